This design comes from an exercise in tuning for a short achievable clock period and few clock cycles on the open sky130 flow, not from production work.
In this exercise RTL edits were held to simulation tests only and were not proved equivalent to the original.
Order is by start time. A run may have started before the one above it ended, and the first run may already hold edits.
The series may have gaps, and a smaller design here may also do less where the tests do not look.
Power is estimated from default activity; no workload was simulated.

--- flow/run.sh ---
#!/bin/bash
# synth_recipe.tcl (not shown) runs the flow's synth.tcl, then flattens the netlist and writes it again
# the make line also repeats each setting of config.mk as NAME=value (left out here)
make -C /OpenROAD-flow-scripts/flow DESIGN_CONFIG=/design/flow/config.mk WORK_HOME=/design/flow/orfs CLKGATE_MAP_FILE= SYNTH_SCRIPT=/design/flow/synth_recipe.tcl finish
--- flow/config.mk ---
export PLATFORM = sky130hd
export DESIGN_NAME = CPU
export DESIGN_NICKNAME = CPU
export VERILOG_FILES = /design/flow/design.v
export SDC_FILE = /design/flow/constraint.sdc
export NUM_CORES = 4
export LEC_CHECK = 0
export CAP_MARGIN = 20
export CORE_MARGIN = 2
export CORE_UTILIZATION = 25
export SLEW_MARGIN = 20
--- flow/constraint.sdc ---
create_clock -name core_clock -period 13.5 [get_ports {Clk}]
set_input_delay 2.7000 -clock core_clock [delete_from_list [all_inputs] [get_ports {Clk}]]
set_output_delay 2.7000 -clock core_clock [all_outputs]
set_load 0.01 [all_outputs]
--- flow/design.v ---
module MUX2X5(A0, A1, S, Y);
	input [4:0] A0;
	input [4:0] A1;
	input S;
	output [4:0] Y;
	assign Y = S? A1 : A0;
endmodule
module MUX2X32(A0, A1, S, Y);
	input [31:0] A0;
	input [31:0] A1;
	input S;
	output [31:0] Y;
	assign Y = S? A1 : A0; 
endmodule
module MUX4X32(A0 , A1, A2, A3, S, Y);
    input [31:0] A0, A1, A2, A3;
    input [1:0] S;
    output [31:0] Y;
    assign Y = (S == 2'b00)? A0 : (S == 2'b01)? A1 :
	             (S == 2'b10)? A2 : A3; 
endmodule
module dff32(D, Clock, Reset, Q);	 
	input Clock, Reset;
	input [31:0] D;
	output reg [31:0] Q;
	always @(posedge Clock or negedge Reset) begin
		if(Reset == 0) Q <= 0;
		else     Q <= D;
	end
endmodule
module addsub32(A, B, sub, Result);
	input [31:0] A, B;
	input sub;
	output[31:0] Result;
	cla32 as32(A , B^{32{sub}} , sub , Result); 
endmodule
module cla32(a, b, c, s);
	input [31:0] a, b;
	input c;
	output[31:0] s;
	assign s = a + b + c; 
endmodule
module SHIFTER_32(X,Sa, Right, Arith, Sh);
    input[31:0]X;
    input[4:0]Sa;
    input Arith,Right;
    output [31:0]Sh;
    wire [31:0]T4,S4,T3,S3,T2,S2,T1,S1,T0;
    wire a = X[31] & Arith;
    wire [15:0]e={16{a}};
    parameter z=16'b0;
    wire [31:0]L1u,L1d,L2u,L2d,L3u,L3d,L4u,L4d,L5u,L5d;
    assign L1u={X[15:0],z};
    assign L1d={e,X[31:16]};
    MUX2X32 M1l(L1u,L1d,Right,T4);
    MUX2X32 M1r(X,T4,Sa[4],S4);
    assign L2u={S4[23:0],z[7:0]};
    assign L2d={e[7:0],S4[31:8]};
    MUX2X32 M2l(L2u,L2d,Right,T3);
    MUX2X32 M2r(S4,T3,Sa[3],S3);
    assign L3u={S3[27:0],z[3:0]};
    assign L3d={e[3:0],S3[31:4]};
    MUX2X32 M3l(L3u,L3d,Right,T2);
    MUX2X32 M3r(S3,T2,Sa[2],S2);
    assign L4u={S2[29:0],z[1:0]};
    assign L4d={e[1:0],S2[31:2]};
    MUX2X32 M4l(L4u,L4d,Right,T1);
    MUX2X32 M4r(S2,T1,Sa[1],S1);
    assign L5u={S1[30:0],z[0]};
    assign L5d={e[0],S1[31:1]};
    MUX2X32 M5l(L5u,L5d,Right,T0);
    MUX2X32 M5r(S1,T0,Sa[0],Sh);
endmodule
module ALU(X, Y, Aluc, R, Z);
	input [31:0] X, Y;
	input [3:0] Aluc;
	output wire [31:0] R;
	output wire Z;
	wire [31:0] d_and = X & Y;
	wire [31:0] d_or  = X | Y;
	wire [31:0] d_xor = X ^ Y;
	wire [31:0] d_lui = {Y[15:0],16'h0};
	wire [31:0] d_and_or = Aluc[2]? d_or:d_and;
	wire [31:0] d_xor_lui = Aluc[2]? d_lui:d_xor;
	wire [31:0] d_as, d_sh;
	addsub32 as32 (X, Y, Aluc[2], d_as);
	SHIFTER_32 shift_1 (Y, X[4:0], Aluc[2], Aluc[3], d_sh);
	MUX4X32 sel(d_as, d_and_or, d_xor_lui, d_sh, Aluc[1:0], R);
	assign Z = ~|R;
endmodule
module RegFile(Ra, Rb, D, Wr, We, Clk, Clrn, Qa, Qb);
	input [4:0] Ra, Rb, Wr;
	input [31:0] D;
	input Clk, Clrn, We;
	output [31:0] Qa, Qb;
    reg [31:0] Register[1:31];
	 assign Qa = (Ra == 0)? 0 : Register[Ra];
	 assign Qb = (Rb == 0)? 0 : Register[Rb];
	 integer i;
	 always @ (posedge Clk or negedge Clrn) begin
		if (Clrn == 0) begin				
			for (i=1 ; i <=31 ; i = i+1) Register[i] <= 0;
		end else  if (( We ) && ( Wr != 0)) 	
			Register[Wr] <= D;
	end
endmodule
module ControlUnit(Op, Func, Z, Wmem, Wreg, Regrt, Reg2reg, Aluc, Shift, Aluqb, Pcsrc, jal, Se);
	input [5:0] Op, Func;
	input Z;
	output [3:0] Aluc;
	output [1:0] Pcsrc;
	output Wmem, Wreg, Regrt, Se, Shift, Aluqb, Reg2reg, jal;
	wire i_add = (Op == 6'b000000 & Func == 6'b100000)?1:0;
	wire i_sub = (Op == 6'b000000 & Func == 6'b100010)?1:0;
	wire i_and = (Op == 6'b000000 & Func == 6'b100100)?1:0;
	wire i_or  = (Op == 6'b000000 & Func == 6'b100101)?1:0;
	wire i_xor = (Op == 6'b000000 & Func == 6'b100110)?1:0;
	wire i_sll = (Op == 6'b000000 & Func == 6'b000000)?1:0;
	wire i_srl = (Op == 6'b000000 & Func == 6'b000010)?1:0;
	wire i_sra = (Op == 6'b000000 & Func == 6'b000011)?1:0;
	wire i_jr  = (Op == 6'b000000 & Func == 6'b001000)?1:0;
	wire i_addi = (Op == 6'b001000)?1:0;
	wire i_andi = (Op == 6'b001100)?1:0; 
	wire i_ori  = (Op == 6'b001101)?1:0;
	wire i_xori = (Op == 6'b001110)?1:0;
	wire i_lw   = (Op == 6'b100011)?1:0;
	wire i_sw   = (Op == 6'b101011)?1:0;
	wire i_beq  = (Op == 6'b000100)?1:0;
	wire i_bne  = (Op == 6'b000101)?1:0;
	wire i_lui  = (Op == 6'b001111)?1:0;
	wire i_j    = (Op == 6'b000010)?1:0;
	wire i_jal  = (Op == 6'b000011)?1:0; 
	assign Wreg  = i_add  | i_sub  | i_and | i_or | i_xor  | 
	i_sll | i_srl |i_sra |	i_addi | i_andi | 
	i_ori | i_or | i_xori | i_lw  | i_lui |i_jal;
	assign Regrt  = i_addi | i_andi | i_ori | i_xori |i_lw |i_lui;
	assign jal = i_jal;
	assign Reg2reg  = i_lw;
	assign Shift  = i_sll | i_srl |i_sra;
	assign Aluqb = i_addi | i_andi | i_ori | i_xori | i_lw | i_lui |i_sw;
	assign Se = i_addi | i_lw | i_sw | i_beq | i_bne;
	assign Aluc[3] = i_sra;
	assign Aluc[2] = i_sub |i_or | i_srl | i_sra | i_ori |i_lui;
	assign Aluc[1] = i_xor | i_sll | i_srl | i_sra | i_xori |
	 i_beq | i_bne | i_lui;
	assign Aluc[0] = i_and | i_or | i_sll | i_srl |i_sra |
	 i_andi  | i_ori;
	assign Wmem  = i_sw;
	assign Pcsrc[1] = i_jr | i_j | i_jal;
	assign Pcsrc[0] = i_beq & Z | i_bne&~Z | i_j | i_jal;
endmodule
module CPU(Clk, Clrn, Inst, Dread, Iaddr, Wmem, Dwirte, Daddr);
	input Clk, Clrn;
	input [31:0] Inst, Dread;
	output [31:0] Iaddr, Daddr, Dwirte;
	output Wmem;
    wire [31:0] p4, adr, npc, res, ra, alu_mem, alua, alub;
    wire [4:0] reg_dest, wn;
    wire [3:0] aluc;
    wire [1:0] Pcsrc;
    wire zero, wreg, regrt, reg2reg, shift, aluqb, jal, se;
	ControlUnit CU (Inst[31:26], Inst[5:0], zero,         
					Wmem, wreg, regrt, reg2reg, aluc,
                    shift, aluqb, Pcsrc, jal, se);
	wire [31:0] sa = {27'b0 , Inst[10:6]};  
	wire e = se & Inst[15];
	wire [15:0] sign = {16{e}};
	wire [31:0] offset = {sign[13:0], Inst[15:0], 2'b00}; 
    wire [31:0] immdiate = {sign , Inst[15:0]}; 
	dff32 ip (npc , Clk , Clrn , Iaddr); 
	cla32 pcplus4(Iaddr , 32'h4 , 1'b0 , p4);
	cla32 br_adr(p4, offset, 1'b0, adr);
	wire [31:0] jpc = {p4[31:28] , Inst[25:0],2'b00}; 
	assign wn = reg_dest | {5{jal}}; 
	RegFile rf (Inst[25:21], Inst[20:16], res, wn,
	                wreg, Clk, Clrn, ra, Daddr);               
	MUX2X32 alu_a (ra , sa , shift , alua);
	MUX2X32 alu_b (Daddr, immdiate, aluqb, alub);
	ALU alu(alua, alub, aluc, Dwirte, zero);
	MUX2X5 reg_wn (Inst[15:11], Inst[20:16], regrt, reg_dest);
	MUX2X32 res_mem(Dwirte, Dread, reg2reg , alu_mem);
	MUX2X32 link(alu_mem,  p4 , jal , res);
	MUX4X32 nextpc( p4 , adr , ra , jpc , Pcsrc , npc);		
endmodule
==> results of run 1 <==
==> stage by stage <==
step | cell area, um^2 | cells | hold WS [ns] | setup WS, ns
floorplan | 63600 | 7720 | 0.450 | 1.66
global placement | 71900 | 11100 | 0.462 | 0.226
detailed placement | 72000 | 11100 | 0.471 | 0.392
CTS | 76100 | 11300 | 0.485 | 0.367
global route | 76300 | 11300 | 0.525 | 0.0717
finish | 76300 | 11300 | 0.497 | 0.179
==> final timing paths <==
path | start | endpoint | slack [ns] | depth (start not counted)
min reg2reg | rf.Register[26][2] | rf.Register[26][2] | 0.50 | 2
max in group asynchronous | Clrn | rf.Register[29][4] | 8.91 | 3
min | rf.Register[26][2] | rf.Register[26][2] | 0.50 | 2
max reg2reg | rf.Register[7][7] | ip.Q[20] | 4.60 | 32
min in group asynchronous | Clrn | rf.Register[25][22] | 2.01 | 1
max | Inst[20] | Dwirte[30] | 0.18 | 26
==> layout make-up <==
class                           instances  area (um^2)  area share
Timing Repair Buffer                  738         6460      0.0846
Tap cell                             3366         4210      0.0552
Clock buffer                          147         3140      0.0412
Clock inverter                         55          911      0.0119
Sequential cell                      1024        25600       0.336
Multi-Input combinational cell       5843        35400       0.464
Inverter                              137          517     0.00677
Antenna cell                           24         60.1    0.000787
==> power breakdown <==
part	switching, mW	leakage [nW]	internal, mW
Sequential	0.395	14.1	3.30
Clock	1.42	1.98	2.04
Combinational	1.77	17.5	0.840
Total	3.58	33.6	6.18
==> sequential cells by signal, summed over array words and instances, names as in the netlist <==
| signal | count |
|---|---|
| ip.Q | 32 |
| rf.Register | 992 |
==> cells in the mapped netlist (26+ instances only) <==
| master | n | share of area |
|---|---|---|
| sky130_fd_sc_hd__a211oi_1 | 54 | 0.0064 |
| sky130_fd_sc_hd__and3_1 | 440 | 0.043 |
| sky130_fd_sc_hd__o2111ai_1 | 27 | 0.0037 |
| sky130_fd_sc_hd__o21ai_1 | 27 | 0.0021 |
| sky130_fd_sc_hd__o22ai_1 | 50 | 0.0049 |
| sky130_fd_sc_hd__nor4_1 | 41 | 0.0040 |
| sky130_fd_sc_hd__a21oi_1 | 260 | 0.020 |
| sky130_fd_sc_hd__clkbuf_1 | 538 | 0.032 |
| sky130_fd_sc_hd__xnor2_1 | 65 | 0.0090 |
| sky130_fd_sc_hd__buf_1 | 33 | 0.0019 |
| sky130_fd_sc_hd__mux2i_1 | 42 | 0.0066 |
| sky130_fd_sc_hd__a31oi_1 | 34 | 0.0033 |
| sky130_fd_sc_hd__nand4_1 | 143 | 0.014 |
| sky130_fd_sc_hd__dfrtp_1 | 1024 | 0.40 |
| sky130_fd_sc_hd__o21ai_0 | 1172 | 0.092 |
| sky130_fd_sc_hd__inv_1 | 128 | 0.0076 |
| sky130_fd_sc_hd__nand3b_1 | 44 | 0.0052 |
| sky130_fd_sc_hd__buf_2 | 106 | 0.0083 |
| sky130_fd_sc_hd__nor3_1 | 74 | 0.0058 |
| sky130_fd_sc_hd__nand3_1 | 242 | 0.019 |
| sky130_fd_sc_hd__a22oi_1 | 350 | 0.041 |
| sky130_fd_sc_hd__a22o_1 | 78 | 0.011 |
| sky130_fd_sc_hd__a2111oi_0 | 125 | 0.017 |
| sky130_fd_sc_hd__ha_1 | 140 | 0.028 |
| sky130_fd_sc_hd__nand2_1 | 1338 | 0.079 |
| sky130_fd_sc_hd__nand2b_1 | 26 | 0.0026 |
| sky130_fd_sc_hd__a21o_1 | 27 | 0.0032 |
| sky130_fd_sc_hd__a221oi_1 | 114 | 0.016 |
| sky130_fd_sc_hd__o211ai_1 | 76 | 0.0090 |
| sky130_fd_sc_hd__nor2_1 | 325 | 0.019 |
==> routing by layer <==
layer	vias up	track usage	share of wire
met5	-	0	0.00073
met4	34	0.229	0.091
met3	1962	0.120	0.14
met2	6386	0.454	0.39
met1	35300	0.411	0.38
li1	28700	-	-
==> layout by cell type (no fill, tap or decap), drive strengths merged, types with 65 or more instances in the layout <==
cell	netlist	routed
nand3	245	245
clkbuf	539	147
clkdlybuf4s50	0	151
a22o	78	78
buf	177	587
nor2	336	336
xnor2	65	65
and3	440	440
a2111oi	133	133
inv	137	141
nand2	1340	1340
nor3	76	76
nand4	143	143
a22oi	360	360
a221oi	115	115
a21oi	264	264
o211ai	80	80
ha	140	140
dfrtp	1024	1024
o21ai	1205	1205
==> cell families (layout without fill, tap and decap cells) <==
logic type,Yosys count,in the layout
AO/OA/AOI/OAI,2691,2691
XOR/XNOR,89,89
adder cells (fa/ha/maj),142,142
buffers and inverters,853,1077
flip-flops,1024,1024
multiplexers,53,53
other,0,24
AND/OR/NAND/NOR,2868,2868
==> critical path, cell delays in order <==
cell and delay (ns):
sky130_fd_sc_hd__buf_4 0.26, sky130_fd_sc_hd__buf_12 0.25, sky130_fd_sc_hd__nand2b_1 0.34, sky130_fd_sc_hd__buf_4 0.29, sky130_fd_sc_hd__nor2_4 0.62, sky130_fd_sc_hd__a2111oi_0 0.27
sky130_fd_sc_hd__and4_1 0.35, sky130_fd_sc_hd__a211oi_2 0.49, sky130_fd_sc_hd__o221ai_2 0.23, sky130_fd_sc_hd__a21boi_0 0.21, sky130_fd_sc_hd__fa_1 0.49, sky130_fd_sc_hd__a21o_1 0.21
sky130_fd_sc_hd__a21oi_1 0.20, sky130_fd_sc_hd__o21bai_1 0.12, sky130_fd_sc_hd__a221o_1 0.44, sky130_fd_sc_hd__a211oi_2 0.57, sky130_fd_sc_hd__buf_4 0.23, sky130_fd_sc_hd__nor2_1 0.04
sky130_fd_sc_hd__o31a_1 0.31, sky130_fd_sc_hd__o41ai_1 0.39, sky130_fd_sc_hd__buf_4 0.20, sky130_fd_sc_hd__o21ai_0 0.12, sky130_fd_sc_hd__xnor2_1 0.22, sky130_fd_sc_hd__nand2_1 0.09
sky130_fd_sc_hd__o311ai_0 0.22, sky130_fd_sc_hd__clkdlybuf4s50_1 0.67
==> qor_table.md, run 1 <==
| Result | Value | Unit |
| --- | --- | --- |
| Arrival time at the worst endpoint | 10.62 | ns |
| Part of the cycle the worst path needs | 0.987 | - |
| Syn avg cell area | 8.24 | um^2 |
| Floorplan die width | 508 | um |
| Gate count after technology mapping | 7720 | - |
| Maximum clock frequency | 0.0751 | GHz |
| Final HPWL from detailed placement | 308000 | um |
| Pre-Repair DR Iteration Count | 13 | - |
| Setup-violating endpoint count in the final report | 0 | - |
| Number of standard-cell rows in the floorplan | 185 | - |
| Vert. Die Dim | 508 | um |
| Time the worst path needs with I/O delays and setup | 13.32 | ns |
| Worst-path maximum fanout | 38 | - |
| Total wire length after detailed routing | 436000 | um |
| Number of global-route vias before repair | 66200 | - |
| Initial antenna violation count | 40 | - |
| Max H-tree Level | 3 | - |
| Basic-gate share of the synthesized area counting and, or, nand and nor cells | 0.217 | - |
| HP Class | reg -> reg | - |
| Global route overflow | 0 | - |
| Antenna Violating Nets Remaining | 0 | - |
| Reg clk slew, reported paths | 0.06 | ns |
| TritonCTS clock tree | built | - |
| Share of the synthesized netlist area taken by xor and xnor gates | 0.0123 | - |
| Least-Margin Pin Slew | 1.38 | ns |
| Overall die area | 0.258 | mm^2 |
| Routed length per placed instance | 38.5 | um |
| CTS Buf Count | 109 | - |
| Violation count after the first detailed-route iteration | 13900 | - |
| Pin count of the biggest net entering global routing | 147 | - |
| Weighted congestion reported at the end of routability-driven placement | 1.06 | - |
| Count of endpoints failing hold in the final timing report | 0 | - |
| Via total after detailed routing | 72400 | - |
| Setup Total Neg Slack | 0 | ns |
| Initial standard-cell utilization of the core | 0.251 | - |
| Critical path endpoint category | output port | - |
| Clock buffer depth | 3 | - |
| # hold bufs at CTS | 0 | - |
| Fraction of layout instances using a drive strength above 1 | 0.133 | - |
| Final core area utilization | 0.301 | - |
| Synthesized area | 0.0636 | mm^2 |
| Number of max-cap violations | 0 | - |
| Overall routing resource usage | 0.325 | - |
| Number of distinct library cells after synthesis | 118 | - |
| Share of synthesized area occupied by flip-flops and latches | 0.403 | - |
| Post-synthesis share of cell area spent on full adders, half adders and majority gates | 0.0282 | - |
| Post CTS Setup Buffer Count | 0 | - |
| Worst vdd rail ir drop | 108 | uV |
| Worst clock skew | 0.0476 | ns |
| Global-route wire length before repair | 584000 | um |
| CTS Sinks | 1024 | - |
| Fraction of registers with async set or reset after synthesis | 1.00 | - |
| Pwr Total | 9.76 | mW |
| Post-synthesis mux area share | 0.00874 | - |
| Unrepaired setup endpoints after global routing | no | - |
| IO buf count | 162 | - |
| CORE AREA | 0.253 | mm^2 |
| Number of placed I/O pins | 163 | - |
| PostCTS Resize Cnt | 0 | - |
| Largest family of logic cells by synthesized area | compound AO/OA/AOI/OAI gates | - |
| Result of the run | complete, no violations | - |
| Total number of yosys warnings | 3 | - |
| DRC violation count after routing | 0 | - |
| Type of element launching the critical path | input port | - |
| Clock network latency to the later pin of the worst-skew pair | 0.78 | ns |
| Static leakage power | 33.6 | nW |
| Final slew viol count | 0 | - |
| Start-to-end type of the worst setup path | in -> out | - |
| CTS root buffer | sky130_fd_sc_hd__clkbuf_16 | - |
| Vias per Instance | 6.39 | - |
| EDFF count, synth | 0 | - |
| Power density over the cells | 128 | mW/mm^2 |
| Number of inserted filler cells in the final layout | 26800 | - |
| Register bit count reported by yosys | 1024 | - |
| Nets in the synthesized netlist | 7928 | - |
| Fraction of the mapped netlist area in compound gates | 0.275 | - |
| Predominant post-synthesis flop cell | sky130_fd_sc_hd__dfrtp_1 | - |
| Total number of nets in the final design | 8061 | - |
| Worst EP required | 10.80 | ns |
| Worst max-slew margin expressed relative to the limit | 0.0685 | - |
| Synthesis-to-finish area growth | 20.0 | % |
Testbench counts, summed over its fixed seeds: cycles 27,706.
==> run 2, diff against run 1 <==
--- a/flow/design.v
+++ b/flow/design.v
@@ -88,19 +88,19 @@
 	MUX4X32 sel(d_as, d_and_or, d_xor_lui, d_sh, Aluc[1:0], R);
 	assign Z = ~|R;
 endmodule
-module RegFile(Ra, Rb, D, Wr, We, Clk, Clrn, Qa, Qb);
+module RegFile(Ra, Rb, D, Wr, Clk, Clrn, Qa, Qb);
 	input [4:0] Ra, Rb, Wr;
 	input [31:0] D;
-	input Clk, Clrn, We;
+	input Clk, Clrn;
 	output [31:0] Qa, Qb;
-    reg [31:0] Register[1:31];
-	 assign Qa = (Ra == 0)? 0 : Register[Ra];
-	 assign Qb = (Rb == 0)? 0 : Register[Rb];
-	 integer i;
-	 always @ (posedge Clk or negedge Clrn) begin
-		if (Clrn == 0) begin				
-			for (i=1 ; i <=31 ; i = i+1) Register[i] <= 0;
-		end else  if (( We ) && ( Wr != 0)) 	
+	reg [31:0] Register[1:31];
+	assign Qa = (Ra == 0) ? 32'h0 : Register[Ra];
+	assign Qb = (Rb == 0) ? 32'h0 : Register[Rb];
+	integer i;
+	always @(posedge Clk or negedge Clrn) begin
+		if (Clrn == 0) begin
+			for (i = 1; i <= 31; i = i + 1) Register[i] <= 0;
+		end else if (Wr != 0)
 			Register[Wr] <= D;
 	end
 endmodule
@@ -154,31 +154,116 @@
 	input [31:0] Inst, Dread;
 	output [31:0] Iaddr, Daddr, Dwirte;
 	output Wmem;
-    wire [31:0] p4, adr, npc, res, ra, alu_mem, alua, alub;
-    wire [4:0] reg_dest, wn;
-    wire [3:0] aluc;
-    wire [1:0] Pcsrc;
-    wire zero, wreg, regrt, reg2reg, shift, aluqb, jal, se;
-	ControlUnit CU (Inst[31:26], Inst[5:0], zero,         
-					Wmem, wreg, regrt, reg2reg, aluc,
-                    shift, aluqb, Pcsrc, jal, se);
-	wire [31:0] sa = {27'b0 , Inst[10:6]};  
-	wire e = se & Inst[15];
-	wire [15:0] sign = {16{e}};
-	wire [31:0] offset = {sign[13:0], Inst[15:0], 2'b00}; 
-    wire [31:0] immdiate = {sign , Inst[15:0]}; 
-	dff32 ip (npc , Clk , Clrn , Iaddr); 
-	cla32 pcplus4(Iaddr , 32'h4 , 1'b0 , p4);
-	cla32 br_adr(p4, offset, 1'b0, adr);
-	wire [31:0] jpc = {p4[31:28] , Inst[25:0],2'b00}; 
-	assign wn = reg_dest | {5{jal}}; 
-	RegFile rf (Inst[25:21], Inst[20:16], res, wn,
-	                wreg, Clk, Clrn, ra, Daddr);               
-	MUX2X32 alu_a (ra , sa , shift , alua);
-	MUX2X32 alu_b (Daddr, immdiate, aluqb, alub);
-	ALU alu(alua, alub, aluc, Dwirte, zero);
-	MUX2X5 reg_wn (Inst[15:11], Inst[20:16], regrt, reg_dest);
-	MUX2X32 res_mem(Dwirte, Dread, reg2reg , alu_mem);
-	MUX2X32 link(alu_mem,  p4 , jal , res);
-	MUX4X32 nextpc( p4 , adr , ra , jpc , Pcsrc , npc);		
-endmodule
+	reg [31:0] pc;               
+	reg [31:0] ir;               
+	reg [31:0] pc4x;             
+	reg [31:0] res_m;            
+	reg [4:0]  rd_m;             
+	reg        ld_m;             
+	reg [31:0] dadr_m, dst_m;    
+	reg        wmem_m;
+	assign Iaddr  = pc;
+	assign Dwirte = dadr_m;
+	assign Daddr  = dst_m;
+	assign Wmem   = wmem_m;
+	wire [31:0] pc4  = pc + 32'd4;
+	wire        f_j  = (Inst[31:27] == 5'b00001);           
+	wire [31:0] f_jt = {pc4[31:28], Inst[25:0], 2'b00};
+	wire [5:0] op = ir[31:26];
+	wire [5:0] fn = ir[5:0];
+	wire [4:0] rs = ir[25:21];
+	wire [4:0] rt = ir[20:16];
+	wire [4:0] rd = ir[15:11];
+	wire rtype  = (op == 6'h00);
+	wire i_add  = rtype & (fn == 6'h20);
+	wire i_sub  = rtype & (fn == 6'h22);
+	wire i_and  = rtype & (fn == 6'h24);
+	wire i_or   = rtype & (fn == 6'h25);
+	wire i_xor  = rtype & (fn == 6'h26);
+	wire i_sll  = rtype & (fn == 6'h00);
+	wire i_srl  = rtype & (fn == 6'h02);
+	wire i_sra  = rtype & (fn == 6'h03);
+	wire i_jr   = rtype & (fn == 6'h08);
+	wire i_addi = (op == 6'h08);
+	wire i_andi = (op == 6'h0c);
+	wire i_ori  = (op == 6'h0d);
+	wire i_xori = (op == 6'h0e);
+	wire i_lui  = (op == 6'h0f);
+	wire i_lw   = (op == 6'h23);
+	wire i_sw   = (op == 6'h2b);
+	wire i_beq  = (op == 6'h04);
+	wire i_bne  = (op == 6'h05);
+	wire i_jal  = (op == 6'h03);
+	wire wr_rd = i_add | i_sub | i_and | i_or | i_xor | i_sll | i_srl | i_sra;
+	wire wr_rt = i_addi | i_andi | i_ori | i_xori | i_lui | i_lw;
+	wire [4:0] dest = wr_rd ? rd : wr_rt ? rt : i_jal ? 5'd31 : 5'd0;
+	wire use_rs = i_add | i_sub | i_and | i_or | i_xor | i_jr | i_addi | i_andi |
+	              i_ori | i_xori | i_lw | i_sw | i_beq | i_bne;
+	wire use_rt = i_add | i_sub | i_and | i_or | i_xor | i_sll | i_srl | i_sra |
+	              i_sw | i_beq | i_bne;
+	wire stall = ld_m & (rd_m != 5'd0) &
+	             ((use_rs & (rd_m == rs)) | (use_rt & (rd_m == rt)));
+	wire [31:0] qa, qb;
+	wire [31:0] wdata = ld_m ? Dread : res_m;
+	RegFile rf (rs, rt, wdata, rd_m, Clk, Clrn, qa, qb);
+	wire fwd_a = (rd_m != 5'd0) & (rd_m == rs);
+	wire fwd_b = (rd_m != 5'd0) & (rd_m == rt);
+	wire [31:0] a = fwd_a ? res_m : qa;
+	wire [31:0] b = fwd_b ? res_m : qb;
+	wire        sext  = i_addi | i_lw | i_sw;
+	wire        useimm = sext | i_andi | i_ori | i_xori;
+	wire [31:0] imm   = {{16{sext & ir[15]}}, ir[15:0]};
+	wire [31:0] bo    = useimm ? imm : b;
+	wire [31:0] sum   = a + (i_sub ? ~bo : bo) + {31'b0, i_sub};
+	wire [63:0] shr64 = {{32{i_sra & b[31]}}, b} >> ir[10:6];
+	wire [31:0] shr   = shr64[31:0];
+	wire [31:0] shl   = b << ir[10:6];
+	wire s_add = i_add | i_sub | i_addi | i_lw | i_sw;
+	wire s_and = i_and | i_andi;
+	wire s_or  = i_or | i_ori;
+	wire s_xor = i_xor | i_xori;
+	wire [31:0] res = ({32{s_add}} & sum) |
+	                  ({32{s_and}} & (a & bo)) |
+	                  ({32{s_or}}  & (a | bo)) |
+	                  ({32{s_xor}} & (a ^ bo)) |
+	                  ({32{i_sll}} & shl) |
+	                  ({32{i_srl | i_sra}} & shr) |
+	                  ({32{i_lui}} & {ir[15:0], 16'h0}) |
+	                  ({32{i_jal}} & pc4x);
+	wire        eq     = (a == b);
+	wire        taken  = ~stall & ((i_beq & eq) | (i_bne & ~eq));
+	wire        jr_go  = ~stall & i_jr;
+	wire [31:0] btgt   = pc4x + {{14{ir[15]}}, ir[15:0], 2'b00};
+	wire        xred   = taken | jr_go;
+	wire [31:0] xtgt   = i_jr ? a : btgt;
+	always @(posedge Clk or negedge Clrn) begin
+		if (Clrn == 0) begin
+			pc     <= 32'h0;
+			ir     <= 32'h0;
+			pc4x   <= 32'h0;
+			res_m  <= 32'h0;
+			rd_m   <= 5'd0;
+			ld_m   <= 1'b0;
+			dadr_m <= 32'h0;
+			dst_m  <= 32'h0;
+			wmem_m <= 1'b0;
+		end else begin
+			res_m  <= res;
+			rd_m   <= stall ? 5'd0 : dest;
+			ld_m   <= ~stall & i_lw;
+			dadr_m <= sum;
+			dst_m  <= b;
+			wmem_m <= ~stall & i_sw;
+			if (!stall) begin
+				if (xred) begin
+					pc <= xtgt;
+					ir <= 32'h0;
+				end else begin
+					pc   <= f_j ? f_jt : pc4;
+					ir   <= Inst;
+					pc4x <= pc4;
+				end
+			end
+		end
+	end
+endmodule
==> run 2 against run 1 <==
Compared with the run above:
- design area increased by 4.7%
- still clean
- largest power group unchanged
- worst setup slack improved by 4.2 ns
- synthesized area grew 7.6%
- highest routed layer unchanged
- utilization shrank 0.82 points
- clock-buffer cell count increased by 43
- first-iteration DRC count fell by 1.3%
- fmax up 46%
- non-clock buffer count down 271
- clock power grew 24%
- power rose by 25%
==> qor_table.md, run 2 <==
| Result | Value | Unit | Delta |
| --- | --- | --- | --- |
| Result of the run | complete, no violations | - |  |
| Setup Total Neg Slack | 0 | ns | unchanged |
| Number of placed I/O pins | 163 | - | unchanged |
| Largest register FFs | 992 | - | unchanged |
| Worst EP required | 14.22 | ns | +3.42 ns |
| Nets in the synthesized netlist | 8248 | - | +4.0% |
| Total number of nets in the final design | 8105 | - | +0.55% |
| Part of the cycle the worst path needs | 0.678 | - | -0.309 |
| IO buf count | 162 | - | unchanged |
| Number of cells on the critical path | 26 | - | unchanged |
| Reg clk slew, reported paths | 0.06 | ns | about the same |
| CP Buf/Inv Count | 3 | - | -3 |
| Time the worst path needs with I/O delays and setup | 9.15 | ns | -4.17 ns |
| Initial antenna violation count | 36 | - | -10% |
| Most frequent cell on the critical path | sky130_fd_sc_hd__o21ai_0 | - |  |
| Initial standard-cell utilization of the core | 0.251 | - | about the same |
| Area share of the leading cell type in the synthesized netlist | 0.435 | - | +0.0324 |
| Share of synthesized area occupied by flip-flops and latches | 0.435 | - | +0.0324 |
| Max H-tree Level | 4 | - | +1 |
| Finished layout cell area | 0.0800 | mm^2 | +4.7% |
| CTS Sinks | 1191 | - | +16% |
| Maximum clock frequency | 0.109 | GHz | +46% |
| Total number of yosys warnings | 3 | - | unchanged |
| Number of global-route vias before repair | 67000 | - | +1.1% |
| Power density over the cells | 153 | mW/mm^2 | +20% |
| Number of distinct library cells after synthesis | 94 | - | -20% |
| EDFF count, synth | 0 | - | unchanged |
| Gate count after technology mapping | 8056 | - | +4.4% |
| # hold bufs at CTS | 0 | - | unchanged |
| Number of max-cap violations | 0 | - | unchanged |
| Fraction of layout instances using a drive strength above 1 | 0.0999 | - | -0.0329 |
| Worst clock skew | 0.0611 | ns | +0.0134 ns |
| Floorplan die width | 527 | um | +3.7% |
| Critical Path End | res_m[16] | - |  |
| Global-route wire length before repair | 545000 | um | -6.6% |
| Static leakage power | 32.0 | nW | -4.8% |
| Routed length per placed instance | 34.0 | um | -12% |
| DRC violation count after routing | 0 | - | unchanged |
| Area post-placement | 0.0746 | mm^2 | +3.6% |
| CORE AREA | 0.273 | mm^2 | +7.7% |
| Post CTS Setup Buffer Count | 0 | - | unchanged |
| Highest-count cells in the layout ignoring fill and taps | 1181 x sky130_fd_sc_hd__dfrtp_1, 856 x sky130_fd_sc_hd__nor2_1, 851 x sky130_fd_sc_hd__a21oi_1, 815 x sky130_fd_sc_hd__nand3_1, 590 x sky130_fd_sc_hd__nand2_1 | - |  |
| Most instantiated library cell after synthesis | sky130_fd_sc_hd__dfrtp_1 | - |  |
| Most area-hungry cell type in the Yosys netlist | sky130_fd_sc_hd__dfrtp_1 | - |  |
| HP Class | reg -> reg | - |  |
| Critical path endpoint category | flip-flop | - |  |
| Number of inserted filler cells in the final layout | 28800 | - | +7.3% |
| Final slew viol count | 0 | - | unchanged |
| R2R Path End | res_m[16] | - |  |
| Flop2flop setup slack | 4.35 | ns | -0.25 ns |
| Least-Margin Pin Slew | 1.25 | ns | -0.132 ns |
| Beginning of the critical path | ir[17] | - |  |
| Unrepaired setup endpoints after global routing | no | - |  |
| Violation count after the first detailed-route iteration | 13800 | - | -1.3% |
| Arrival time at the worst endpoint | 9.87 | ns | -0.75 ns |
| Overall routing resource usage | 0.274 | - | -0.0511 |
| Count of endpoints failing hold in the final timing report | 0 | - | unchanged |
| CP max stage delay | 0.85 | ns | +0.18 ns |
| Type of element launching the critical path | flip-flop | - |  |
| Predominant post-synthesis flop cell | sky130_fd_sc_hd__dfrtp_1 | - |  |
| Syn avg cell area | 8.50 | um^2 | +3.2% |
| Weighted congestion reported at the end of routability-driven placement | 1.04 | - | -1.4% |
| Fraction of registers with async set or reset after synthesis | 1.00 | - | unchanged |
| Pwr Total | 12.2 | mW | +25% |
| Antenna Violating Nets Remaining | 0 | - | unchanged |
| Overall die area | 0.278 | mm^2 | +7.6% |
| Worst max-slew margin expressed relative to the limit | 0.165 | - | +0.0962 |
| Commonest non-fill, non-tap cell in the layout | sky130_fd_sc_hd__dfrtp_1 | - |  |
| Clock network latency to the later pin of the worst-skew pair | 0.87 | ns | +0.09 ns |
| Worst vdd rail ir drop | 117 | uV | +8.3% |
| CTS Buf Count | 142 | - | +30% |
| Commonest cells in the netlist | 1191 x sky130_fd_sc_hd__dfrtp_1, 905 x sky130_fd_sc_hd__nor2_1, 856 x sky130_fd_sc_hd__a21oi_1, 816 x sky130_fd_sc_hd__nand3_1, 603 x sky130_fd_sc_hd__nand2_1 | - |  |
| Number of standard-cell rows in the floorplan | 192 | - | +3.8% |
| TritonCTS clock tree | built | - |  |
| Total wire length after detailed routing | 395000 | um | -9.3% |
| Vert. Die Dim | 527 | um | +3.7% |
| Synthesized area | 0.0685 | mm^2 | +7.6% |
| Slowest stage cell, crit path | sky130_fd_sc_hd__nor3b_4 | - |  |
| Worst-path maximum fanout | 46 | - | +21% |
| Post-route insts no fill | 11600 | - | +2.8% |
| Register bit count reported by yosys | 1191 | - | +16% |
| Number of cells on the worst reg-to-reg path | 26 | - | -19% |
| PostCTS Resize Cnt | 0 | - | unchanged |
| Family with the most delay on the worst path | compound AO/OA/AOI/OAI gates | - |  |
| Pre-Repair DR Iteration Count | 12 | - | -1 |
| Synthesis-to-finish area growth | 16.8 | % |  |
| CTS root buffer | sky130_fd_sc_hd__clkbuf_16 | - |  |
| Most area-consuming cells after synthesis | sky130_fd_sc_hd__dfrtp_1 44%, sky130_fd_sc_hd__a21oi_1 6.3%, sky130_fd_sc_hd__nand3_1 6.0% | - |  |
| Global route overflow | 0 | - | unchanged |
| Total placed cells including tap cells | 11400 | - | +2.3% |
| Pin count of the biggest net entering global routing | 159 | - | +8.2% |
| Clock buffer depth | 3 | - | unchanged |
| Via total after detailed routing | 72900 | - | +0.67% |
| Reg-to-reg critical path startpoint | ir[17] | - |  |
| Largest reg by FF count | rf.Register | - |  |
| Vias per Instance | 6.26 | - | -2.0% |
| Start-to-end type of the worst setup path | reg -> reg | - |  |
| Setup-violating endpoint count in the final report | 0 | - | unchanged |
| Final HPWL from detailed placement | 256000 | um | -17% |
[run 2: cell count changes after synthesis, moves of 84 or more]
cell and delta:
sky130_fd_sc_hd__nand2_1 -735, sky130_fd_sc_hd__dfrtp_1 +167, sky130_fd_sc_hd__a21oi_1 +596, sky130_fd_sc_hd__nand3_1 +574
sky130_fd_sc_hd__o21ai_0 -647, sky130_fd_sc_hd__nor2_1 +580, sky130_fd_sc_hd__a221oi_1 -84, sky130_fd_sc_hd__and3_1 -224
sky130_fd_sc_hd__nand4_1 +113, sky130_fd_sc_hd__mux2i_1 +180
[run 2: worst min path at each step]
stage,start,depth (start not counted),slack [ns],endpoint
after floorplan,rf.Register[17][22],2,0.46,rf.Register[17][22]
after CTS,rf.Register[1][20],2,0.50,rf.Register[1][20]
after detailed placement,rf.Register[6][0],2,0.49,rf.Register[6][0]
after global routing,rf.Register[17][22],2,0.53,rf.Register[17][22]
final,rf.Register[1][20],2,0.50,rf.Register[1][20]
after global placement,rf.Register[1][20],2,0.47,rf.Register[1][20]
[run 2: power by group]
part	leakage [nW]	total, mW	switching (mW)	internal (mW)
Combinational	17.4	3.26	2.11	1.15
Clock	2.50	4.30	1.77	2.54
Sequential	12.0	4.67	0.603	4.07
[run 2: worst reg2reg max path, stage by stage (launching register included)]
cell and delay (ns):
sky130_fd_sc_hd__dfrtp_2 0.74, sky130_fd_sc_hd__buf_4 0.51, sky130_fd_sc_hd__nor3b_4 0.85, sky130_fd_sc_hd__buf_4 0.40
sky130_fd_sc_hd__buf_4 0.74, sky130_fd_sc_hd__and3_1 0.28, sky130_fd_sc_hd__a2111oi_0 0.05, sky130_fd_sc_hd__nor4bb_1 0.15
sky130_fd_sc_hd__a211oi_1 0.60, sky130_fd_sc_hd__a21oi_1 0.35, sky130_fd_sc_hd__nand2_1 0.14, sky130_fd_sc_hd__o21ai_0 0.18
sky130_fd_sc_hd__xnor2_1 0.19, sky130_fd_sc_hd__ha_1 0.37, sky130_fd_sc_hd__nor2b_1 0.15, sky130_fd_sc_hd__o21ai_0 0.37
sky130_fd_sc_hd__a21boi_0 0.23, sky130_fd_sc_hd__o21ai_0 0.43, sky130_fd_sc_hd__a21boi_0 0.27, sky130_fd_sc_hd__o31a_1 0.35
sky130_fd_sc_hd__o21ai_0 0.29, sky130_fd_sc_hd__a21oi_1 0.16, sky130_fd_sc_hd__a31oi_1 0.29, sky130_fd_sc_hd__nor2b_1 0.11
sky130_fd_sc_hd__o21a_1 0.18, sky130_fd_sc_hd__or3_1 0.33, sky130_fd_sc_hd__a311o_1 0.31
[run 2: layer usage]
metal  global-route usage  vias to the layer above  routed length, um
met5              0.00173                        -                368
met4                0.182                       40              32500
met3                0.111                     1863              56600
met2                0.385                     6410             159000
met1                0.342                    35500             147000
li1                     -                    29100                  -
[run 2: logic make-up (layout without fill, tap and decap cells)]
group           Yosys count  in the layout  share of synthesized area
flops                  1191           1191                      0.435
fa+ha+maj               126            126                     0.0232
compound gates         2266           2266                      0.205
buf+inv                 909            880                     0.0545
xor+xnor                140            140                     0.0179
other cells               0             31                          0
simple gates           3158           3158                      0.222
mux                     266            266                     0.0418
[run 2: through the flow]
| step | utilization | worst slack (ns) | hold WS, ns |
|---|---|---|---|
| detailed placement | 0.273 | 4.97 | 0.491 |
| global placement | 0.273 | 4.90 | 0.474 |
| floorplan | - | 8.13 | 0.455 |
| CTS | 0.292 | 4.95 | 0.504 |
| finish | 0.293 | 4.35 | 0.504 |
| global route | 0.293 | 4.47 | 0.529 |
[run 2: area by class of cell]
| cell class | instances | area (um^2) | share of cell area |
|---|---|---|---|
| clock buffers | 190 | 4010 | 0.0501 |
| inverters | 155 | 587 | 0.00734 |
| diodes | 31 | 77.6 | 0.000970 |
| flip-flops and latches | 1191 | 29800 | 0.373 |
| well taps | 3589 | 4490 | 0.0562 |
| clock inverters | 68 | 1130 | 0.0142 |
| multi-input cells | 5956 | 35800 | 0.447 |
| repair buffers | 467 | 4060 | 0.0508 |
Testbench counts for the RTL of run 2, summed over its fixed seeds: cycles 30,609.
==> run 3, diff against run 2 <==
--- a/flow/design.v
+++ b/flow/design.v
@@ -88,20 +88,29 @@
 	MUX4X32 sel(d_as, d_and_or, d_xor_lui, d_sh, Aluc[1:0], R);
 	assign Z = ~|R;
 endmodule
-module RegFile(Ra, Rb, D, Wr, Clk, Clrn, Qa, Qb);
-	input [4:0] Ra, Rb, Wr;
+module RegFile(Sa, Sb, D, We, Clk, Clrn, Qa, Qb);
+	input [31:1] Sa, Sb, We;
 	input [31:0] D;
 	input Clk, Clrn;
-	output [31:0] Qa, Qb;
+	output reg [31:0] Qa, Qb;
 	reg [31:0] Register[1:31];
-	assign Qa = (Ra == 0) ? 32'h0 : Register[Ra];
-	assign Qb = (Rb == 0) ? 32'h0 : Register[Rb];
+	integer k;
+	always @(*) begin
+		Qa = 32'h0;
+		Qb = 32'h0;
+		for (k = 1; k <= 31; k = k + 1) begin
+			Qa = Qa | ({32{Sa[k]}} & Register[k]);
+			Qb = Qb | ({32{Sb[k]}} & Register[k]);
+		end
+	end
 	integer i;
 	always @(posedge Clk or negedge Clrn) begin
 		if (Clrn == 0) begin
 			for (i = 1; i <= 31; i = i + 1) Register[i] <= 0;
-		end else if (Wr != 0)
-			Register[Wr] <= D;
+		end else begin
+			for (i = 1; i <= 31; i = i + 1)
+				if (We[i]) Register[i] <= D;
+		end
 	end
 endmodule
 module ControlUnit(Op, Func, Z, Wmem, Wreg, Regrt, Reg2reg, Aluc, Shift, Aluqb, Pcsrc, jal, Se);
@@ -154,26 +163,33 @@
 	input [31:0] Inst, Dread;
 	output [31:0] Iaddr, Daddr, Dwirte;
 	output Wmem;
-	reg [31:0] pc;               
-	reg [31:0] ir;               
-	reg [31:0] pc4x;             
-	reg [31:0] res_m;            
-	reg [4:0]  rd_m;             
-	reg        ld_m;             
-	reg [31:0] dadr_m, dst_m;    
+	reg [31:0] pc;                  
+	reg [31:0] ras;                 
+	reg [31:0] pc4x;                
+	reg [31:1] sa_x, sb_x;          
+	reg        fa_x, fb_x;          
+	reg        stall_x;             
+	reg [31:0] immv_x;              
+	reg [31:0] constv_x;            
+	reg [4:0]  sh_x;                
+	reg [4:0]  dest_x;              
+	reg        useimm_x, sub_x, sra_x;
+	reg        s_add_x, s_and_x, s_or_x, s_xor_x, s_sll_x, s_sr_x;
+	reg        lw_x, sw_x, beq_x, bne_x, jr_x;
+	reg [31:0] res_m;               
+	reg [31:1] we_m;                
+	reg        ld_m;                
+	reg [31:0] dadr_m, dst_m;       
 	reg        wmem_m;
 	assign Iaddr  = pc;
 	assign Dwirte = dadr_m;
 	assign Daddr  = dst_m;
 	assign Wmem   = wmem_m;
-	wire [31:0] pc4  = pc + 32'd4;
-	wire        f_j  = (Inst[31:27] == 5'b00001);           
-	wire [31:0] f_jt = {pc4[31:28], Inst[25:0], 2'b00};
-	wire [5:0] op = ir[31:26];
-	wire [5:0] fn = ir[5:0];
-	wire [4:0] rs = ir[25:21];
-	wire [4:0] rt = ir[20:16];
-	wire [4:0] rd = ir[15:11];
+	wire [5:0] op = Inst[31:26];
+	wire [5:0] fn = Inst[5:0];
+	wire [4:0] rs = Inst[25:21];
+	wire [4:0] rt = Inst[20:16];
+	wire [4:0] rd = Inst[15:11];
 	wire rtype  = (op == 6'h00);
 	wire i_add  = rtype & (fn == 6'h20);
 	wire i_sub  = rtype & (fn == 6'h22);
@@ -193,6 +209,7 @@
 	wire i_sw   = (op == 6'h2b);
 	wire i_beq  = (op == 6'h04);
 	wire i_bne  = (op == 6'h05);
+	wire i_j    = (op == 6'h02);
 	wire i_jal  = (op == 6'h03);
 	wire wr_rd = i_add | i_sub | i_and | i_or | i_xor | i_sll | i_srl | i_sra;
 	wire wr_rt = i_addi | i_andi | i_ori | i_xori | i_lui | i_lw;
@@ -201,68 +218,145 @@
 	              i_ori | i_xori | i_lw | i_sw | i_beq | i_bne;
 	wire use_rt = i_add | i_sub | i_and | i_or | i_xor | i_sll | i_srl | i_sra |
 	              i_sw | i_beq | i_bne;
-	wire stall = ld_m & (rd_m != 5'd0) &
-	             ((use_rs & (rd_m == rs)) | (use_rt & (rd_m == rt)));
+	wire sext = i_addi | i_lw | i_sw | i_beq | i_bne;
+	wire [31:0] immv = {{16{sext & Inst[15]}}, Inst[15:0]};
+	wire fa = (dest_x != 5'd0) & (dest_x == rs) & ~lw_x;
+	wire fb = (dest_x != 5'd0) & (dest_x == rt) & ~lw_x;
+	wire ldu = lw_x & (dest_x != 5'd0) &
+	           ((use_rs & (dest_x == rs)) | (use_rt & (dest_x == rt)));
+	reg [31:1] rs_oh, rt_oh;
+	integer n;
+	always @(*) begin
+		for (n = 1; n <= 31; n = n + 1) begin
+			rs_oh[n] = (rs == n) & ~fa;
+			rt_oh[n] = (rt == n) & ~fb;
+		end
+	end
+	wire [31:0] pc4    = pc + 32'd4;
+	wire        f_same = (rs == rt);
+	wire        f_pt   = (i_beq & f_same) | (i_bne & ~f_same);
+	wire [11:0] f_blo  = pc4[13:2] + Inst[11:0];
+	wire [31:0] f_btgt = {pc4[31:14], f_blo, 2'b00};
+	wire [31:0] f_jt   = {pc4[31:28], Inst[25:0], 2'b00};
+	wire [31:0] f_npc  = f_pt ? f_btgt : (i_j | i_jal) ? f_jt : i_jr ? ras : pc4;
 	wire [31:0] qa, qb;
 	wire [31:0] wdata = ld_m ? Dread : res_m;
-	RegFile rf (rs, rt, wdata, rd_m, Clk, Clrn, qa, qb);
-	wire fwd_a = (rd_m != 5'd0) & (rd_m == rs);
-	wire fwd_b = (rd_m != 5'd0) & (rd_m == rt);
-	wire [31:0] a = fwd_a ? res_m : qa;
-	wire [31:0] b = fwd_b ? res_m : qb;
-	wire        sext  = i_addi | i_lw | i_sw;
-	wire        useimm = sext | i_andi | i_ori | i_xori;
-	wire [31:0] imm   = {{16{sext & ir[15]}}, ir[15:0]};
-	wire [31:0] bo    = useimm ? imm : b;
-	wire [31:0] sum   = a + (i_sub ? ~bo : bo) + {31'b0, i_sub};
-	wire [63:0] shr64 = {{32{i_sra & b[31]}}, b} >> ir[10:6];
-	wire [31:0] shr   = shr64[31:0];
-	wire [31:0] shl   = b << ir[10:6];
-	wire s_add = i_add | i_sub | i_addi | i_lw | i_sw;
-	wire s_and = i_and | i_andi;
-	wire s_or  = i_or | i_ori;
-	wire s_xor = i_xor | i_xori;
-	wire [31:0] res = ({32{s_add}} & sum) |
-	                  ({32{s_and}} & (a & bo)) |
-	                  ({32{s_or}}  & (a | bo)) |
-	                  ({32{s_xor}} & (a ^ bo)) |
-	                  ({32{i_sll}} & shl) |
-	                  ({32{i_srl | i_sra}} & shr) |
-	                  ({32{i_lui}} & {ir[15:0], 16'h0}) |
-	                  ({32{i_jal}} & pc4x);
-	wire        eq     = (a == b);
-	wire        taken  = ~stall & ((i_beq & eq) | (i_bne & ~eq));
-	wire        jr_go  = ~stall & i_jr;
-	wire [31:0] btgt   = pc4x + {{14{ir[15]}}, ir[15:0], 2'b00};
-	wire        xred   = taken | jr_go;
-	wire [31:0] xtgt   = i_jr ? a : btgt;
+	RegFile rf (sa_x, sb_x, wdata, we_m, Clk, Clrn, qa, qb);
+	wire [31:0] a  = qa | ({32{fa_x}} & res_m);
+	wire [31:0] b  = qb | ({32{fb_x}} & res_m);
+	wire [31:0] bo = useimm_x ? immv_x : b;
+	wire [31:0] sum = a + (sub_x ? ~bo : bo) + {31'b0, sub_x};
+	wire [31:0] shl = b << sh_x;
+	wire [63:0] shr64 = {{32{sra_x & b[31]}}, b} >> sh_x;
+	wire [31:0] res = ({32{s_add_x}} & sum) |
+	                  ({32{s_and_x}} & (a & bo)) |
+	                  ({32{s_or_x}}  & (a | bo)) |
+	                  ({32{s_xor_x}} & (a ^ bo)) |
+	                  ({32{s_sll_x}} & shl) |
+	                  ({32{s_sr_x}}  & shr64[31:0]) |
+	                  constv_x;
+	wire [31:0] btgtx = pc4x + {immv_x[29:0], 2'b00};
+	wire        eq    = (a == b);
+	wire        taken = (beq_x & eq) | (bne_x & ~eq);
+	wire        m_t   = (pc == btgtx);
+	wire        m_n   = (pc == pc4x);
+	wire        m_j   = (pc == a);
+	wire        xred  = ~stall_x & ((((beq_x | bne_x) & (taken ? ~m_t : ~m_n))) | (jr_x & ~m_j));
+	wire [31:0] xtgt  = jr_x ? a : taken ? btgtx : pc4x;
+	wire        go    = ~stall_x & ~xred;    
+	reg [31:1] dest_oh;
+	integer m;
+	always @(*)
+		for (m = 1; m <= 31; m = m + 1) dest_oh[m] = (dest_x == m);
 	always @(posedge Clk or negedge Clrn) begin
 		if (Clrn == 0) begin
-			pc     <= 32'h0;
-			ir     <= 32'h0;
-			pc4x   <= 32'h0;
-			res_m  <= 32'h0;
-			rd_m   <= 5'd0;
-			ld_m   <= 1'b0;
-			dadr_m <= 32'h0;
-			dst_m  <= 32'h0;
-			wmem_m <= 1'b0;
+			pc       <= 32'h0;
+			ras      <= 32'h0;
+			pc4x     <= 32'h0;
+			sa_x     <= 31'h0;
+			sb_x     <= 31'h0;
+			fa_x     <= 1'b0;
+			fb_x     <= 1'b0;
+			stall_x  <= 1'b0;
+			immv_x   <= 32'h0;
+			constv_x <= 32'h0;
+			sh_x     <= 5'd0;
+			dest_x   <= 5'd0;
+			useimm_x <= 1'b0;
+			sub_x    <= 1'b0;
+			sra_x    <= 1'b0;
+			s_add_x  <= 1'b0;
+			s_and_x  <= 1'b0;
+			s_or_x   <= 1'b0;
+			s_xor_x  <= 1'b0;
+			s_sll_x  <= 1'b0;
+			s_sr_x   <= 1'b0;
+			lw_x     <= 1'b0;
+			sw_x     <= 1'b0;
+			beq_x    <= 1'b0;
+			bne_x    <= 1'b0;
+			jr_x     <= 1'b0;
+			res_m    <= 32'h0;
+			we_m     <= 31'h0;
+			ld_m     <= 1'b0;
+			dadr_m   <= 32'h0;
+			dst_m    <= 32'h0;
+			wmem_m   <= 1'b0;
 		end else begin
 			res_m  <= res;
-			rd_m   <= stall ? 5'd0 : dest;
-			ld_m   <= ~stall & i_lw;
+			we_m   <= stall_x ? 31'h0 : dest_oh;
+			ld_m   <= ~stall_x & lw_x;
 			dadr_m <= sum;
 			dst_m  <= b;
-			wmem_m <= ~stall & i_sw;
-			if (!stall) begin
-				if (xred) begin
-					pc <= xtgt;
-					ir <= 32'h0;
-				end else begin
-					pc   <= f_j ? f_jt : pc4;
-					ir   <= Inst;
-					pc4x <= pc4;
-				end
+			wmem_m <= ~stall_x & sw_x;
+			if (stall_x) begin
+				stall_x <= 1'b0;
+			end else if (xred) begin
+				pc       <= xtgt;
+				sa_x     <= 31'h0;
+				sb_x     <= 31'h0;
+				fa_x     <= 1'b0;
+				fb_x     <= 1'b0;
+				constv_x <= 32'h0;
+				dest_x   <= 5'd0;
+				s_add_x  <= 1'b0;
+				s_and_x  <= 1'b0;
+				s_or_x   <= 1'b0;
+				s_xor_x  <= 1'b0;
+				s_sll_x  <= 1'b0;
+				s_sr_x   <= 1'b0;
+				lw_x     <= 1'b0;
+				sw_x     <= 1'b0;
+				beq_x    <= 1'b0;
+				bne_x    <= 1'b0;
+				jr_x     <= 1'b0;
+			end else begin
+				pc       <= f_npc;
+				if (i_jal) ras <= pc4;
+				pc4x     <= pc4;
+				sa_x     <= rs_oh;
+				sb_x     <= rt_oh;
+				fa_x     <= fa;
+				fb_x     <= fb;
+				stall_x  <= ldu;
+				immv_x   <= immv;
+				constv_x <= i_lui ? {Inst[15:0], 16'h0} : i_jal ? pc4 : 32'h0;
+				sh_x     <= Inst[10:6];
+				dest_x   <= dest;
+				useimm_x <= i_addi | i_lw | i_sw | i_andi | i_ori | i_xori;
+				sub_x    <= i_sub;
+				sra_x    <= i_sra;
+				s_add_x  <= i_add | i_sub | i_addi | i_lw | i_sw;
+				s_and_x  <= i_and | i_andi;
+				s_or_x   <= i_or | i_ori;
+				s_xor_x  <= i_xor | i_xori;
+				s_sll_x  <= i_sll;
+				s_sr_x   <= i_srl | i_sra;
+				lw_x     <= i_lw;
+				sw_x     <= i_sw;
+				beq_x    <= i_beq;
+				bne_x    <= i_bne;
+				jr_x     <= i_jr;
 			end
 		end
 	end
==> flow/flow/run.sh (new file) <==
#!/bin/bash
set -euo pipefail
bash standard.sh SETUP_SLACK_MARGIN=9.5 finish > orfs_make.log 2>&1
==> flow/standard.sh (new file) <==
#!/bin/bash
# synth_recipe.tcl (not shown) runs the flow's synth.tcl, then flattens the netlist and writes it again
# the make line also repeats each setting of config.mk as NAME=value (left out here)
make -C /OpenROAD-flow-scripts/flow DESIGN_CONFIG=/design/flow/config.mk WORK_HOME=/design/flow/orfs CLKGATE_MAP_FILE= SYNTH_SCRIPT=/design/flow/synth_recipe.tcl "${@:-finish}"
--- a/flow/config.mk
+++ b/flow/config.mk
@@ -5,6 +5,7 @@
 export SDC_FILE = /design/flow/constraint.sdc
 export NUM_CORES = 4
 export LEC_CHECK = 0
+export ABC_CLOCK_PERIOD_IN_PS = 3000
 export CAP_MARGIN = 20
 export CORE_MARGIN = 2
 export CORE_UTILIZATION = 25
removed: flow/run.sh
==> run 3 against run 2 <==
Compared with the run above:
- largest power group unchanged
- sequential share of layout area grew 0.27 points
- register-to-register slack gained 3.2 ns
- combinational power grew 44%
- flip-flop and latch count grew 159
- clock-buffer cell count grew 30
- synthesized area grew 4.8%
- fmax grew 55%
- highest routed layer unchanged
- first-iteration DRC count grew 1.2%
- design area grew 14%
- synthesized cell count shrank 2.6%
- utilization grew 2.6 points
==> qor_table.md, run 3 <==
| Result | Value | Unit | Delta |
| --- | --- | --- | --- |
| Antenna Violating Nets Remaining | 0 | - | unchanged |
| Overall die area | 0.291 | mm^2 | +4.7% |
| Post-layout worst setup margin | 7.58 | ns | +3.23 ns |
| Pin count of the biggest net entering global routing | 163 | - | +2.5% |
| Synthesis-to-finish area growth | 26.7 | % |  |
| Initial standard-cell utilization of the core | 0.251 | - | +0.000600 |
| Number of standard-cell rows in the floorplan | 196 | - | +2.1% |
| Number of global-route vias before repair | 69400 | - | +3.5% |
| Total placed cells including tap cells | 11200 | - | -0.98% |
| Sequential cell area | 0.0341 | mm^2 | +14% |
| Worst vdd rail ir drop | 105 | uV | -9.9% |
| Syn avg cell area | 9.14 | um^2 | +7.5% |
| Power density over the cells | 160 | mW/mm^2 | +4.7% |
| Worst-path maximum fanout | 16 | - | -65% |
| Most area-hungry cell type in the Yosys netlist | sky130_fd_sc_hd__dfrtp_1 | - |  |
| Setup-violating endpoint count in the final report | 0 | - | unchanged |
| CP Buf/Inv Count | 8 | - | +5 |
| R2R Path End | ras[12] | - |  |
| Gate count after technology mapping | 7848 | - | -2.6% |
| Nets in the synthesized netlist | 8052 | - | -2.4% |
| Violation count after the first detailed-route iteration | 13900 | - | +1.2% |
| CTS Buf Count | 155 | - | +9.2% |
| Combined area of the multi-input logic cells | 0.0378 | mm^2 | +5.8% |
| Total number of nets in the final design | 8183 | - | +0.96% |
| Synthesized area | 0.0717 | mm^2 | +4.8% |
| Highest-count cells in the layout ignoring fill and taps | 1213 x sky130_fd_sc_hd__nor2_1, 1194 x sky130_fd_sc_hd__dfrtp_1, 1110 x sky130_fd_sc_hd__a21oi_1, 994 x sky130_fd_sc_hd__a22oi_1, 351 x sky130_fd_sc_hd__buf_4 | - |  |
| Final HPWL from detailed placement | 258000 | um | +1.0% |
| Static leakage power | 34.5 | nW | +7.8% |
| Global route overflow | 0 | - | unchanged |
| Max H-tree Level | 4 | - | unchanged |
| Initial antenna violation count | 30 | - | -17% |
| EDFF count, synth | 0 | - | unchanged |
| Vias per Instance | 6.27 | - | +0.11% |
| Via total after detailed routing | 74400 | - | +2.0% |
| Weighted congestion reported at the end of routability-driven placement | 1.05 | - | +0.25% |
| Predominant post-synthesis flop cell | sky130_fd_sc_hd__dfrtp_1 | - |  |
| Final slew viol count | 0 | - | unchanged |
| Topmost layer with routed signal wires | met5 | - |  |
| Commonest cells in the netlist | 1350 x sky130_fd_sc_hd__dfrtp_1, 1229 x sky130_fd_sc_hd__nor2_1, 1144 x sky130_fd_sc_hd__a21oi_1, 1041 x sky130_fd_sc_hd__a22oi_1, 678 x sky130_fd_sc_hd__clkbuf_1 | - |  |
| Fraction of layout instances using a drive strength above 1 | 0.206 | - | +0.106 |
| TritonCTS clock tree | built | - |  |
| IO buf count | 162 | - | unchanged |
| Wire length on met2 | 165000 | um | +3.6% |
| Reg clk slew, reported paths | 0.07 | ns | about the same |
| Slowest stage cell, crit path | sky130_fd_sc_hd__dfrtp_4 | - |  |
| Clock network latency to the later pin of the worst-skew pair | 0.87 | ns | about the same |
| Length of routed met3 wiring | 64600 | um | +14% |
| Part of the cycle the worst path needs | 0.439 | - | -0.239 |
| Worst EP required | 14.17 | ns | -0.05 ns |
| Family with the most delay on the worst path | simple AND/OR/NAND/NOR gates | - |  |
| Number of distinct library cells after synthesis | 79 | - | -16% |
| Vert. Die Dim | 540 | um | +2.3% |
| Largest reg by FF count | rf.Register | - |  |
| Worst max-slew margin expressed relative to the limit | 0.0581 | - | -0.107 |
| Routed length per placed instance | 34.9 | um | +2.9% |
| Commonest non-fill, non-tap cell in the layout | sky130_fd_sc_hd__nor2_1 | - |  |
| Worst clock skew | 0.0920 | ns | +0.0309 ns |
| Critical Path End | ras[12] | - |  |
| Number of cells on the critical path | 21 | - | -19% |
| Arrival time at the worst endpoint | 6.59 | ns | -3.28 ns |
| Post-Place Worst Slack | 5.51 | ns | +0.531 ns |
| Floorplan die width | 540 | um | +2.3% |
| Start-to-end type of the worst setup path | reg -> reg | - |  |
| CTS Sinks | 1350 | - | +13% |
| Area share of the leading cell type in the synthesized netlist | 0.471 | - | +0.0357 |
| CTS root buffer | sky130_fd_sc_hd__clkbuf_16 | - |  |
| DRC violation count after routing | 0 | - | unchanged |
| # hold bufs at CTS | 0 | - | unchanged |
| HP Class | reg -> reg | - |  |
| Number of inserted filler cells in the final layout | 28900 | - | +0.25% |
| Number of placed I/O pins | 163 | - | unchanged |
| Result of the run | complete, no violations | - |  |
| Metal-1 WL | 148000 | um | +0.61% |
| Beginning of the critical path | sa_x[17] | - |  |
| Count of endpoints failing hold in the final timing report | 0 | - | unchanged |
| Maximum clock frequency | 0.169 | GHz | +55% |
| Total wire length after detailed routing | 415000 | um | +4.9% |
| Type of element launching the critical path | flip-flop | - |  |
| Share of synthesized area occupied by flip-flops and latches | 0.471 | - | +0.0357 |
| Setup Total Neg Slack | 0 | ns | unchanged |
| Cells along the critical path | buf_4 -> buf_6 -> a22oi_1 -> nand4_1 -> nor3_2 -> nand2_1 -> inv_1 -> xnor2_1 -> nor4_1 -> nand4_1 -> o21ai_2 -> nor4b_4 -> nand4_1 -> and2_4 -> buf_12 -> nor4_4 -> buf_6 -> buf_6 -> buf_12 -> buf_16 -> mux2_4 | - |  |
| Register bit count reported by yosys | 1350 | - | +13% |
| Most instantiated library cell after synthesis | sky130_fd_sc_hd__dfrtp_1 | - |  |
| Clock buffer depth | 4 | - | +1 |
| Pre-Repair DR Iteration Count | 13 | - | +1 |
| CORE AREA | 0.285 | mm^2 | +4.5% |
| Least-Margin Pin Slew | 1.41 | ns | +0.160 ns |
| Number of cells on the worst reg-to-reg path | 21 | - | -19% |
| Unrepaired setup endpoints after global routing | yes | - |  |
| Pwr Total | 14.6 | mW | +19% |
| Total number of yosys warnings | 3 | - | unchanged |
| Number of max-cap violations | 0 | - | unchanged |
| Global-route wire length before repair | 563000 | um | +3.2% |
| Post-route insts no fill | 11900 | - | +1.9% |
| Overall routing resource usage | 0.271 | - | -0.00276 |
| Fraction of registers with async set or reset after synthesis | 1.00 | - | unchanged |
| Critical path endpoint category | flip-flop | - |  |
| Largest register FFs | 992 | - | unchanged |
| Reg-to-reg critical path startpoint | sa_x[17] | - |  |
| Time the worst path needs with I/O delays and setup | 5.92 | ns | -3.23 ns |
| Most area-consuming cells after synthesis | sky130_fd_sc_hd__dfrtp_1 47%, sky130_fd_sc_hd__a22oi_1 11%, sky130_fd_sc_hd__a21oi_1 8.0% | - |  |
| Flop2flop setup slack | 7.58 | ns | +3.23 ns |
| CP max stage delay | 0.61 | ns | -0.24 ns |
[run 3: cell types whose count changed in the layout (fill, tap and decap cells not counted), sizes merged, moves of 42 or more]
cell | previous run | this run
xnor2 | 84 | 194
clkdlybuf4s50 | 161 | 61
o21ai | 528 | 188
a21oi | 856 | 1144
mux2 | 31 | 93
nand3 | 816 | 72
nor2 | 911 | 1229
nand2 | 605 | 275
a2111oi | 62 | 20
a22oi | 354 | 1041
and3 | 216 | 22
dfrtp | 1191 | 1350
buf | 305 | 668
[run 3: worst min path at each step]
| stage | startpoint | to | slack, ns | cells past startpoint |
|---|---|---|---|---|
| 3_5_place_dp | constv_x[26] | constv_x[26] | 0.48 | 2 |
| 6_report | constv_x[26] | constv_x[26] | 0.49 | 2 |
| 3_3_place_gp | constv_x[23] | constv_x[23] | 0.46 | 2 |
| 4_1_cts | constv_x[26] | constv_x[26] | 0.49 | 2 |
| 2_1_floorplan | constv_x[17] | constv_x[17] | 0.45 | 2 |
| 5_1_grt | constv_x[18] | constv_x[18] | 0.52 | 2 |
[run 3: area by class of cell]
| cell class | instances | area share |
|---|---|---|
| Antenna cell | 18 | 0.000496 |
| Clock buffer | 220 | 0.0501 |
| Clock inverter | 47 | 0.00767 |
| Inverter | 150 | 0.00624 |
| Multi-Input combinational cell | 5579 | 0.417 |
| Sequential cell | 1350 | 0.376 |
| Tap cell | 3762 | 0.0518 |
| Timing Repair Buffer | 743 | 0.0913 |
[run 3: cells by family after synthesis]
kind of cell | Yosys count | share of synthesized area
buffers and inverters | 920 | 0.0492
multiplexers | 287 | 0.0420
XOR/XNOR | 257 | 0.0322
flip-flops | 1350 | 0.471
AND/OR/NAND/NOR | 2147 | 0.136
adder cells (fa/ha/maj) | 138 | 0.0244
AO/OA/AOI/OAI | 2749 | 0.245
[run 3: repair_timing]
item                       4_1_cts  5_1_grt
gates resized for setup       1091      239
pin swaps                      130      103
gates cloned                    33        4
setup buffers                  232       68
setup endpoints to repair      936      820
[run 3: layer usage]
| metal | GRT usage | vias up |
|---|---|---|
| li1 | - | 28900 |
| met1 | 0.327 | 36500 |
| met2 | 0.381 | 6775 |
| met3 | 0.129 | 2217 |
| met4 | 0.182 | 26 |
| met5 | 0 | - |
[run 3: worst register-to-register path: cells and delay by family, from the launching register on]
kind / cells / cell delay, ns
multiplexers: 1 / 0.31
AND/OR/NAND/NOR: 9 / 2.28
buffers and inverters: 8 / 1.53
flip-flops: 1 / 0.61
AO/OA/AOI/OAI: 2 / 0.89
XOR/XNOR: 1 / 0.19
[run 3: power by group]
group / switching, mW / internal (mW) / total, mW
Clock: 1.87 / 2.65 / 4.52
Combinational: 2.79 / 1.92 / 4.70
Sequential: 0.744 / 4.59 / 5.34
Total: 5.40 / 9.16 / 14.6
[run 3: metrics by stage]
| stage | util | hold slack, ns | area [um^2] |
|---|---|---|---|
| finish | 0.319 | 0.492 | 90800 |
| global route | 0.318 | 0.518 | 90800 |
| detailed placement | 0.274 | 0.475 | 78100 |
| floorplan | - | 0.446 | 73300 |
| CTS | 0.312 | 0.487 | 88900 |
| global placement | 0.274 | 0.461 | 78100 |
Testbench counts for the RTL of run 3, summed over its fixed seeds: cycles 28,818.
==> run 4, diff against run 3 <==
--- a/flow/design.v
+++ b/flow/design.v
@@ -88,10 +88,10 @@
 	MUX4X32 sel(d_as, d_and_or, d_xor_lui, d_sh, Aluc[1:0], R);
 	assign Z = ~|R;
 endmodule
-module RegFile(Sa, Sb, D, We, Clk, Clrn, Qa, Qb);
+module RegFile(Sa, Sb, D, We, Clk, Qa, Qb);
 	input [31:1] Sa, Sb, We;
 	input [31:0] D;
-	input Clk, Clrn;
+	input Clk;
 	output reg [31:0] Qa, Qb;
 	reg [31:0] Register[1:31];
 	integer k;
@@ -104,14 +104,9 @@
 		end
 	end
 	integer i;
-	always @(posedge Clk or negedge Clrn) begin
-		if (Clrn == 0) begin
-			for (i = 1; i <= 31; i = i + 1) Register[i] <= 0;
-		end else begin
-			for (i = 1; i <= 31; i = i + 1)
-				if (We[i]) Register[i] <= D;
-		end
-	end
+	always @(posedge Clk)
+		for (i = 1; i <= 31; i = i + 1)
+			if (We[i]) Register[i] <= D;
 endmodule
 module ControlUnit(Op, Func, Z, Wmem, Wreg, Regrt, Reg2reg, Aluc, Shift, Aluqb, Pcsrc, jal, Se);
 	input [5:0] Op, Func;
@@ -165,10 +160,12 @@
 	output Wmem;
 	reg [31:0] pc;                  
 	reg [31:0] ras;                 
+	reg [31:1] rv;                  
+	reg        v_x;                 
+	reg        stall_x;             
 	reg [31:0] pc4x;                
 	reg [31:1] sa_x, sb_x;          
 	reg        fa_x, fb_x;          
-	reg        stall_x;             
 	reg [31:0] immv_x;              
 	reg [31:0] constv_x;            
 	reg [4:0]  sh_x;                
@@ -220,16 +217,18 @@
 	              i_sw | i_beq | i_bne;
 	wire sext = i_addi | i_lw | i_sw | i_beq | i_bne;
 	wire [31:0] immv = {{16{sext & Inst[15]}}, Inst[15:0]};
-	wire fa = (dest_x != 5'd0) & (dest_x == rs) & ~lw_x;
-	wire fb = (dest_x != 5'd0) & (dest_x == rt) & ~lw_x;
-	wire ldu = lw_x & (dest_x != 5'd0) &
-	           ((use_rs & (dest_x == rs)) | (use_rt & (dest_x == rt)));
-	reg [31:1] rs_oh, rt_oh;
+	wire [4:0] dx  = v_x ? dest_x : 5'd0;
+	wire fa  = (dx != 5'd0) & (dx == rs) & ~lw_x;
+	wire fb  = (dx != 5'd0) & (dx == rt) & ~lw_x;
+	wire ldu = lw_x & (dx != 5'd0) &
+	           ((use_rs & (dx == rs)) | (use_rt & (dx == rt)));
+	reg [31:1] rs_oh, rt_oh, dx_oh;
 	integer n;
 	always @(*) begin
 		for (n = 1; n <= 31; n = n + 1) begin
-			rs_oh[n] = (rs == n) & ~fa;
-			rt_oh[n] = (rt == n) & ~fb;
+			dx_oh[n] = (dx == n);
+			rs_oh[n] = (rs == n) & ~fa & (rv[n] | we_m[n] | dx_oh[n]);
+			rt_oh[n] = (rt == n) & ~fb & (rv[n] | we_m[n] | dx_oh[n]);
 		end
 	end
 	wire [31:0] pc4    = pc + 32'd4;
@@ -241,7 +240,7 @@
 	wire [31:0] f_npc  = f_pt ? f_btgt : (i_j | i_jal) ? f_jt : i_jr ? ras : pc4;
 	wire [31:0] qa, qb;
 	wire [31:0] wdata = ld_m ? Dread : res_m;
-	RegFile rf (sa_x, sb_x, wdata, we_m, Clk, Clrn, qa, qb);
+	RegFile rf (sa_x, sb_x, wdata, we_m, Clk, qa, qb);
 	wire [31:0] a  = qa | ({32{fa_x}} & res_m);
 	wire [31:0] b  = qb | ({32{fb_x}} & res_m);
 	wire [31:0] bo = useimm_x ? immv_x : b;
@@ -255,109 +254,72 @@
 	                  ({32{s_sll_x}} & shl) |
 	                  ({32{s_sr_x}}  & shr64[31:0]) |
 	                  constv_x;
+	wire        xgo   = v_x & ~stall_x;      
 	wire [31:0] btgtx = pc4x + {immv_x[29:0], 2'b00};
 	wire        eq    = (a == b);
 	wire        taken = (beq_x & eq) | (bne_x & ~eq);
 	wire        m_t   = (pc == btgtx);
 	wire        m_n   = (pc == pc4x);
 	wire        m_j   = (pc == a);
-	wire        xred  = ~stall_x & ((((beq_x | bne_x) & (taken ? ~m_t : ~m_n))) | (jr_x & ~m_j));
+	wire        xred  = xgo & ((((beq_x | bne_x) & (taken ? ~m_t : ~m_n))) | (jr_x & ~m_j));
 	wire [31:0] xtgt  = jr_x ? a : taken ? btgtx : pc4x;
-	wire        go    = ~stall_x & ~xred;    
 	reg [31:1] dest_oh;
 	integer m;
 	always @(*)
-		for (m = 1; m <= 31; m = m + 1) dest_oh[m] = (dest_x == m);
+		for (m = 1; m <= 31; m = m + 1) dest_oh[m] = xgo & (dest_x == m);
 	always @(posedge Clk or negedge Clrn) begin
 		if (Clrn == 0) begin
-			pc       <= 32'h0;
-			ras      <= 32'h0;
-			pc4x     <= 32'h0;
-			sa_x     <= 31'h0;
-			sb_x     <= 31'h0;
-			fa_x     <= 1'b0;
-			fb_x     <= 1'b0;
-			stall_x  <= 1'b0;
-			immv_x   <= 32'h0;
-			constv_x <= 32'h0;
-			sh_x     <= 5'd0;
-			dest_x   <= 5'd0;
-			useimm_x <= 1'b0;
-			sub_x    <= 1'b0;
-			sra_x    <= 1'b0;
-			s_add_x  <= 1'b0;
-			s_and_x  <= 1'b0;
-			s_or_x   <= 1'b0;
-			s_xor_x  <= 1'b0;
-			s_sll_x  <= 1'b0;
-			s_sr_x   <= 1'b0;
-			lw_x     <= 1'b0;
-			sw_x     <= 1'b0;
-			beq_x    <= 1'b0;
-			bne_x    <= 1'b0;
-			jr_x     <= 1'b0;
-			res_m    <= 32'h0;
-			we_m     <= 31'h0;
-			ld_m     <= 1'b0;
-			dadr_m   <= 32'h0;
-			dst_m    <= 32'h0;
-			wmem_m   <= 1'b0;
+			pc      <= 32'h0;
+			ras     <= 32'h0;
+			rv      <= 31'h0;
+			v_x     <= 1'b0;
+			stall_x <= 1'b0;
+			we_m    <= 31'h0;
+			ld_m    <= 1'b0;
+			wmem_m  <= 1'b0;
 		end else begin
-			res_m  <= res;
-			we_m   <= stall_x ? 31'h0 : dest_oh;
-			ld_m   <= ~stall_x & lw_x;
-			dadr_m <= sum;
-			dst_m  <= b;
-			wmem_m <= ~stall_x & sw_x;
+			rv     <= rv | we_m;
+			we_m   <= dest_oh;
+			ld_m   <= xgo & lw_x;
+			wmem_m <= xgo & sw_x;
 			if (stall_x) begin
 				stall_x <= 1'b0;
-			end else if (xred) begin
-				pc       <= xtgt;
-				sa_x     <= 31'h0;
-				sb_x     <= 31'h0;
-				fa_x     <= 1'b0;
-				fb_x     <= 1'b0;
-				constv_x <= 32'h0;
-				dest_x   <= 5'd0;
-				s_add_x  <= 1'b0;
-				s_and_x  <= 1'b0;
-				s_or_x   <= 1'b0;
-				s_xor_x  <= 1'b0;
-				s_sll_x  <= 1'b0;
-				s_sr_x   <= 1'b0;
-				lw_x     <= 1'b0;
-				sw_x     <= 1'b0;
-				beq_x    <= 1'b0;
-				bne_x    <= 1'b0;
-				jr_x     <= 1'b0;
 			end else begin
-				pc       <= f_npc;
+				v_x     <= ~xred;
+				stall_x <= ldu & ~xred;
+				pc      <= xred ? xtgt : f_npc;
 				if (i_jal) ras <= pc4;
-				pc4x     <= pc4;
-				sa_x     <= rs_oh;
-				sb_x     <= rt_oh;
-				fa_x     <= fa;
-				fb_x     <= fb;
-				stall_x  <= ldu;
-				immv_x   <= immv;
-				constv_x <= i_lui ? {Inst[15:0], 16'h0} : i_jal ? pc4 : 32'h0;
-				sh_x     <= Inst[10:6];
-				dest_x   <= dest;
-				useimm_x <= i_addi | i_lw | i_sw | i_andi | i_ori | i_xori;
-				sub_x    <= i_sub;
-				sra_x    <= i_sra;
-				s_add_x  <= i_add | i_sub | i_addi | i_lw | i_sw;
-				s_and_x  <= i_and | i_andi;
-				s_or_x   <= i_or | i_ori;
-				s_xor_x  <= i_xor | i_xori;
-				s_sll_x  <= i_sll;
-				s_sr_x   <= i_srl | i_sra;
-				lw_x     <= i_lw;
-				sw_x     <= i_sw;
-				beq_x    <= i_beq;
-				bne_x    <= i_bne;
-				jr_x     <= i_jr;
 			end
 		end
 	end
+	always @(posedge Clk) begin
+		res_m  <= res;
+		dadr_m <= sum;
+		dst_m  <= b;
+		if (!stall_x) begin
+			pc4x     <= pc4;
+			sa_x     <= rs_oh;
+			sb_x     <= rt_oh;
+			fa_x     <= fa;
+			fb_x     <= fb;
+			immv_x   <= immv;
+			constv_x <= i_lui ? {Inst[15:0], 16'h0} : i_jal ? pc4 : 32'h0;
+			sh_x     <= Inst[10:6];
+			dest_x   <= dest;
+			useimm_x <= i_addi | i_lw | i_sw | i_andi | i_ori | i_xori;
+			sub_x    <= i_sub;
+			sra_x    <= i_sra;
+			s_add_x  <= i_add | i_sub | i_addi | i_lw | i_sw;
+			s_and_x  <= i_and | i_andi;
+			s_or_x   <= i_or | i_ori;
+			s_xor_x  <= i_xor | i_xori;
+			s_sll_x  <= i_sll;
+			s_sr_x   <= i_srl | i_sra;
+			lw_x     <= i_lw;
+			sw_x     <= i_sw;
+			beq_x    <= i_beq;
+			bne_x    <= i_bne;
+			jr_x     <= i_jr;
+		end
+	end
 endmodule
==> run 4 against run 3 <==
Compared with the run above:
- flip-flop and latch count up 32
- clock power down 5.8%
- sequential power down 5.1%
- power down 16%
- sequential share of layout area up 8.2 points
- critical path depth down 1
- via count down 14%
- wire length down 5.9%
==> qor_table.md, run 4 <==
| Result | Value | Unit | Delta |
| --- | --- | --- | --- |
| Result of the run | complete, no violations | - |  |
| HP Class | reg -> reg | - |  |
| Total wire length after detailed routing | 390000 | um | -5.9% |
| Worst clock skew | 0.0786 | ns | -0.0134 ns |
| DRC violation count after routing | 0 | - | unchanged |
| Violation count after the first detailed-route iteration | 15700 | - | +13% |
| Worst EP required | 14.20 | ns | +0.03 ns |
| Synthesized area | 0.0674 | mm^2 | -6.0% |
| Global route overflow | 0 | - | unchanged |
| Final HPWL from detailed placement | 207000 | um | -20% |
| Gate count after technology mapping | 5493 | - | -30% |
| Pin count of the biggest net entering global routing | 85 | - | -48% |
| Post-route insts no fill | 9815 | - | -17% |
| Syn avg cell area | 12.3 | um^2 | +34% |
| Cells along the critical path | clkbuf_16 -> a22oi_1 -> nand4_1 -> or4_4 -> mux2i_4 -> xnor2_2 -> inv_2 -> fa_2 -> nor2b_4 -> o21ai_2 -> a21boi_2 -> o21ai_2 -> a311oi_4 -> nor4_4 -> o31a_1 -> o21ba_4 -> o21ai_4 -> a31oi_4 -> mux2i_1 -> a211o_1 | - |  |
| Area share of the leading cell type in the synthesized netlist | 0.515 | - | +0.0439 |
| CP max stage delay | 0.68 | ns | +0.07 ns |
| Maximum clock frequency | 0.197 | GHz | +17% |
| Number of distinct library cells after synthesis | 94 | - | +19% |
| TritonCTS clock tree | built | - |  |
| Weighted congestion reported at the end of routability-driven placement | 1.03 | - | -1.2% |
| Overall die area | 0.274 | mm^2 | -6.0% |
| P_sw | 3.90 | mW | -28% |
| Startpoint of the most critical hold path | rv[13] | - |  |
| Vert. Die Dim | 523 | um | -3.0% |
| Pre-Repair DR Iteration Count | 14 | - | +1 |
| Fraction of registers with async set or reset after synthesis | 0.0941 | - | -0.906 |
| Number of global-route vias before repair | 57700 | - | -17% |
| Unrepaired setup endpoints after global routing | yes | - |  |
| Global-route wire length before repair | 506000 | um | -10% |
| Beginning of the critical path | sb_x[16] | - |  |
| Sw Ratio | 0.317 | - | -0.0538 |
| Number of standard-cell rows in the floorplan | 190 | - | -3.1% |
| Critical path endpoint category | flip-flop | - |  |
| Fraction of power consumed by combinational cells | 0.240 | - | -0.083 |
| Part of the cycle the worst path needs | 0.376 | - | -0.0626 |
| Overall routing resource usage | 0.270 | - | -0.00180 |
| Initial antenna violation count | 34 | - | +13% |
| Start-to-end type of the worst setup path | reg -> reg | - |  |
| Family with the most delay on the worst path | compound AO/OA/AOI/OAI gates | - |  |
| Nets in the synthesized netlist | 5697 | - | -29% |
| Final core area utilization | 0.327 | - | +0.00828 |
| Max H-tree Level | 4 | - | unchanged |
| Total number of yosys warnings | 3 | - | unchanged |
| Area post-placement | 0.0737 | mm^2 | -5.7% |
| Clock network latency to the later pin of the worst-skew pair | 0.87 | ns | about the same |
| Sequential share of power | 0.413 | - | +0.047 |
| Type of element launching the critical path | flip-flop | - |  |
| CTS Buf Count | 146 | - | -5.8% |
| Largest reg by FF count | rf.Register | - |  |
| Final slew viol count | 0 | - | unchanged |
| Commonest non-fill, non-tap cell in the layout | sky130_fd_sc_hd__edfxtp_1 | - |  |
| CP Buf/Inv Count | 2 | - | -6 |
| Total number of nets in the final design | 6306 | - | -23% |
| Most frequent cell on the critical path | sky130_fd_sc_hd__o21ai_2 | - |  |
| Number of max-cap violations | 0 | - | unchanged |
| Worst vdd rail ir drop | 99.1 | uV | -5.6% |
| Vias per Instance | 6.51 | - | +3.9% |
| Floorplan die width | 523 | um | -3.0% |
| Finished layout cell area | 0.0876 | mm^2 | -3.5% |
| Least-Margin Pin Slew | 1.19 | ns | -0.226 ns |
| Reg clk slew, reported paths | 0.06 | ns | about the same |
| Worst-path maximum fanout | 16 | - | unchanged |
| Clock network power share | 0.347 | - | +0.036 |
| Setup-violating endpoint count in the final report | 0 | - | unchanged |
| Most area-consuming cells after synthesis | sky130_fd_sc_hd__edfxtp_1 51%, sky130_fd_sc_hd__a22oi_1 11%, sky130_fd_sc_hd__dfrtp_1 4.8% | - |  |
| Clock buffer depth | 3 | - | -1 |
| IO buf count | 162 | - | unchanged |
| # hold bufs at CTS | 0 | - | unchanged |
| Worst max-slew margin expressed relative to the limit | 0.209 | - | +0.150 |
| Number of placed I/O pins | 163 | - | unchanged |
| Total placed cells including tap cells | 8990 | - | -20% |
| Count of endpoints failing hold in the final timing report | 0 | - | unchanged |
| Slowest stage cell, crit path | sky130_fd_sc_hd__or4_4 | - |  |
| Routed length per placed instance | 39.8 | um | +14% |
| Arrival time at the worst endpoint | 5.78 | ns | -0.81 ns |
| Static leakage power | 31.3 | nW | -9.3% |
| Largest register FFs | 992 | - | unchanged |
| Most area-hungry cell type in the Yosys netlist | sky130_fd_sc_hd__edfxtp_1 | - |  |
| Register bit count reported by yosys | 1382 | - | +2.4% |
| Power density over the cells | 140 | mW/mm^2 | -13% |
| Via total after detailed routing | 63900 | - | -14% |
| Predominant post-synthesis flop cell | sky130_fd_sc_hd__edfxtp_1 | - |  |
| Synthesis-to-finish area growth | 30.0 | % |  |
| CTS root buffer | sky130_fd_sc_hd__clkbuf_16 | - |  |
| Antenna Violating Nets Remaining | 0 | - | unchanged |
| Setup Total Neg Slack | 0 | ns | unchanged |
| Time the worst path needs with I/O delays and setup | 5.08 | ns | -0.845 ns |
| Initial standard-cell utilization of the core | 0.251 | - | about the same |
| Share of synthesized area occupied by flip-flops and latches | 0.592 | - | +0.121 |
| CTS Sinks | 1382 | - | +2.4% |
| Most instantiated library cell after synthesis | sky130_fd_sc_hd__edfxtp_1 | - |  |
| CORE AREA | 0.268 | mm^2 | -6.0% |
| Reg-to-reg critical path startpoint | sb_x[16] | - |  |
| Fraction of layout instances using a drive strength above 1 | 0.274 | - | +0.0686 |
| EDFF count, synth | 1156 | - | +1156 |
| Commonest cells in the netlist | 1156 x sky130_fd_sc_hd__edfxtp_1, 1004 x sky130_fd_sc_hd__a22oi_1, 276 x sky130_fd_sc_hd__nor2_1, 263 x sky130_fd_sc_hd__nand4_1, 238 x sky130_fd_sc_hd__clkbuf_1 | - |  |
| Cell internal power dissipation | 8.38 | mW | -8.5% |
| Highest-count cells in the layout ignoring fill and taps | 1156 x sky130_fd_sc_hd__edfxtp_1, 944 x sky130_fd_sc_hd__a22oi_1, 423 x sky130_fd_sc_hd__buf_4, 263 x sky130_fd_sc_hd__nand4_1, 241 x sky130_fd_sc_hd__nor2_1 | - |  |
run 4: final timing paths:
kind                        endpoint  slack (ns)  depth (start not counted)
hold reg to reg               rv[13]        0.44                          1
max in group asynchronous    we_m[7]       10.20                          2
min in group asynchronous     ras[0]        1.91                          1
setup / recovery           res_m[30]        8.42                         20
setup reg to reg           res_m[30]        8.42                         20
hold / removal                rv[13]        0.44                          1
run 4: metrics by stage:
stage | worst slack, ns | power (mW) | hold slack, ns
CTS | 8.69 | 12.0 | 0.447
finish | 8.42 | 12.3 | 0.445
detailed placement | 7.39 | 7.39 | 0.434
global route | 8.41 | 12.5 | 0.455
global placement | 7.34 | 7.40 | 0.430
floorplan | 8.64 | 6.37 | 0.420
run 4: cell type report:
| type | count | area, um^2 |
|---|---|---|
| Timing Repair Buffer | 856 | 9330 |
| Inverter | 149 | 574 |
| Tap cell | 3552 | 4440 |
| Antenna cell | 40 | 100 |
| Clock buffer | 195 | 4030 |
| Fill cell | 26300 | 181000 |
| Sequential cell | 1382 | 40100 |
| Clock inverter | 74 | 942 |
| Multi-Input combinational cell | 3567 | 28100 |
run 4: metal layers:
| layer | routed length (um) | vias up | part of all wire | global-route usage |
|---|---|---|---|---|
| li1 | - | 23100 | - | - |
| met1 | 131000 | 30700 | 0.34 | 0.324 |
| met2 | 146000 | 7705 | 0.37 | 0.357 |
| met3 | 73500 | 2301 | 0.19 | 0.151 |
| met4 | 39200 | 46 | 0.10 | 0.193 |
| met5 | 849 | - | 0.0022 | 0.00728 |
run 4: power by group through the flow:
stage	logic (mW)	registers, mW	clock network (mW)
3_3_place_gp	2.15	5.25	0
6_report	2.94	5.07	4.26
2_1_floorplan	1.36	5.01	0
3_5_place_dp	2.15	5.24	0
4_1_cts	2.69	5.05	4.24
5_1_grt	3.01	5.07	4.39
run 4: cell families after synthesis:
group / Yosys count / synth area share
and+or+nand+nor: 1263 / 0.101
muxes: 182 / 0.0281
DFF: 1382 / 0.592
adders and majority gates: 138 / 0.0259
AOI/OAI and AO/OA: 1737 / 0.185
xor gates and xnor gates: 240 / 0.0337
buffers and inverters: 551 / 0.0343
run 4: timing repair:
action | 4_1_cts | 5_1_grt
setup endpoints to repair | 299 | 190
pin swaps | 125 | 125
buffers inserted | 339 | 127
cloned | 40 | 9
resized for setup | 1311 | 176
run 4: worst register-to-register path, cell delays in order, from the launching register on:
cell	delay [ns]
sky130_fd_sc_hd__edfxtp_1	0.42
sky130_fd_sc_hd__clkbuf_16	0.25
sky130_fd_sc_hd__a22oi_1	0.24
sky130_fd_sc_hd__nand4_1	0.13
sky130_fd_sc_hd__or4_4	0.68
sky130_fd_sc_hd__mux2i_4	0.25
sky130_fd_sc_hd__xnor2_2	0.18
sky130_fd_sc_hd__inv_2	0.07
sky130_fd_sc_hd__fa_2	0.37
sky130_fd_sc_hd__nor2b_4	0.12
sky130_fd_sc_hd__o21ai_2	0.07
sky130_fd_sc_hd__a21boi_2	0.20
sky130_fd_sc_hd__o21ai_2	0.12
sky130_fd_sc_hd__a311oi_4	0.43
sky130_fd_sc_hd__nor4_4	0.08
sky130_fd_sc_hd__o31a_1	0.35
sky130_fd_sc_hd__o21ba_4	0.22
sky130_fd_sc_hd__o21ai_4	0.21
sky130_fd_sc_hd__a31oi_4	0.12
sky130_fd_sc_hd__mux2i_1	0.16
sky130_fd_sc_hd__a211o_1	0.27
Testbench counts for the RTL of run 4, summed over its fixed seeds: cycles 28,818.

[what the ideal ports hide]
The results above use ideal ports. As a check the final layouts listed here were re-extracted and re-timed, cells and wires unchanged.
Step 1 assumes that a clkbuf_16 drives the clock port and a buf_2 every other input.
Step 2 times the ports against the registers' clock, not the clock port: input delays grow and output delays shrink by t, the midpoint of the rising clock arrivals with the driver on.
a / b / c = ideal ports / drivers / drivers and shift; a / b = the first two.
run | t, ns | slack for setup (ns) | worst setup path at the end | worst register clock-pin slew, ns | cell pins on the clock port's net
run 1 | 0.836 | 0.179 / 0.142 / 0.142 | input to output | 0.07 / 0.07 | 1
run 2 | 0.913 | 4.350 / 4.350 / 4.350 | register to register | 0.07 / 0.07 | 1
run 3 | 0.913 | 7.578 / 7.578 / 7.227 | input to register | 0.09 / 0.09 | 1
run 4 | 0.926 | 8.422 / 8.422 / 8.124 | input to register | 0.07 / 0.07 | 1
After both steps setup and hold are still met in every run listed. The setup slack of run 3, which loses most, moves by 0.000 ns with the drivers and by -0.351 ns with both steps.
